This is an optimization exercise on Yosys and OpenROAD, whose aim is small area, not a production implementation. RTL that was checked went through simulation tests only; none was proved equivalent to the original. Runs are listed by start time; runs that overlapped did not see each other's results, and the first one shown may already differ from the original design. The series may have gaps, and a smaller design here may also do less where the tests do not look. For runs 2 to 4, only the layout was checked, not whether the RTL still works. The clock port is modelled as an ideal driver; clocking choices that lean on that would not hold on a real chip.

File: run.sh
#!/bin/bash
# synth_recipe.tcl (not shown) runs the flow's synth.tcl, then flattens the netlist and writes it again
# the make line also repeats each setting of config.mk as NAME=value (left out here)
make -C /OpenROAD-flow-scripts/flow DESIGN_CONFIG=/design/flow/config.mk WORK_HOME=/design/flow/orfs CLKGATE_MAP_FILE= SYNTH_SCRIPT=/design/flow/synth_recipe.tcl finish
File: config.mk
export PLATFORM = sky130hd
export DESIGN_NAME = axi_lite_wrapper
export DESIGN_NICKNAME = axi_lite_wrapper
export VERILOG_FILES = /design/flow/design.v
export SDC_FILE = /design/flow/constraint.sdc
export NUM_CORES = 4
export LEC_CHECK = 0
export CAP_MARGIN = 20
export CORE_MARGIN = 2
export CORE_UTILIZATION = 40
export SLEW_MARGIN = 20
File: constraint.sdc
create_clock -name core_clock -period 5.0 [get_ports {m00_axi_aclk}]
set_input_delay 1.0000 -clock core_clock [delete_from_list [all_inputs] [get_ports {m00_axi_aclk}]]
set_output_delay 1.0000 -clock core_clock [all_outputs]
set_load 0.01 [all_outputs]
File: design.v
`timescale 1 ns / 1 ps
module axi_lite_wrapper_master_lite_v1_0_M00_AXI (
	input  wire          INIT_AXI_READ,
	input  wire          INIT_AXI_WRITE,
	input  wire          INIT_AXI_TXN,
	output reg           ERROR,
	output wire          TXN_DONE,
	input  wire          M_AXI_ACLK,
	input  wire          M_AXI_ARESETN,
	output wire [15 : 2] M_AXI_AWADDR,
	output reg           M_AXI_AWVALID,
	input  wire          M_AXI_AWREADY,
	output wire [31 : 0] M_AXI_WDATA,
	output reg           M_AXI_WVALID,
	input  wire          M_AXI_WREADY,
	input  wire [1 : 0]  M_AXI_BRESP,
	input  wire          M_AXI_BVALID,
	output reg           M_AXI_BREADY,
	output wire [15 : 2] M_AXI_ARADDR,
	output reg           M_AXI_ARVALID,
	input  wire          M_AXI_ARREADY,
	input  wire [1 : 0]  M_AXI_RRESP,
	input  wire          M_AXI_RVALID,
	output reg           M_AXI_RREADY
);
	reg         init_txn_ff, init_txn_ff2;
	reg         init_read_ff, init_read_ff2;
	reg         init_write_ff, init_write_ff2;
	reg  [1:0]  mst_exec_state;    
	reg         writes_done, reads_done, error_reg;
	reg  [15:2] axi_awaddr, axi_araddr;
	reg  [9:0]  write_index;
	reg  [10:0] read_index;
	wire rst   = !M_AXI_ARESETN;
	wire txn_p = init_txn_ff & !init_txn_ff2;
	wire rd_p  = init_read_ff & !init_read_ff2;
	wire wr_p  = init_write_ff & !init_write_ff2;
	wire clr   = rst | txn_p;
	wire mst_wr = !mst_exec_state[1] & mst_exec_state[0];
	wire mst_rd = mst_exec_state[1] & !mst_exec_state[0];
	wire last_w  = &write_index;
	wire w_done  = M_AXI_WVALID & M_AXI_WREADY & (M_AXI_AWREADY | !M_AXI_AWVALID);
	wire b_hs    = M_AXI_BREADY & M_AXI_BVALID;
	wire r_hs    = M_AXI_RREADY & M_AXI_RVALID;
	assign M_AXI_AWADDR = axi_awaddr;
	assign M_AXI_ARADDR = axi_araddr;
	assign M_AXI_WDATA  = {22'h2A8000, write_index};
	assign TXN_DONE     = writes_done | reads_done;
	always @(posedge M_AXI_ACLK) begin
		if (rst) begin
			init_txn_ff <= 1'b0; init_txn_ff2 <= 1'b0;
			init_read_ff <= 1'b0; init_read_ff2 <= 1'b0;
			init_write_ff <= 1'b0; init_write_ff2 <= 1'b0;
		end else begin
			init_txn_ff <= INIT_AXI_TXN; init_txn_ff2 <= init_txn_ff;
			init_read_ff <= INIT_AXI_READ; init_read_ff2 <= init_read_ff;
			init_write_ff <= INIT_AXI_WRITE; init_write_ff2 <= init_write_ff;
		end
	end
	always @(posedge M_AXI_ACLK) begin
		if (clr) begin
			M_AXI_AWVALID <= 1'b0;
			M_AXI_WVALID  <= 1'b0;
			M_AXI_BREADY  <= 1'b0;
			axi_awaddr    <= 14'd0;
			write_index   <= 10'd0;
		end else begin
			if (M_AXI_AWVALID & M_AXI_AWREADY)
				axi_awaddr <= axi_awaddr + 14'd1;
			if (w_done)
				write_index <= write_index + 10'd1;
			if (!M_AXI_WVALID) begin
				if (mst_wr) begin
					M_AXI_AWVALID <= 1'b1;
					M_AXI_WVALID  <= 1'b1;
				end else if (b_hs)
					M_AXI_BREADY <= 1'b0;
			end else if (M_AXI_AWVALID & !M_AXI_AWREADY) begin
				if (b_hs)
					M_AXI_BREADY <= 1'b0;
			end else if (M_AXI_AWVALID) begin
				M_AXI_AWVALID <= M_AXI_WREADY & !last_w;
				M_AXI_WVALID  <= !(M_AXI_WREADY & last_w);
				M_AXI_BREADY  <= M_AXI_WREADY;
			end else if (M_AXI_WREADY) begin
				M_AXI_AWVALID <= !last_w;
				M_AXI_WVALID  <= !last_w;
				M_AXI_BREADY  <= 1'b1;
			end
		end
	end
	always @(posedge M_AXI_ACLK) begin
		if (clr) begin
			M_AXI_ARVALID <= 1'b0;
			M_AXI_RREADY  <= 1'b0;
			axi_araddr    <= 14'd0;
			read_index    <= 11'd0;
		end else begin
			if (M_AXI_ARVALID) begin
				if (M_AXI_ARREADY) begin
					M_AXI_ARVALID <= 1'b0;
					M_AXI_RREADY  <= 1'b1;
					axi_araddr    <= axi_araddr + 14'd1;
				end
			end else if (M_AXI_RREADY) begin
				if (M_AXI_RVALID) begin
					M_AXI_RREADY  <= 1'b0;
					M_AXI_ARVALID <= mst_rd;
					read_index    <= mst_rd ? read_index + 11'd1 : 11'd0;
				end
			end else if (mst_rd)
				M_AXI_ARVALID <= 1'b1;
		end
	end
	always @(posedge M_AXI_ACLK) begin
		if (rst) begin
			mst_exec_state <= 2'b00;
			ERROR <= 1'b0;
		end else begin
			case (mst_exec_state)
				2'b00:
					if (wr_p) begin
						mst_exec_state <= 2'b01;
						ERROR <= 1'b0;
					end else if (rd_p) begin
						mst_exec_state <= 2'b10;
						ERROR <= 1'b0;
					end
				2'b01:
					if (writes_done) mst_exec_state <= 2'b00;
					else ERROR <= error_reg;
				2'b10:
					if (reads_done) mst_exec_state <= 2'b00;
					else ERROR <= error_reg;
				default:
					mst_exec_state <= 2'b00;
			endcase
		end
	end
	always @(posedge M_AXI_ACLK) begin
		if (clr) begin
			writes_done <= 1'b0;
			reads_done  <= 1'b0;
			error_reg   <= 1'b0;
		end else begin
			if (last_w & b_hs)
				writes_done <= 1'b1;
			if ((read_index == 11'd1023) & r_hs)
				reads_done <= 1'b1;
			if ((b_hs & M_AXI_BRESP[1]) | (r_hs & M_AXI_RRESP[1]))
				error_reg <= 1'b1;
		end
	end
endmodule
`timescale 1 ns / 1 ps
module axi_lite_wrapper (
	input  wire          m00_axi_read,
	input  wire          m00_axi_write,
	input  wire          m00_axi_init_axi_txn,
	output wire          m00_axi_error,
	output wire          m00_axi_txn_done,
	input  wire          m00_axi_aclk,
	input  wire          m00_axi_aresetn,
	output wire [15 : 2] m00_axi_awaddr,
	output wire          m00_axi_awvalid,
	input  wire          m00_axi_awready,
	output wire [31 : 0] m00_axi_wdata,
	output wire          m00_axi_wvalid,
	input  wire          m00_axi_wready,
	input  wire [1 : 0]  m00_axi_bresp,
	input  wire          m00_axi_bvalid,
	output wire          m00_axi_bready,
	output wire [15 : 2] m00_axi_araddr,
	output wire          m00_axi_arvalid,
	input  wire          m00_axi_arready,
	input  wire [31 : 0] m00_axi_rdata,
	input  wire [1 : 0]  m00_axi_rresp,
	input  wire          m00_axi_rvalid,
	output wire          m00_axi_rready
);
	axi_lite_wrapper_master_lite_v1_0_M00_AXI core (
		.INIT_AXI_READ(m00_axi_read),
		.INIT_AXI_WRITE(m00_axi_write),
		.INIT_AXI_TXN(m00_axi_init_axi_txn),
		.ERROR(m00_axi_error),
		.TXN_DONE(m00_axi_txn_done),
		.M_AXI_ACLK(m00_axi_aclk),
		.M_AXI_ARESETN(m00_axi_aresetn),
		.M_AXI_AWADDR(m00_axi_awaddr),
		.M_AXI_AWVALID(m00_axi_awvalid),
		.M_AXI_AWREADY(m00_axi_awready),
		.M_AXI_WDATA(m00_axi_wdata),
		.M_AXI_WVALID(m00_axi_wvalid),
		.M_AXI_WREADY(m00_axi_wready),
		.M_AXI_BRESP(m00_axi_bresp),
		.M_AXI_BVALID(m00_axi_bvalid),
		.M_AXI_BREADY(m00_axi_bready),
		.M_AXI_ARADDR(m00_axi_araddr),
		.M_AXI_ARVALID(m00_axi_arvalid),
		.M_AXI_ARREADY(m00_axi_arready),
		.M_AXI_RRESP(m00_axi_rresp),
		.M_AXI_RVALID(m00_axi_rvalid),
		.M_AXI_RREADY(m00_axi_rready)
	);
endmodule
==> results list, run 1 <==
* Run status: no timing/DRC/antenna violations
* Startpoint kind of the worst setup timing path: primary input
- Area of the die: 8650 sq um
* Routed wire per std cell: roughly 13 um
- H-tree depth reported by CTS: 3
- Max clock buf depth: 2
* IO Count: about 110
- CTS tree: yes
* RSZ-0062 raised after global routing: false
- In this run, post-CTS hold repair placed 0 buffers.
* Worst path arrival time: a little under 3 ns
- Upper clock frequency limit: 377 MHz
* Average size of a mapped cell: ~9 sq um
- Buf/Inv on CP: 2
- Row generation in the floorplan step produced 32 rows.
- First-pass GRT wire length: ~11000 um
* Slowest cell delay on critical path: slightly below 0.7 ns
* Clock latency reported for the late side of the worst-skew pair: around 0.34 ns
* Worst path slowest cell: sky130_fd_sc_hd__clkdlybuf4s50_1
- Using the TritonRoute via totals, the vias-per-cell ratio works out to between 5 and 6.
- Shortest period the worst path allows: 2.65 ns
- From synthesis to final layout, the design area changed by 23.8%.
- Flop and latch count out of synthesis: between 60 and 70
- Sequential cell area: approximately 1300 sq um
* Routability congestion estimate from global placement: 0.754
- Remaining max-slew budget at the tightest pin: 0.427
* Clock Root Buffer: sky130_fd_sc_hd__clkbuf_8
- Synthesized area: 3170 sq um
- At the pin with the least slew margin, the transition time is approximately 0.86 ns.
- Final Cycle Share: 0.530
- The filler cells instantiated in the layout total around 780.
- Class of the most critical hold timing path: reg -> reg
* Register-to-register path setup slack: between 3 and 4 ns
* Routed wire length: roughly 6600 um
- During placement, the flow inserted port buffers numbering between 50 and 60.
* Post-Syn Instances: roughly 360
* Proportion of synthesized chip area in sequential cells: 0.417
* Main synth FF type: sky130_fd_sc_hd__dfxtp_1
- Post CTS Setup Buffer Count: 0
- Area occupied by multi-input gates: about 1700 sq um
- The final-report hold violation count came to 0.
- The total area inside the core boundary comes to just under 8000 sq um.
* CTS sink count: 66
- Clock edge transition at the registers on the reported setup and hold paths: 0.07 ns
- DR pass1 iterations: 4
- For this run, the total global-route usage over all layers was measured as 0.160.
* Number of max-cap violations: 0
- The die is 93.0 um wide.
- Max Transition Viols Final: 0
- Kind of end point of the critical path: flip-flop
- Req. time, crit path: 5.26 ns
* Setup CP Type: in -> reg
- Final clock skew: ~0.011 ns
* Layout net count: 469
- Cell breakdown of the critical path: clkdlybuf4s50_1 -> o21ai_4 -> buf_4 -> or4_1 -> o21ai_0
- The number of antenna diodes in the final layout is 0.
- Buffers inserted during clock tree synthesis total 9.
- Grouping stages by cell kind, the critical path spends the most delay in buffers and inverters.
- For this run, the number of Yosys warnings is 1.
- Total half-perimeter wirelength after legalization and detailed placement: between 4000 and 5000 um
- Maximum number of pins on one net before global-route repair: 32
* DR iter-0 viols: between 90 and 100
- The initial utilization of the core area, before any placement, comes to 0.412.
- The detail route stage leaves a number of antenna-violating nets equal to 0.
* DRC: 0
- The floorplan step set the die height to between 90 and 100 um.
* Via count of the first global-routing pass: ~2400
- Final TNS setup: 0 ns
- Post_cts resized: 0
* Overall overflow remaining after global route: 0
- Synthesis instantiated between 50 and 60 different standard cells from the library.
* Count of endpoints failing setup in the final report: 0
* Post-synth EDFFs: 0
- Number of antenna violations at the first check in global routing: 0
- The largest registers in the layout are core.axi_araddr (14), core.axi_awaddr (14), core.read_index (11).
* Layout cells sized above 1: 0.0667
* Total number of vias: roughly 2600
- Biggest fanout along the worst timing path: 31
* Share of synthesized registers carrying an async set or reset: 0
## per-stage QoR
step | instance area, sq um | hold slack, ns | utilization | setup slack, ns | std cells
2_1_floorplan | 3240 | 0.430 | - | 3.10 | 382
4_1_cts | 3930 | 0.467 | 0.511 | 2.32 | 522
5_1_grt | 3930 | 0.503 | 0.511 | 2.19 | 522
3_5_place_dp | 3710 | 0.448 | 0.482 | 1.95 | 506
6_report | 3930 | 0.461 | 0.511 | 2.35 | 522
3_3_place_gp | 3710 | 0.437 | 0.482 | 1.97 | 506
## placed cells by master (no fill, tap or decap), drive strengths merged, types with 3 or more instances in the layout
cell / count
nor2b: 4
inv: 8
nand2b: 3
clkbuf: 11
a21oi: 22
nor2: 36
and3: 7
nand4: 14
clkdlybuf4s50: 56
xnor2: 6
nand3: 22
nor4: 3
and2: 8
a31oi: 3
o21ai: 19
dfxtp: 66
or4: 4
conb: 22
and4: 9
or3: 10
ha: 8
xor2: 20
nand2: 23
nor3: 4
o21a: 5
## synth_stat cells (2+ instances only)
| cell | number | area share |
|---|---|---|
| sky130_fd_sc_hd__a21oi_1 | 21 | 0.033 |
| sky130_fd_sc_hd__a31oi_1 | 3 | 0.0059 |
| sky130_fd_sc_hd__and2_1 | 8 | 0.016 |
| sky130_fd_sc_hd__and3_1 | 7 | 0.014 |
| sky130_fd_sc_hd__and4_1 | 7 | 0.019 |
| sky130_fd_sc_hd__buf_2 | 6 | 0.0095 |
| sky130_fd_sc_hd__buf_4 | 23 | 0.054 |
| sky130_fd_sc_hd__clkbuf_1 | 4 | 0.0047 |
| sky130_fd_sc_hd__clkbuf_8 | 2 | 0.0087 |
| sky130_fd_sc_hd__conb_1 | 2 | 0.0024 |
| sky130_fd_sc_hd__dfxtp_1 | 66 | 0.42 |
| sky130_fd_sc_hd__ha_1 | 8 | 0.032 |
| sky130_fd_sc_hd__inv_1 | 8 | 0.0095 |
| sky130_fd_sc_hd__mux2i_1 | 2 | 0.0063 |
| sky130_fd_sc_hd__nand2_1 | 22 | 0.026 |
| sky130_fd_sc_hd__nand2b_1 | 2 | 0.0039 |
| sky130_fd_sc_hd__nand3_1 | 22 | 0.035 |
| sky130_fd_sc_hd__nand4_1 | 13 | 0.026 |
| sky130_fd_sc_hd__nor2_1 | 36 | 0.043 |
| sky130_fd_sc_hd__nor2b_1 | 4 | 0.0079 |
| sky130_fd_sc_hd__nor3_1 | 3 | 0.0047 |
| sky130_fd_sc_hd__nor4_1 | 3 | 0.0059 |
| sky130_fd_sc_hd__o21a_1 | 5 | 0.012 |
| sky130_fd_sc_hd__o21ai_0 | 19 | 0.030 |
| sky130_fd_sc_hd__or3_1 | 10 | 0.020 |
| sky130_fd_sc_hd__or3b_1 | 2 | 0.0055 |
| sky130_fd_sc_hd__or4_1 | 4 | 0.0095 |
| sky130_fd_sc_hd__xnor2_1 | 6 | 0.017 |
| sky130_fd_sc_hd__xor2_1 | 20 | 0.055 |
## per-layer routing
metal  share of wire  vias to the layer above  routed length (um)  track usage
met4           0.019                        0                 122       0.0625
met3           0.046                       14                 304       0.0387
li1                -                     1341                   -            -
met1            0.47                     1204                3110        0.211
met2            0.46                       69                3030        0.252
met5               0                        -                   0            0
## path summary, 6_finish.rpt
kind | endpoint | depth (start not counted) | start
hold reg to reg | core.init_txn_ff2$_SDFF_PN0_ | 1 | core.init_txn_ff$_SDFF_PN0_
setup / recovery | core.read_index[5]$_SDFFE_PP0P_ | 5 | m00_axi_aresetn
setup reg to reg | core.read_index[10]$_SDFFE_PP0P_ | 5 | core.mst_exec_state[0]$_SDFFE_PN0P_
hold / removal | core.init_txn_ff2$_SDFF_PN0_ | 1 | core.init_txn_ff$_SDFF_PN0_
## layout make-up
type,instances,share of cell area
timing repair buffer,57,0.145
sequential,66,0.337
clock inverter,5,0.0198
multi-input combinational,273,0.423
inverter,8,0.00765
tap,102,0.0325
clock buffer,11,0.0360
## cell families after synthesis
family | synth area share
mux | 0.00987
buf+inv | 0.0869
fa+ha+maj | 0.0316
flops | 0.417
compound gates | 0.112
other cells | 0.00237
simple gates | 0.268
xor+xnor | 0.0719
Power of run 1 is not shown: the default activity estimate is doubtful for this run.
==> run 2, diff against run 1 <==
--- a/design.v
+++ b/design.v
@@ -1,4 +1,21 @@
 `timescale 1 ns / 1 ps
+module axi_lite_ripple_cnt #(parameter integer W = 14) (
+	input  wire         clk,
+	input  wire         clr,
+	input  wire         inc,
+	output reg  [W-1:0] q
+);
+	wire [W:0] t;
+	assign t[0] = inc;
+	genvar i;
+	generate
+		for (i = 0; i < W; i = i + 1) begin : bit_
+			assign t[i+1] = t[i] & q[i];
+			always @(posedge clk)
+				q[i] <= ~clr & (q[i] ^ t[i]);
+		end
+	endgenerate
+endmodule
 module axi_lite_wrapper_master_lite_v1_0_M00_AXI (
 	input  wire          INIT_AXI_READ,
 	input  wire          INIT_AXI_WRITE,
@@ -28,9 +45,7 @@
 	reg         init_write_ff, init_write_ff2;
 	reg  [1:0]  mst_exec_state;    
 	reg         writes_done, reads_done, error_reg;
-	reg  [15:2] axi_awaddr, axi_araddr;
-	reg  [9:0]  write_index;
-	reg  [10:0] read_index;
+	wire [9:0]  write_index, read_index;
 	wire rst   = !M_AXI_ARESETN;
 	wire txn_p = init_txn_ff & !init_txn_ff2;
 	wire rd_p  = init_read_ff & !init_read_ff2;
@@ -42,8 +57,14 @@
 	wire w_done  = M_AXI_WVALID & M_AXI_WREADY & (M_AXI_AWREADY | !M_AXI_AWVALID);
 	wire b_hs    = M_AXI_BREADY & M_AXI_BVALID;
 	wire r_hs    = M_AXI_RREADY & M_AXI_RVALID;
-	assign M_AXI_AWADDR = axi_awaddr;
-	assign M_AXI_ARADDR = axi_araddr;
+	axi_lite_ripple_cnt #(14) awaddr_cnt (
+		.clk(M_AXI_ACLK), .clr(clr), .inc(M_AXI_AWVALID & M_AXI_AWREADY), .q(M_AXI_AWADDR));
+	axi_lite_ripple_cnt #(14) araddr_cnt (
+		.clk(M_AXI_ACLK), .clr(clr), .inc(M_AXI_ARVALID & M_AXI_ARREADY), .q(M_AXI_ARADDR));
+	axi_lite_ripple_cnt #(10) windex_cnt (
+		.clk(M_AXI_ACLK), .clr(clr), .inc(w_done), .q(write_index));
+	axi_lite_ripple_cnt #(10) rindex_cnt (
+		.clk(M_AXI_ACLK), .clr(clr | (r_hs & !mst_rd)), .inc(r_hs), .q(read_index));
 	assign M_AXI_WDATA  = {22'h2A8000, write_index};
 	assign TXN_DONE     = writes_done | reads_done;
 	always @(posedge M_AXI_ACLK) begin
@@ -62,13 +83,7 @@
 			M_AXI_AWVALID <= 1'b0;
 			M_AXI_WVALID  <= 1'b0;
 			M_AXI_BREADY  <= 1'b0;
-			axi_awaddr    <= 14'd0;
-			write_index   <= 10'd0;
-		end else begin
-			if (M_AXI_AWVALID & M_AXI_AWREADY)
-				axi_awaddr <= axi_awaddr + 14'd1;
-			if (w_done)
-				write_index <= write_index + 10'd1;
+		end else begin
 			if (!M_AXI_WVALID) begin
 				if (mst_wr) begin
 					M_AXI_AWVALID <= 1'b1;
@@ -93,20 +108,16 @@
 		if (clr) begin
 			M_AXI_ARVALID <= 1'b0;
 			M_AXI_RREADY  <= 1'b0;
-			axi_araddr    <= 14'd0;
-			read_index    <= 11'd0;
 		end else begin
 			if (M_AXI_ARVALID) begin
 				if (M_AXI_ARREADY) begin
 					M_AXI_ARVALID <= 1'b0;
 					M_AXI_RREADY  <= 1'b1;
-					axi_araddr    <= axi_araddr + 14'd1;
 				end
 			end else if (M_AXI_RREADY) begin
 				if (M_AXI_RVALID) begin
 					M_AXI_RREADY  <= 1'b0;
 					M_AXI_ARVALID <= mst_rd;
-					read_index    <= mst_rd ? read_index + 11'd1 : 11'd0;
 				end
 			end else if (mst_rd)
 				M_AXI_ARVALID <= 1'b1;
@@ -145,7 +156,7 @@
 		end else begin
 			if (last_w & b_hs)
 				writes_done <= 1'b1;
-			if ((read_index == 11'd1023) & r_hs)
+			if ((&read_index) & r_hs)
 				reads_done <= 1'b1;
 			if ((b_hs & M_AXI_BRESP[1]) | (r_hs & M_AXI_RRESP[1]))
 				error_reg <= 1'b1;
==> flow/run.sh (new file) <==
#!/bin/bash
set -euo pipefail
bash standard.sh \
  "BUFFER_PORTS_ARGS=-buffer_cell sky130_fd_sc_hd__buf_1" \
  "CTS_ARGS=-sink_clustering_enable -repair_clock_nets -dont_use_dummy_load" \
  finish > standard.log 2>&1
==> standard.sh (new file) <==
#!/bin/bash
# synth_recipe.tcl (not shown) runs the flow's synth.tcl, then flattens the netlist and writes it again
# the make line also repeats each setting of config.mk as NAME=value (left out here)
make -C /OpenROAD-flow-scripts/flow DESIGN_CONFIG=/design/flow/config.mk WORK_HOME=/design/flow/orfs CLKGATE_MAP_FILE= SYNTH_SCRIPT=/design/flow/synth_recipe.tcl "${@:-finish}"
removed: run.sh
==> results list, run 2 <==
- Class of the most critical hold timing path: reg -> reg
* Commonest cells after routing, fill and taps aside: sky130_fd_sc_hd__dfxtp_1, sky130_fd_sc_hd__buf_1, sky130_fd_sc_hd__ha_1
- Top flop regs: core.araddr_cnt.q (14), core.awaddr_cnt.q (14)
- In this run, CTS created clock tree buffers numbering 9.
- CTS tree: yes
- Setup CP Type: in -> reg
- Final Cycle Share: 0.731
- STA classifies the critical path endpoint as a flip-flop.
- Summing over every cut layer, the via total after detailed routing is around 2000.
* Via count of the first global-routing pass: 1783
- Subtracting the final worst setup slack from the clock period gives 3.65 ns.
- Yosys printed 3 warnings.
- After synthesis, the netlist uses slightly above 40 different library cells.
- Share of synthesized registers carrying an async set or reset: 0
* Routed wire per std cell: between 10 and 15 um
- Core outline area: roughly 7100 sq um
- Startpoint kind of the worst setup timing path: primary input
- Critical path origin: m00_axi_arready
* RSZ-0062 raised after global routing: false
* IO Count: 113
- Area leader, netlist: sky130_fd_sc_hd__dfxtp_1
- CTS sink count: between 60 and 70
- Number of antenna violations at the first check in global routing: 0
- For this run, the total global-route usage over all layers was measured as 0.138.
- DR pass1 iterations: 4
* Number of buffers added on ports: 56
- Flop and latch count out of synthesis: 65
- Synthesized area: ~3000 sq um
- DR iter-0 viols: 63
* Leading cell type by number of instances after synthesis: sky130_fd_sc_hd__dfxtp_1
* Worst R2R Start: core.M_AXI_ARVALID$_SDFF_PN0_
* Routed wire length: around 5000 um
- The endpoint identified for the worst register-to-register timing path is core.araddr_cnt.q[12]$_DFF_P_.
* Count of endpoints failing setup in the final report: 0
* Initial core utilization: 0.408
- The H-tree was split into 3 levels.
- Post-synth EDFFs: 0
- Based on the critical path, the design can be clocked at up to about 270 MHz.
- Across the run, the number of max-cap violations was 0.
- Total half-perimeter wirelength after legalization and detailed placement: ~3600 um
* Number of hold-slack violations in the final timing report: 0
- Run status: no timing/DRC/antenna violations
- The cell sitting at the root of the clock tree is a sky130_fd_sc_hd__clkbuf_8.
- Average vias per placed instance: about 4.6
- For the worst setup path, the data arrival time is approximately 3.9 ns.
- Register-to-register path setup slack: around 1.8 ns
* Horiz. Die Dim: about 89 um
- Post CTS Setup Buffer Count: 0
* # rows: 31
* Req. time, crit path: 5.22 ns
* Max Transition Viols Final: 0
- Maximum number of pins on one net before global-route repair: around 50
- Most frequent cells after synthesis: sky130_fd_sc_hd__dfxtp_1, sky130_fd_sc_hd__ha_1, sky130_fd_sc_hd__and3_1
- The most critical setup path has its endpoint at core.araddr_cnt.q[12]$_DFF_P_.
- After technology mapping, the gate count stands at 270.
- Most common library cell in the layout ignoring fill and taps: sky130_fd_sc_hd__dfxtp_1
- Final clock skew: slightly below 0.02 ns
* DRC: 0
- Of the post-synthesis cell area, the dominant cell type holds 0.447.
* Clock edge transition at the registers on the reported setup and hold paths: approximately 0.05 ns
* First-pass GRT wire length: 8120 um
- Main synth FF type: sky130_fd_sc_hd__dfxtp_1
- Of the cells placed in the final design, the portion with a size suffix greater than 1 is 0.0552.
* Average size of a mapped cell: 10.8 sq um
- Ant. Diodes: 0
- Hold bufs inserted after CTS: 0
* Post_cts resized: 0
- Routability congestion estimate from global placement: approximately 0.74
- Global routing finished with a remaining overflow of 0.
- Biggest fanout along the worst timing path: 2
* Path depth of the worst reg2reg path: 15
- For this run, the register share of the synthesized area comes to 0.447.
- From synthesis to final layout, the design area changed by 11.6%.
- No sink is reached through more buffers than the 2 on the longest clock path.
* Clock latency reported for the late side of the worst-skew pair: 0.34 ns
- In the final timing run, aggregate negative setup slack is 0 ns.
* Antenna Nets Post-Route: 0
- In the final design database the tool counted approximately 420 nets.
- Area of the die: around 8000 sq um
- Die height: slightly below 90 um
- By area the synthesized netlist is led by sky130_fd_sc_hd__dfxtp_1, sky130_fd_sc_hd__ha_1, sky130_fd_sc_hd__and3_1.
[run 2: layout make-up]
type,instances,area (sq um)
Sequential cell,65,1300
Multi-Input combinational cell,188,1450
Tap cell,99,124
Inverter,6,22.5
Timing Repair Buffer,58,225
Fill cell,727,3890
Clock buffer,9,124
[run 2: worst max-delay path: stages]
cell                     delay (ns)
sky130_fd_sc_hd__buf_1         0.07
sky130_fd_sc_hd__and2_1        0.21
sky130_fd_sc_hd__ha_1          0.21
sky130_fd_sc_hd__ha_1          0.18
sky130_fd_sc_hd__ha_1          0.18
sky130_fd_sc_hd__ha_1          0.18
sky130_fd_sc_hd__ha_1          0.17
sky130_fd_sc_hd__ha_1          0.19
sky130_fd_sc_hd__ha_1          0.19
sky130_fd_sc_hd__ha_1          0.18
sky130_fd_sc_hd__ha_1          0.18
sky130_fd_sc_hd__ha_1          0.18
sky130_fd_sc_hd__ha_1          0.18
sky130_fd_sc_hd__ha_1          0.18
sky130_fd_sc_hd__ha_1          0.26
sky130_fd_sc_hd__and3_1        0.16
[run 2: kinds of logic (layout without fill, tap and decap cells)]
| logic type | count (synthesis) | count (layout) | synth area share |
|---|---|---|---|
| AOI/OAI and AO/OA | 17 | 17 | 0.0472 |
| xor gates and xnor gates | 4 | 4 | 0.0120 |
| adders and majority gates | 48 | 48 | 0.206 |
| buffers and inverters | 37 | 73 | 0.0803 |
| DFF | 65 | 65 | 0.447 |
| muxes | 2 | 2 | 0.00687 |
| other | 2 | 22 | 0.00258 |
| and+or+nand+nor | 95 | 95 | 0.198 |
[run 2: worst min-delay path by stage]
stage                                start                            to  slack, ns  depth (start not counted)
2_1_floorplan  core.init_txn_ff$_SDFF_PN0_  core.init_txn_ff2$_SDFF_PN0_       0.45                          1
3_3_place_gp       core.ERROR$_SDFFE_PN0P_       core.ERROR$_SDFFE_PN0P_       0.45                          2
3_5_place_dp       core.ERROR$_SDFFE_PN0P_       core.ERROR$_SDFFE_PN0P_       0.45                          2
4_1_cts            core.ERROR$_SDFFE_PN0P_       core.ERROR$_SDFFE_PN0P_       0.46                          2
5_1_grt            core.ERROR$_SDFFE_PN0P_       core.ERROR$_SDFFE_PN0P_       0.48                          2
6_report           core.ERROR$_SDFFE_PN0P_       core.ERROR$_SDFFE_PN0P_       0.46                          2
[run 2: through the flow]
stage	hold slack, ns	setup WS, ns	utilization	instances	instance area, sq um
floorplan	0.447	1.28	-	290	2990
global placement	0.450	1.00	0.438	416	3130
detailed placement	0.452	1.01	0.438	416	3130
CTS	0.461	1.34	0.455	425	3250
global route	0.477	1.25	0.455	425	3250
finish	0.461	1.35	0.455	425	3250
[run 2: per-layer routing]
| metal | GRT usage | share of wire |
|---|---|---|
| met4 | 0.0611 | 0.016 |
| met5 | 0 | 0 |
| met1 | 0.162 | 0.49 |
| met3 | 0.0508 | 0.051 |
| met2 | 0.224 | 0.45 |
Power of run 2 is not shown: the default activity estimate is doubtful for this run.
==> run 3, diff against run 2 <==
==> flow/run.sh (replaced) <==
#!/bin/bash
set -euo pipefail
bash standard.sh \
  "BUFFER_PORTS_ARGS=-buffer_cell sky130_fd_sc_hd__buf_1" \
  "CTS_ARGS=-repair_clock_nets -dont_use_dummy_load -buf_list {sky130_fd_sc_hd__clkbuf_16}" \
  finish > standard.log 2>&1
==> results list, run 3 <==
- For this run, design rule violations remaining after detail routing come to 0.
* Max clock buf depth: 2
* Class of the most critical hold timing path: reg -> reg
* Clock latency reported for the late side of the worst-skew pair: approximately 0.33 ns
* First-pass GRT wire length: about 8100 um
- Horiz. Die Dim: slightly below 90 um
* Area of the die: about 8000 sq um
* RSZ-0062 raised after global routing: false
- DR iter-0 viols: 51
* Shortest period the worst path allows: between 3 and 4 ns
- The largest registers in the layout are core.araddr_cnt.q (14), core.awaddr_cnt.q (14).
* Worst R2R Start: core.M_AXI_ARVALID$_SDFF_PN0_
- After synthesis, the netlist uses just over 40 different library cells.
* # rows: 31
- Startpoint kind of the worst setup timing path: primary input
* Setup CP Type: in -> reg
- Overall overflow remaining after global route: 0
- The tree is rooted in a sky130_fd_sc_hd__clkbuf_16.
* Worst path arrival time: 3.86 ns
- The run finished with no timing, DRC or antenna violations.
* Commonest cells after routing, fill and taps aside: sky130_fd_sc_hd__dfxtp_1, sky130_fd_sc_hd__buf_1, sky130_fd_sc_hd__ha_1
- In the synthesized netlist, the cells that appear most often are sky130_fd_sc_hd__dfxtp_1, sky130_fd_sc_hd__ha_1, sky130_fd_sc_hd__and3_1.
* Area leader, netlist: sky130_fd_sc_hd__dfxtp_1
* Average vias per placed instance: 4.59
- Critical path origin: m00_axi_arready
- The final number of max-transition violations came to 0.
- Post-Syn Instances: between 200 and 300
- Hold timing on the final database bottoms out at a slack of between 0.4 and 0.5 ns.
- Routed wire length: 5070 um
* Req. time, crit path: between 5 and 6 ns
- Total number of vias: around 2000
* Post-synth EDFFs: 0
- After clock tree synthesis, the clock-pin slew on the worst setup and hold paths is about 0.040 ns.
* Number of hold-slack violations in the final timing report: 0
- CTS tree: yes
- The pre-antenna-repair detailed-routing pass consisted of 4 iterations.
- Setup violations remaining at the end of the flow were counted as 0.
* Final TNS setup: 0 ns
* Upper clock frequency limit: roughly 270 MHz
- After legalization and detailed placement, the total HPWL measured between 3000 and 4000 um.
* Core outline area: 7140 sq um
- On the final layout, the worst clock skew is 0.0138 ns.
- The tool flagged a number of max-cap violations equal to 0.
* Flop and latch count out of synthesis: between 60 and 70
- Synth warnings: 3
- Hold bufs inserted after CTS: 0
* Leading cell type by number of instances after synthesis: sky130_fd_sc_hd__dfxtp_1
- The via count of the first global-routing pass was between 1500 and 2000.
* CTS sink count: 65
- Input and output buffers added on the ports amount to 56.
* IO Count: roughly 110
* Routed wire per std cell: 11.9 um
* Layout cells sized above 1: 0.0552
* Synth-to-layout area growth: 15.0%
- Beginning of the worst hold path: core.ERROR$_SDFFE_PN0P_
- Of the post-synthesis cell area, the dominant cell type holds 0.447.
* Final Cycle Share: 0.730
- Entering global routing, the biggest net connects a little over 50 pins.
* Die height: between 80 and 90 um
- Average size of a mapped cell: 10.8 sq um
- Routability congestion estimate from global placement: 0.737
* Core occupancy in the finished layout: 0.470
* Top cells by area in the synthesized netlist: sky130_fd_sc_hd__dfxtp_1, sky130_fd_sc_hd__ha_1, sky130_fd_sc_hd__and3_1
* Biggest fanout along the worst timing path: 2
- H-tree depth reported by CTS: 3
- Inserted Clock Buffers: 9
- The number of antenna violations at the first check in global routing was 0.
- Ant. Diodes: 0
* Synthesized area: between 2000 and 3000 sq um
* Main synth FF type: sky130_fd_sc_hd__dfxtp_1
- Kind of end point of the critical path: flip-flop
- Of the synthesized area, sequential elements account for 0.447.
- The detail route stage leaves a number of antenna-violating nets equal to 0.
* Gr usage total: 0.137
* Most common library cell in the layout ignoring fill and taps: sky130_fd_sc_hd__dfxtp_1
- Post CTS Setup Buffer Count: 0
* Share of synthesized registers carrying an async set or reset: 0
- Initial core utilization: 0.408
- Post_cts resized: 0
- Layout net count: between 400 and 500
==> run 3: cell counts after synthesis <==
Identical to the previous run, type by type.
==> run 3: through the flow <==
step	cell area (sq um)	cells	setup slack (ns)
floorplan	2990	290	1.28
global placement	3130	416	1.00
detailed placement	3130	416	1.01
CTS	3350	425	1.32
global route	3350	425	1.23
finish	3350	425	1.35
==> run 3: layer usage <==
layer	global-route usage	routed length (um)	vias to the layer above
li1	-	-	1008
met1	0.161	2470	879
met2	0.220	2230	55
met3	0.0591	284	8
met4	0.0570	89	0
met5	0	0	-
==> run 3: layout make-up <==
| cell class | count | area, sq um |
|---|---|---|
| Sequential cell | 65 | 1300 |
| Multi-Input combinational cell | 188 | 1450 |
| Timing Repair Buffer | 58 | 225 |
| Inverter | 6 | 22.5 |
| Tap cell | 99 | 124 |
| Clock buffer | 9 | 225 |
| Fill cell | 721 | 3780 |
==> run 3: worst paths after layout <==
kind,endpoint,slack [ns],depth (start not counted)
setup reg to reg,core.araddr_cnt.q[12]$_DFF_P_,1.77,15
hold / removal,core.ERROR$_SDFFE_PN0P_,0.46,2
hold reg to reg,core.ERROR$_SDFFE_PN0P_,0.46,2
setup / recovery,core.araddr_cnt.q[12]$_DFF_P_,1.35,16
==> run 3: logic make-up (layout without fill, tap and decap cells) <==
logic type | after synthesis | in the layout | synth area share
simple gates | 95 | 95 | 0.198
flops | 65 | 65 | 0.447
fa+ha+maj | 48 | 48 | 0.206
buf+inv | 37 | 73 | 0.0803
compound gates | 17 | 17 | 0.0472
xor+xnor | 4 | 4 | 0.0120
other cells | 2 | 22 | 0.00258
mux | 2 | 2 | 0.00687
==> run 3: worst max-delay path, cell delays in order <==
cell and delay [ns]:
sky130_fd_sc_hd__buf_1 0.07, sky130_fd_sc_hd__and2_1 0.20, sky130_fd_sc_hd__ha_1 0.20, sky130_fd_sc_hd__ha_1 0.18, sky130_fd_sc_hd__ha_1 0.18, sky130_fd_sc_hd__ha_1 0.18
sky130_fd_sc_hd__ha_1 0.17, sky130_fd_sc_hd__ha_1 0.19, sky130_fd_sc_hd__ha_1 0.19, sky130_fd_sc_hd__ha_1 0.18, sky130_fd_sc_hd__ha_1 0.18, sky130_fd_sc_hd__ha_1 0.18
sky130_fd_sc_hd__ha_1 0.18, sky130_fd_sc_hd__ha_1 0.18, sky130_fd_sc_hd__ha_1 0.26, sky130_fd_sc_hd__and3_1 0.16
Power of run 3 is not shown: the default activity estimate is doubtful for this run.
==> run 4, diff against run 3 <==
==> flow/run.sh (replaced) <==
#!/bin/bash
set -euo pipefail
bash standard.sh \
  "BUFFER_PORTS_ARGS=-buffer_cell sky130_fd_sc_hd__buf_1" \
  "CTS_ARGS=-sink_clustering_enable -sink_clustering_size 40 -sink_clustering_max_diameter 200 -repair_clock_nets -dont_use_dummy_load -buf_list {sky130_fd_sc_hd__clkbuf_4 sky130_fd_sc_hd__clkbuf_8}" \
  finish > standard.log 2>&1
==> results list, run 4 <==
* Leading cell type by number of instances after synthesis: sky130_fd_sc_hd__dfxtp_1
- Post-synth EDFFs: 0
- Number of antenna violations at the first check in global routing: 0
* RSZ-0062 raised after global routing: false
- Kind of end point of the critical path: flip-flop
* Synth warnings: 3
* Final Cycle Share: 0.731
- After synthesis, the share of flip-flops with an asynchronous set or reset is 0.
- Routed wire per std cell: about 12 um
- Of the total synthesized cell area, the portion taken by full adders, half adders and majority gates is 0.206.
- The detail route stage leaves a number of antenna-violating nets equal to 0.
* Max Transition Viols Final: 0
- The later pin in the worst-skew pair is clocked with a latency of ~0.34 ns.
- Area leader, netlist: sky130_fd_sc_hd__dfxtp_1
- Layout net count: 422
- Terminus of the critical flop-to-flop path: core.araddr_cnt.q[12]$_DFF_P_
- Clock skew on the completed layout was measured at between 0.015 and 0.02 ns.
- For this design the top-level I/O count stands at 113.
- The worst setup path is launched from a primary input.
- Final TNS setup: 0 ns
- Average vias per placed instance: ~4.6
- Compared with the post-synthesis result, the final layout area differs by 11.6%.
- The flow ran to the end and the layout has no timing, DRC or antenna violations.
- First-pass GRT wire length: 8120 um
- Worst path arrival time: between 3 and 4 ns
* Most common library cell in the layout ignoring fill and taps: sky130_fd_sc_hd__dfxtp_1
- For this block, the initial DRC count from the detailed router was 63.
* Post-Syn Instances: between 200 and 300
* Clock edge transition at the registers on the reported setup and hold paths: 0.05 ns
- Register-to-register path setup slack: around 1.8 ns
- Summed over all layers, the routed wires come to 5070 um.
- The floorplan has 31 rows.
- Main synth FF type: sky130_fd_sc_hd__dfxtp_1
* Dominant combinational cell family by area after synthesis: adder cells
- The number of hold buffers added after CTS was 0.
* Biggest fanout along the worst timing path: 2
* Post_cts resized: 0
- By area the synthesized netlist is led by sky130_fd_sc_hd__dfxtp_1, sky130_fd_sc_hd__ha_1, sky130_fd_sc_hd__and3_1.
- Multiplexer area fraction after synthesis: 0.00687
* Beginning of the worst hold path: core.ERROR$_SDFFE_PN0P_
- Of the total synthesized cell area, the portion taken by AND, OR, NAND and NOR gates is 0.198.
- Commonest cells after routing, fill and taps aside: sky130_fd_sc_hd__dfxtp_1, sky130_fd_sc_hd__buf_1, sky130_fd_sc_hd__ha_1
- Fraction of the mapped netlist area in compound gates: 0.0472
* Proportion of synthesized chip area in sequential cells: 0.447
- Total half-perimeter wirelength after legalization and detailed placement: between 3000 and 4000 um
- Synthesis inferred 65 register bits.
* Average size of a mapped cell: ~11 sq um
* Clock Root Buffer: sky130_fd_sc_hd__clkbuf_8
- The worst register-to-register path begins at core.M_AXI_ARVALID$_SDFF_PN0_.
- The tool flagged a number of max-cap violations equal to 0.
- Of the post-synthesis cell area, the dominant cell type holds 0.447.
* Total number of vias: around 2000
- Initial core utilization: 0.408
- The final-report hold violation count is 0.
- Counting cells, the worst reg-to-reg path comes to 15.
- CTS sink count: 65
* Most frequent cells after synthesis: sky130_fd_sc_hd__dfxtp_1, sky130_fd_sc_hd__ha_1, sky130_fd_sc_hd__and3_1
* Horiz. Die Dim: about 89 um
- TritonCTS created 9 clock buffers.
* DR pass1 iterations: 4
- Routability congestion estimate from global placement: 0.737
* Post CTS Setup Buffer Count: 0
- Upper clock frequency limit: around 270 MHz
- Overall overflow remaining after global route: 0
* Core outline area: roughly 7100 sq um
- Count of endpoints failing setup in the final report: 0
* Area share of xor/xnor cells in the synthesized design: 0.0120
* Number of unique standard cell types used by synthesis: a little over 40
* Max clock buf depth: 2
- Across every metal layer, demand over resource in global routing totals 0.138.
- Class of the most critical hold timing path: reg -> reg
- Via count of the first global-routing pass: approximately 1800
* Layout cells sized above 1: 0.0552
- In this run the cell area of the synthesized design comes to about 3000 sq um.
* Hold Path Stages: 2
- The path with the worst hold slack has its endpoint at core.ERROR$_SDFFE_PN0P_.
- Number of buffers added on ports: 56
- The die is roughly 89 um tall.
* Ant. Diodes: 0
- Top flop regs: core.araddr_cnt.q (14), core.awaddr_cnt.q (14)
- DRC: 0
- Maximum number of pins on one net before global-route repair: between 50 and 60
- Setup CP Type: in -> reg
* CTS tree: yes
- The clock tree synthesis step divided the H-tree into 3 levels.
- Req. time, crit path: between 5 and 6 ns
- Area of the die: 7980 sq um
- Subtracting the final worst setup slack from the clock period gives roughly 3.7 ns.
## run 4: cell type report
class                           instances  area [sq um]
Fill cell                             727          3890
Multi-Input combinational cell        188          1450
Sequential cell                        65          1300
Timing Repair Buffer                   58           225
Clock buffer                            9           124
Tap cell                               99           124
Inverter                                6          22.5
## run 4: cell families after synthesis
family,count (synthesis)
adder cells (fa/ha/maj),48
AO/OA/AOI/OAI,17
other,2
multiplexers,2
XOR/XNOR,4
flip-flops,65
buffers and inverters,37
AND/OR/NAND/NOR,95
## run 4: per-layer routing
metal / vias to the layer above / share of wire / GRT usage
li1: 1004 / - / -
met4: 0 / 0.016 / 0.0611
met1: 885 / 0.49 / 0.162
met5: - / 0 / 0
met2: 55 / 0.45 / 0.224
met3: 7 / 0.051 / 0.0508
## run 4: worst max-delay path by stage
stage / startpoint / end / depth (start not counted)
after global placement: m00_axi_awready / core.awaddr_cnt.q[12]$_DFF_P_ / 16
after detailed placement: m00_axi_awready / core.awaddr_cnt.q[12]$_DFF_P_ / 16
after floorplan: m00_axi_arready / core.araddr_cnt.q[12]$_DFF_P_ / 15
after CTS: m00_axi_arready / core.araddr_cnt.q[12]$_DFF_P_ / 16
after global routing: m00_axi_arready / core.araddr_cnt.q[12]$_DFF_P_ / 16
final: m00_axi_arready / core.araddr_cnt.q[12]$_DFF_P_ / 16
## run 4: worst max-delay path, stage by stage
cell and delay (ns):
sky130_fd_sc_hd__buf_1 0.07, sky130_fd_sc_hd__and2_1 0.21, sky130_fd_sc_hd__ha_1 0.21, sky130_fd_sc_hd__ha_1 0.18, sky130_fd_sc_hd__ha_1 0.18, sky130_fd_sc_hd__ha_1 0.18
sky130_fd_sc_hd__ha_1 0.17, sky130_fd_sc_hd__ha_1 0.19, sky130_fd_sc_hd__ha_1 0.19, sky130_fd_sc_hd__ha_1 0.18, sky130_fd_sc_hd__ha_1 0.18, sky130_fd_sc_hd__ha_1 0.18
sky130_fd_sc_hd__ha_1 0.18, sky130_fd_sc_hd__ha_1 0.18, sky130_fd_sc_hd__ha_1 0.26, sky130_fd_sc_hd__and3_1 0.16
## run 4: stage by stage
| step | worst slack [ns] | hold WS [ns] | cell area, sq um | cells | util |
|---|---|---|---|---|---|
| finish | 1.35 | 0.461 | 3250 | 425 | 0.455 |
| global route | 1.25 | 0.477 | 3250 | 425 | 0.455 |
| CTS | 1.34 | 0.461 | 3250 | 425 | 0.455 |
| detailed placement | 1.01 | 0.452 | 3130 | 416 | 0.438 |
| global placement | 1.00 | 0.450 | 3130 | 416 | 0.438 |
| floorplan | 1.28 | 0.447 | 2990 | 290 | - |
Power of run 4 is not shown: the default activity estimate is doubtful for this run.
==> run 5, diff against run 4 <==
--- a/design.v
+++ b/design.v
@@ -3,10 +3,12 @@
 	input  wire         clk,
 	input  wire         clr,
 	input  wire         inc,
-	output reg  [W-1:0] q
+	output reg  [W-1:0] q,
+	output wire         co
 );
 	wire [W:0] t;
 	assign t[0] = inc;
+	assign co   = t[W];
 	genvar i;
 	generate
 		for (i = 0; i < W; i = i + 1) begin : bit_
@@ -43,39 +45,45 @@
 	reg         init_txn_ff, init_txn_ff2;
 	reg         init_read_ff, init_read_ff2;
 	reg         init_write_ff, init_write_ff2;
-	reg  [1:0]  mst_exec_state;    
+	reg         write_run, read_run;
 	reg         writes_done, reads_done, error_reg;
 	wire [9:0]  write_index, read_index;
+	wire        w_last_done, r_last_done;
 	wire rst   = !M_AXI_ARESETN;
 	wire txn_p = init_txn_ff & !init_txn_ff2;
 	wire rd_p  = init_read_ff & !init_read_ff2;
 	wire wr_p  = init_write_ff & !init_write_ff2;
 	wire clr   = rst | txn_p;
-	wire mst_wr = !mst_exec_state[1] & mst_exec_state[0];
-	wire mst_rd = mst_exec_state[1] & !mst_exec_state[0];
-	wire last_w  = &write_index;
+	wire idle  = !write_run & !read_run;
 	wire w_done  = M_AXI_WVALID & M_AXI_WREADY & (M_AXI_AWREADY | !M_AXI_AWVALID);
 	wire b_hs    = M_AXI_BREADY & M_AXI_BVALID;
 	wire r_hs    = M_AXI_RREADY & M_AXI_RVALID;
 	axi_lite_ripple_cnt #(14) awaddr_cnt (
-		.clk(M_AXI_ACLK), .clr(clr), .inc(M_AXI_AWVALID & M_AXI_AWREADY), .q(M_AXI_AWADDR));
+		.clk(M_AXI_ACLK), .clr(clr), .inc(M_AXI_AWVALID & M_AXI_AWREADY),
+		.q(M_AXI_AWADDR), .co());
 	axi_lite_ripple_cnt #(14) araddr_cnt (
-		.clk(M_AXI_ACLK), .clr(clr), .inc(M_AXI_ARVALID & M_AXI_ARREADY), .q(M_AXI_ARADDR));
+		.clk(M_AXI_ACLK), .clr(clr), .inc(M_AXI_ARVALID & M_AXI_ARREADY),
+		.q(M_AXI_ARADDR), .co());
 	axi_lite_ripple_cnt #(10) windex_cnt (
-		.clk(M_AXI_ACLK), .clr(clr), .inc(w_done), .q(write_index));
+		.clk(M_AXI_ACLK), .clr(clr), .inc(w_done),
+		.q(write_index), .co(w_last_done));
 	axi_lite_ripple_cnt #(10) rindex_cnt (
-		.clk(M_AXI_ACLK), .clr(clr | (r_hs & !mst_rd)), .inc(r_hs), .q(read_index));
+		.clk(M_AXI_ACLK), .clr(clr | (r_hs & !read_run)), .inc(r_hs),
+		.q(read_index), .co(r_last_done));
 	assign M_AXI_WDATA  = {22'h2A8000, write_index};
 	assign TXN_DONE     = writes_done | reads_done;
 	always @(posedge M_AXI_ACLK) begin
+		init_txn_ff2   <= init_txn_ff;
+		init_read_ff2  <= init_read_ff;
+		init_write_ff2 <= init_write_ff;
 		if (rst) begin
-			init_txn_ff <= 1'b0; init_txn_ff2 <= 1'b0;
-			init_read_ff <= 1'b0; init_read_ff2 <= 1'b0;
-			init_write_ff <= 1'b0; init_write_ff2 <= 1'b0;
-		end else begin
-			init_txn_ff <= INIT_AXI_TXN; init_txn_ff2 <= init_txn_ff;
-			init_read_ff <= INIT_AXI_READ; init_read_ff2 <= init_read_ff;
-			init_write_ff <= INIT_AXI_WRITE; init_write_ff2 <= init_write_ff;
+			init_txn_ff   <= 1'b0;
+			init_read_ff  <= 1'b0;
+			init_write_ff <= 1'b0;
+		end else begin
+			init_txn_ff   <= INIT_AXI_TXN;
+			init_read_ff  <= INIT_AXI_READ;
+			init_write_ff <= INIT_AXI_WRITE;
 		end
 	end
 	always @(posedge M_AXI_ACLK) begin
@@ -83,69 +91,53 @@
 			M_AXI_AWVALID <= 1'b0;
 			M_AXI_WVALID  <= 1'b0;
 			M_AXI_BREADY  <= 1'b0;
-		end else begin
-			if (!M_AXI_WVALID) begin
-				if (mst_wr) begin
-					M_AXI_AWVALID <= 1'b1;
-					M_AXI_WVALID  <= 1'b1;
-				end else if (b_hs)
-					M_AXI_BREADY <= 1'b0;
-			end else if (M_AXI_AWVALID & !M_AXI_AWREADY) begin
-				if (b_hs)
-					M_AXI_BREADY <= 1'b0;
-			end else if (M_AXI_AWVALID) begin
-				M_AXI_AWVALID <= M_AXI_WREADY & !last_w;
-				M_AXI_WVALID  <= !(M_AXI_WREADY & last_w);
-				M_AXI_BREADY  <= M_AXI_WREADY;
-			end else if (M_AXI_WREADY) begin
-				M_AXI_AWVALID <= !last_w;
-				M_AXI_WVALID  <= !last_w;
-				M_AXI_BREADY  <= 1'b1;
-			end
+		end else if (!M_AXI_WVALID) begin
+			if (write_run) begin
+				M_AXI_AWVALID <= 1'b1;
+				M_AXI_WVALID  <= 1'b1;
+			end else if (b_hs)
+				M_AXI_BREADY <= 1'b0;
+		end else if (M_AXI_AWVALID & !M_AXI_AWREADY) begin
+			if (b_hs)
+				M_AXI_BREADY <= 1'b0;
+		end else begin
+			M_AXI_AWVALID <= w_done & !w_last_done;
+			M_AXI_WVALID  <= !w_last_done;
+			M_AXI_BREADY  <= M_AXI_WREADY | (M_AXI_BREADY & !M_AXI_AWVALID);
 		end
 	end
 	always @(posedge M_AXI_ACLK) begin
 		if (clr) begin
 			M_AXI_ARVALID <= 1'b0;
 			M_AXI_RREADY  <= 1'b0;
-		end else begin
-			if (M_AXI_ARVALID) begin
-				if (M_AXI_ARREADY) begin
-					M_AXI_ARVALID <= 1'b0;
-					M_AXI_RREADY  <= 1'b1;
-				end
-			end else if (M_AXI_RREADY) begin
-				if (M_AXI_RVALID) begin
-					M_AXI_RREADY  <= 1'b0;
-					M_AXI_ARVALID <= mst_rd;
-				end
-			end else if (mst_rd)
-				M_AXI_ARVALID <= 1'b1;
-		end
+		end else if (M_AXI_ARVALID) begin
+			if (M_AXI_ARREADY) begin
+				M_AXI_ARVALID <= 1'b0;
+				M_AXI_RREADY  <= 1'b1;
+			end
+		end else if (M_AXI_RREADY) begin
+			if (M_AXI_RVALID) begin
+				M_AXI_RREADY  <= 1'b0;
+				M_AXI_ARVALID <= read_run;
+			end
+		end else if (read_run)
+			M_AXI_ARVALID <= 1'b1;
 	end
 	always @(posedge M_AXI_ACLK) begin
 		if (rst) begin
-			mst_exec_state <= 2'b00;
-			ERROR <= 1'b0;
-		end else begin
-			case (mst_exec_state)
-				2'b00:
-					if (wr_p) begin
-						mst_exec_state <= 2'b01;
-						ERROR <= 1'b0;
-					end else if (rd_p) begin
-						mst_exec_state <= 2'b10;
-						ERROR <= 1'b0;
-					end
-				2'b01:
-					if (writes_done) mst_exec_state <= 2'b00;
-					else ERROR <= error_reg;
-				2'b10:
-					if (reads_done) mst_exec_state <= 2'b00;
-					else ERROR <= error_reg;
-				default:
-					mst_exec_state <= 2'b00;
-			endcase
+			write_run <= 1'b0;
+			read_run  <= 1'b0;
+			ERROR     <= 1'b0;
+		end else if (idle) begin
+			write_run <= wr_p;
+			read_run  <= !wr_p & rd_p;
+			if (wr_p | rd_p)
+				ERROR <= 1'b0;
+		end else begin
+			write_run <= write_run & !writes_done;
+			read_run  <= read_run & !reads_done;
+			if ((write_run & !writes_done) | (read_run & !reads_done))
+				ERROR <= error_reg;
 		end
 	end
 	always @(posedge M_AXI_ACLK) begin
@@ -154,9 +146,9 @@
 			reads_done  <= 1'b0;
 			error_reg   <= 1'b0;
 		end else begin
-			if (last_w & b_hs)
+			if ((&write_index) & b_hs)
 				writes_done <= 1'b1;
-			if ((&read_index) & r_hs)
+			if (r_last_done)
 				reads_done <= 1'b1;
 			if ((b_hs & M_AXI_BRESP[1]) | (r_hs & M_AXI_RRESP[1]))
 				error_reg <= 1'b1;
==> flow/run.sh (replaced) <==
#!/bin/bash
set -euo pipefail
bash standard.sh \
  "BUFFER_PORTS_ARGS=-buffer_cell sky130_fd_sc_hd__buf_1" \
  "CTS_ARGS=-sink_clustering_enable -repair_clock_nets -dont_use_dummy_load -buf_list sky130_fd_sc_hd__clkbuf_4 -root_buf sky130_fd_sc_hd__clkbuf_4" \
  finish > standard.log 2>&1
--- a/config.mk
+++ b/config.mk
@@ -7,5 +7,5 @@
 export LEC_CHECK = 0
 export CAP_MARGIN = 20
 export CORE_MARGIN = 2
-export CORE_UTILIZATION = 40
+export CORE_UTILIZATION = 85
 export SLEW_MARGIN = 20
==> results list, run 5 <==
- Portion of synthesized cell area occupied by the leading cell type: 0.474
- After synthesis the cells add up to 2750 sq um.
* Top cells by area in the synthesized netlist: sky130_fd_sc_hd__dfxtp_1, sky130_fd_sc_hd__ha_1, sky130_fd_sc_hd__and2_1
- From left edge to right edge, the die measures roughly 60 um.
* Most frequent cells after synthesis: sky130_fd_sc_hd__dfxtp_1, sky130_fd_sc_hd__and2_1, sky130_fd_sc_hd__ha_1
* Post-synth EDFFs: 0
- Area leader, netlist: sky130_fd_sc_hd__dfxtp_1
- Initial core utilization: 0.900
* Post-Syn Instances: roughly 240
* Tool error message: [ERROR GPL-0301] Utilization 100.525 % exceeds 100%.
* Leading cell type by number of instances after synthesis: sky130_fd_sc_hd__dfxtp_1
- For this run, the leading register cell type out of synthesis is sky130_fd_sc_hd__dfxtp_1.
- After synthesis, the mean cell area works out to between 10 and 15 sq um.
- Counting flops with an async set or reset pin after synthesis yields a share of 0.
* Number of unique standard cell types used by synthesis: 33
- The run stopped with a tool error.
* # rows: 20
- Flop and latch count out of synthesis: 65
* Stage at which the flow ended: global placement without I/O (3_1_place_gp_skip_io)
- In this run the vertical extent of the chip is 60.9 um.
- Synth warnings: 3
- Of the synthesized area, sequential elements account for 0.474.
==> run 5: logic make-up after synthesis <==
family                   after synthesis  synth area share
other                                  2           0.00273
AND/OR/NAND/NOR                       81             0.178
AO/OA/AOI/OAI                         17            0.0478
flip-flops                            65             0.474
XOR/XNOR                               2           0.00638
adder cells (fa/ha/maj)               46             0.209
buffers and inverters                 30            0.0783
multiplexers                           1           0.00364
==> run 6, diff against run 5 <==
--- a/config.mk
+++ b/config.mk
@@ -7,5 +7,5 @@
 export LEC_CHECK = 0
 export CAP_MARGIN = 20
 export CORE_MARGIN = 2
-export CORE_UTILIZATION = 85
+export CORE_UTILIZATION = 70
 export SLEW_MARGIN = 20
==> results list, run 6 <==
- Top flop regs: core.araddr_cnt.q (14), core.awaddr_cnt.q (14)
- Startpoint kind of the worst setup timing path: primary input
- Shortest period the worst path allows: 3.58 ns
- In this run the worst path has a maximum fanout of 4.
- After clock tree synthesis, the flow added hold-fix buffers numbering 0.
- The share of synthesized area in the top cell type comes to 0.474.
- The die is 66.7 um wide.
* Average size of a mapped cell: approximately 11 sq um
- DRC: 0
* Average vias per placed instance: about 4.9
- On the final layout, the worst clock skew is just under 0.02 ns.
- The tightest min-delay check is of the reg -> reg type.
- From synthesis to final layout, the design area changed by 7.92%.
- In the global route stage, overall resource usage came out at 0.212.
- Along the worst hold path, the cell count comes to 0.
* Number of hold-slack violations in the final timing report: 0
- The first global-routing pass estimated approximately 6800 um of wire.
- In this run, synthesis produced a sequential element count of between 60 and 70.
- Post-synth EDFFs: 0
* DR iter-0 viols: between 60 and 70
- Row generation in the floorplan step produced 22 rows.
- Data on the critical path is required at its endpoint by around 5.4 ns.
- Area of the die: 4440 sq um
- Routability congestion estimate from global placement: between 0.7 and 0.8
- Commonest cells after routing, fill and taps aside: sky130_fd_sc_hd__dfxtp_1, sky130_fd_sc_hd__buf_1, sky130_fd_sc_hd__and2_1
* Upper clock frequency limit: ~280 MHz
- Synthesized area: ~2700 sq um
* Ant. Diodes: 0
* Share of synthesized registers carrying an async set or reset: 0
- Antenna Nets Post-Route: 0
- Dividing the final minimum period by the clock period gives 0.715.
- The number of setup buffers added after CTS is 0.
* Synth warnings: 3
- Layout cells sized above 1: 0.0462
* Count of endpoints failing setup in the final report: 0
* RSZ-0062 raised after global routing: false
* Overall overflow remaining after global route: 0
- For hold timing, the worst endpoint is core.init_read_ff2$_DFF_P_.
- Setup CP Type: in -> reg
- Input and output buffers added on the ports amount to 56.
- Main synth FF type: sky130_fd_sc_hd__dfxtp_1
* Top cells by area in the synthesized netlist: sky130_fd_sc_hd__dfxtp_1, sky130_fd_sc_hd__ha_1, sky130_fd_sc_hd__and2_1
- Die height: about 67 um
* CTS sink count: 65
- CTS tree: yes
* Via count of the first global-routing pass: 1569
- The HPWL after detailed placement is around 3200 um.
- The run finished with no timing, DRC or antenna violations.
- The H-tree was split into 3 levels.
* Maximum number of pins on one net before global-route repair: 39
- The biggest area contributor in the post-synthesis netlist is sky130_fd_sc_hd__dfxtp_1.
* Number of unique standard cell types used by synthesis: 33
- Clock latency reported for the late side of the worst-skew pair: ~0.39 ns
* Path depth of the worst reg2reg path: 16
* Most frequent cells after synthesis: sky130_fd_sc_hd__dfxtp_1, sky130_fd_sc_hd__and2_1, sky130_fd_sc_hd__ha_1
* Core outline area: ~3700 sq um
* Transition time of the tightest slew-check pin: between 0.6 and 0.7 ns
- After clock tree synthesis, the clock-pin slew on the worst setup and hold paths is about 0.1 ns.
- Layout net count: between 300 and 400
* Total number of vias: between 1500 and 2000
- Terminus of the critical flop-to-flop path: core.araddr_cnt.q[13]$_DFF_P_
* Inserted Clock Buffers: 9
* Number of antenna violations at the first check in global routing: 0
* Most common library cell in the layout ignoring fill and taps: sky130_fd_sc_hd__dfxtp_1
- Number of max-cap violations: 0
- No sink is reached through more buffers than the 2 on the longest clock path.
* Max Transition Viols Final: 0
* Kind of end point of the critical path: flip-flop
- IO Count: between 100 and 150
- Register-to-register path setup slack: approximately 1.8 ns
- Clock Root Buffer: sky130_fd_sc_hd__clkbuf_4
- For the worst setup path, the data arrival time is between 3 and 4 ns.
* Post_cts resized: 0
* Post-Syn Instances: approximately 240
- Summed over all layers, the routed wires come to ~4200 um.
* Leading cell type by number of instances after synthesis: sky130_fd_sc_hd__dfxtp_1
* Routed wire per std cell: about 12 um
* Worst R2R Start: core.M_AXI_ARVALID$_SDFF_PN0_
- Proportion of synthesized chip area in sequential cells: 0.474
- Remaining max-slew budget at the tightest pin: 0.582
- DR pass1 iterations: 4
- Final TNS setup: 0 ns
- The initial utilization of the core area, before any placement, comes to 0.739.
- Beginning of the worst hold path: core.init_read_ff$_SDFF_PN0_
-- run 6: cell counts after synthesis --
Identical to the previous run, type by type.
-- run 6: worst max-delay path, cell delays in order --
cell and delay (ns):
sky130_fd_sc_hd__buf_1 0.11, sky130_fd_sc_hd__nand2b_1 0.16, sky130_fd_sc_hd__and3_1 0.20, sky130_fd_sc_hd__ha_1 0.19, sky130_fd_sc_hd__ha_1 0.19, sky130_fd_sc_hd__ha_1 0.18
sky130_fd_sc_hd__ha_1 0.19, sky130_fd_sc_hd__ha_1 0.18, sky130_fd_sc_hd__ha_1 0.18, sky130_fd_sc_hd__ha_1 0.18, sky130_fd_sc_hd__ha_1 0.18, sky130_fd_sc_hd__ha_1 0.18
sky130_fd_sc_hd__ha_1 0.19, sky130_fd_sc_hd__nand2b_1 0.16, sky130_fd_sc_hd__a311oi_1 0.29, sky130_fd_sc_hd__o21a_1 0.16
-- run 6: cell type report --
cell class | count | area (sq um)
fillers | 274 | 751
clock buffers | 9 | 67.6
well taps | 48 | 60.1
inverters | 4 | 15.0
multi-input cells | 169 | 1310
repair buffers | 56 | 210
flip-flops and latches | 65 | 1300
-- run 6: cells by family after synthesis --
kind of cell | after synthesis | synth area share
AO/OA/AOI/OAI | 17 | 0.0478
XOR/XNOR | 2 | 0.00638
adder cells (fa/ha/maj) | 46 | 0.209
buffers and inverters | 30 | 0.0783
flip-flops | 65 | 0.474
multiplexers | 1 | 0.00364
other | 2 | 0.00273
AND/OR/NAND/NOR | 81 | 0.178
-- run 6: how the worst max path moves through the flow --
stage,from,endpoint,cells after the start
2_1_floorplan,m00_axi_arready,core.araddr_cnt.q[12]$_DFF_P_,15
3_3_place_gp,m00_axi_awready,core.awaddr_cnt.q[12]$_DFF_P_,16
3_5_place_dp,m00_axi_arready,core.araddr_cnt.q[13]$_DFF_P_,17
4_1_cts,m00_axi_arready,core.araddr_cnt.q[13]$_DFF_P_,17
5_1_grt,m00_axi_awready,core.M_AXI_AWVALID$_SDFFE_PN0P_,16
6_report,m00_axi_awready,core.M_AXI_AWVALID$_SDFFE_PN0P_,16
-- run 6: metal layers --
layer | part of all wire | vias up | wire (um) | global-route usage
met3 | 0.068 | 8 | 286 | 0.0693
li1 | - | 892 | - | -
met5 | 0 | - | 0 | 0
met4 | 0.020 | 0 | 84 | 0.115
met1 | 0.46 | 772 | 1960 | 0.248
met2 | 0.45 | 60 | 1910 | 0.344
-- run 6: metrics by stage --
step           worst slack (ns)  utilization  area (sq um)  instances  hold WS, ns
2_1_floorplan              1.31            -          2820        264        0.323
3_3_place_gp               1.05        0.778          2890        342        0.330
3_5_place_dp               1.01        0.778          2890        342        0.336
4_1_cts                    1.41        0.797          2960        351        0.355
5_1_grt                    1.26        0.798          2970        351        0.362
6_report                   1.42        0.798          2970        351        0.353
Power of run 6 is not shown: the default activity estimate is doubtful for this run.
==> run 7, diff against run 6 <==
--- a/design.v
+++ b/design.v
@@ -3,12 +3,10 @@
 	input  wire         clk,
 	input  wire         clr,
 	input  wire         inc,
-	output reg  [W-1:0] q,
-	output wire         co
+	output reg  [W-1:0] q
 );
 	wire [W:0] t;
 	assign t[0] = inc;
-	assign co   = t[W];
 	genvar i;
 	generate
 		for (i = 0; i < W; i = i + 1) begin : bit_
@@ -47,8 +45,7 @@
 	reg         init_write_ff, init_write_ff2;
 	reg         write_run, read_run;
 	reg         writes_done, reads_done, error_reg;
-	wire [9:0]  write_index, read_index;
-	wire        w_last_done, r_last_done;
+	wire [9:0]  write_index;
 	wire rst   = !M_AXI_ARESETN;
 	wire txn_p = init_txn_ff & !init_txn_ff2;
 	wire rd_p  = init_read_ff & !init_read_ff2;
@@ -58,20 +55,16 @@
 	wire w_done  = M_AXI_WVALID & M_AXI_WREADY & (M_AXI_AWREADY | !M_AXI_AWVALID);
 	wire b_hs    = M_AXI_BREADY & M_AXI_BVALID;
 	wire r_hs    = M_AXI_RREADY & M_AXI_RVALID;
+	wire w_last  = &write_index;
 	axi_lite_ripple_cnt #(14) awaddr_cnt (
 		.clk(M_AXI_ACLK), .clr(clr), .inc(M_AXI_AWVALID & M_AXI_AWREADY),
-		.q(M_AXI_AWADDR), .co());
+		.q(M_AXI_AWADDR));
 	axi_lite_ripple_cnt #(14) araddr_cnt (
 		.clk(M_AXI_ACLK), .clr(clr), .inc(M_AXI_ARVALID & M_AXI_ARREADY),
-		.q(M_AXI_ARADDR), .co());
-	axi_lite_ripple_cnt #(10) windex_cnt (
-		.clk(M_AXI_ACLK), .clr(clr), .inc(w_done),
-		.q(write_index), .co(w_last_done));
-	axi_lite_ripple_cnt #(10) rindex_cnt (
-		.clk(M_AXI_ACLK), .clr(clr | (r_hs & !read_run)), .inc(r_hs),
-		.q(read_index), .co(r_last_done));
-	assign M_AXI_WDATA  = {22'h2A8000, write_index};
-	assign TXN_DONE     = writes_done | reads_done;
+		.q(M_AXI_ARADDR));
+	assign write_index = M_AXI_AWADDR[11:2] - {9'd0, M_AXI_WVALID & !M_AXI_AWVALID};
+	assign M_AXI_WDATA = {22'h2A8000, write_index};
+	assign TXN_DONE    = writes_done | reads_done;
 	always @(posedge M_AXI_ACLK) begin
 		init_txn_ff2   <= init_txn_ff;
 		init_read_ff2  <= init_read_ff;
@@ -101,8 +94,8 @@
 			if (b_hs)
 				M_AXI_BREADY <= 1'b0;
 		end else begin
-			M_AXI_AWVALID <= w_done & !w_last_done;
-			M_AXI_WVALID  <= !w_last_done;
+			M_AXI_AWVALID <= M_AXI_WREADY & !w_last;
+			M_AXI_WVALID  <= !(M_AXI_WREADY & w_last);
 			M_AXI_BREADY  <= M_AXI_WREADY | (M_AXI_BREADY & !M_AXI_AWVALID);
 		end
 	end
@@ -146,9 +139,9 @@
 			reads_done  <= 1'b0;
 			error_reg   <= 1'b0;
 		end else begin
-			if ((&write_index) & b_hs)
+			if (w_last & b_hs)
 				writes_done <= 1'b1;
-			if (r_last_done)
+			if (M_AXI_ARADDR[12] & r_hs)
 				reads_done <= 1'b1;
 			if ((b_hs & M_AXI_BRESP[1]) | (r_hs & M_AXI_RRESP[1]))
 				error_reg <= 1'b1;
==> results list, run 7 <==
* Final clock skew: about 0.0092 ns
- Core outline area: roughly 3000 sq um
- In this run the worst path has a maximum fanout of 4.
- Placed insts: ~300
- After synthesis, the netlist uses 42 different library cells.
- DR pass1 iterations: 4
- Fillers: 238
- STA classifies the critical path endpoint as a flip-flop.
* Max clock buf depth: 2
* First-pass GRT wire length: approximately 5100 um
- Most common library cell in the layout ignoring fill and taps: sky130_fd_sc_hd__buf_1
* Ant. Diodes: 0
- Average vias per placed instance: between 5 and 6
- Number of max-cap violations: 0
- Cell area reported after detailed placement: 2310 sq um
- Gr usage total: 0.191
- Total half-perimeter wirelength after legalization and detailed placement: about 2500 um
* RSZ-0062 raised after global routing: false
- Upper clock frequency limit: ~280 MHz
* Share of synthesized registers carrying an async set or reset: 0
- Of the post-synthesis cell area, the dominant cell type holds 0.416.
- Worst path most repeated cell: sky130_fd_sc_hd__ha_1
* Via count of the first global-routing pass: roughly 1200
* Most frequent cells after synthesis: sky130_fd_sc_hd__dfxtp_1, sky130_fd_sc_hd__and2_1, sky130_fd_sc_hd__ha_1
* Synth-to-layout area growth: 8.67%
- Leading cell type by number of instances after synthesis: sky130_fd_sc_hd__dfxtp_1
- Proportion of synthesized chip area in sequential cells: 0.416
- At the later pin of the worst-skew pair, clock insertion delay measures roughly 0.34 ns.
- Flop and latch count out of synthesis: 45
- STA puts the critical path data required time at ~5.2 ns.
* Run status: no timing/DRC/antenna violations
- Clock Root Buffer: sky130_fd_sc_hd__clkbuf_4
- Measured against its own limit, the worst slew margin works out to 0.490.
- Routed wire per std cell: 10.5 um
* Main synth FF type: sky130_fd_sc_hd__dfxtp_1
- Number of buffers added on ports: 56
* Inserted Clock Buffers: 5
- Count of endpoints failing setup in the final report: 0
- Commonest cells after routing, fill and taps aside: sky130_fd_sc_hd__buf_1, sky130_fd_sc_hd__dfxtp_1, sky130_fd_sc_hd__and2_1
- Area occupied by multi-input gates: 1140 sq um
- Shortest period the worst path allows: between 3 and 4 ns
- CTS tree: yes
- The floorplan has 20 rows.
* Number of hold-slack violations in the final timing report: 0
- CTS sink count: 45
- Routability-driven placement finished with a final weighted congestion of approximately 0.84.
* Hold bufs inserted after CTS: 0
* Clock edge transition at the registers on the reported setup and hold paths: 0.11 ns
- The largest individual stage delay along the critical path comes from the cell sky130_fd_sc_hd__ha_1.
- For the pin with the worst max-slew slack, the measured transition is between 0.7 and 0.8 ns.
- Routed wire length: around 3200 um
- The path class of the tightest hold or removal check is reg -> reg.
- Total number of vias: roughly 1500
* Initial core utilization: 0.721
- Cell area after layout: ~2400 sq um
- IO Count: roughly 110
- Final TNS setup: 0 ns
* Synth warnings: 2
- Area leader, netlist: sky130_fd_sc_hd__dfxtp_1
- A synthesized cell averages just over 10 sq um.
* Antenna Nets Post-Route: 0
* Slowest cell delay on critical path: between 0.15 and 0.2 ns
- The number of antenna violations at the first check in global routing was 0.
- The final number of max-transition violations is 0.
- Gates resized during post-CTS repair numbered 0.
- Post-Syn Instances: roughly 210
* Worst path arrival time: ~3.8 ns
- By area the synthesized netlist is led by sky130_fd_sc_hd__dfxtp_1, sky130_fd_sc_hd__ha_1, sky130_fd_sc_hd__and2_1.
- The largest registers in the layout are core.araddr_cnt.q (14), core.awaddr_cnt.q (14).
* Post-synth EDFFs: 0
* Horiz. Die Dim: ~60 um
- The H-tree was split into 2 levels.
- Layout net count: about 350
- DRC: 0
- Entering global routing, the biggest net connects 30 pins.
- DR iter-0 viols: 32
* Die height: roughly 60 um
* Overall overflow remaining after global route: 0
* Final Cycle Share: 0.726
- The worst setup path is of the in -> reg kind.
* Post CTS Setup Buffer Count: 0
- Filler-free cell count of the finished design: slightly above 300
- Cell breakdown of the critical path: buf_1 -> and2_1 -> ha_1 -> ha_1 -> ha_1 -> ha_1 -> ha_1 -> ha_1 -> ha_1 -> ha_1 -> ha_1 -> ha_1 -> ha_1 -> ha_1 -> ha_1 -> xnor2_1 -> nor2_1
- The cell area that synthesis handed to floorplanning was between 2000 and 2500 sq um.
* Layout cells sized above 1: 0.0556
- STA classifies the critical path startpoint as a primary input.
* Area of the die: 3550 sq um
- Sequential cell area: roughly 900 sq um
[run 7: cell types whose count changed after synthesis, sizes merged, moves of 4 or more]
cell | before | now
and2 | 52 | 32
dfxtp | 65 | 45
ha | 46 | 28
nand2 | 1 | 8
buf | 26 | 22
nor2 | 9 | 13
o21ai | 1 | 5
xor2 | 0 | 4
[run 7: kinds of logic after synthesis]
group / after synthesis / share of synthesized area
simple gates: 74 / 0.206
flops: 45 / 0.416
buf+inv: 32 / 0.0936
fa+ha+maj: 28 / 0.162
compound gates: 23 / 0.0734
xor+xnor: 9 / 0.0399
other cells: 2 / 0.00347
mux: 1 / 0.00520
[run 7: final cells by class]
cell class / count / area share
repair buffers: 56 / 0.0894
flip-flops and latches: 45 / 0.383
multi-input cells: 157 / 0.483
well taps: 33 / 0.0176
inverters: 7 / 0.0112
clock buffers: 5 / 0.0160
[run 7: worst paths after layout]
path | end | depth (start not counted) | slack (ns) | from
max | core.awaddr_cnt.q[13]$_DFF_P_ | 17 | 1.37 | m00_axi_awready
min | core.init_read_ff2$_DFF_P_ | 0 | 0.36 | core.init_read_ff$_SDFF_PN0_
max reg2reg | core.awaddr_cnt.q[13]$_DFF_P_ | 16 | 1.76 | core.M_AXI_AWVALID$_SDFFE_PN0P_
min reg2reg | core.init_read_ff2$_DFF_P_ | 0 | 0.36 | core.init_read_ff$_SDFF_PN0_
[run 7: per-layer routing]
layer  track usage  up-vias  share of wire
met5             0        -              0
met4        0.0857        0          0.018
met3        0.0524        7          0.074
met2         0.300       71           0.46
met1         0.246      671           0.45
li1              -      784              -
[run 7: critical path, delay by kind of cell]
family / cells / cell delay [ns]
xor+xnor: 1 / 0.15
fa+ha+maj: 13 / 2.36
buf+inv: 1 / 0.10
simple gates: 2 / 0.21
[run 7: stage by stage]
stage | hold slack (ns) | util | setup WS [ns]
finish | 0.361 | 0.783 | 1.37
CTS | 0.364 | 0.783 | 1.37
global route | 0.369 | 0.783 | 1.21
detailed placement | 0.342 | 0.771 | 1.01
global placement | 0.334 | 0.771 | 1.02
floorplan | 0.323 | - | 1.31
Power of run 7 is not shown: the default activity estimate is doubtful for this run.
==> run 8, diff against run 7 <==
--- a/design.v
+++ b/design.v
@@ -15,6 +15,18 @@
 				q[i] <= ~clr & (q[i] ^ t[i]);
 		end
 	endgenerate
+endmodule
+module axi_lite_xor2 (input wire a, input wire b, output wire y);
+	assign y = a ^ b;
+endmodule
+module axi_lite_xnor2 (input wire a, input wire b, output wire y);
+	assign y = ~(a ^ b);
+endmodule
+module axi_lite_nor2 (input wire a, input wire b, output wire y);
+	assign y = ~(a | b);
+endmodule
+module axi_lite_nand2b (input wire a_n, input wire b, output wire y);
+	assign y = ~(~a_n & b);
 endmodule
 module axi_lite_wrapper_master_lite_v1_0_M00_AXI (
 	input  wire          INIT_AXI_READ,
@@ -62,7 +74,17 @@
 	axi_lite_ripple_cnt #(14) araddr_cnt (
 		.clk(M_AXI_ACLK), .clr(clr), .inc(M_AXI_ARVALID & M_AXI_ARREADY),
 		.q(M_AXI_ARADDR));
-	assign write_index = M_AXI_AWADDR[11:2] - {9'd0, M_AXI_WVALID & !M_AXI_AWVALID};
+	wire [10:0] w_bc;
+	assign w_bc[0] = M_AXI_WVALID & !M_AXI_AWVALID;
+	genvar gi;
+	generate
+		for (gi = 0; gi < 10; gi = gi + 2) begin : wdec
+			axi_lite_xor2   dx (.a(M_AXI_AWADDR[gi+2]), .b(w_bc[gi]),   .y(write_index[gi]));
+			axi_lite_nand2b db (.a_n(M_AXI_AWADDR[gi+2]), .b(w_bc[gi]), .y(w_bc[gi+1]));
+			axi_lite_xnor2  ox (.a(M_AXI_AWADDR[gi+3]), .b(w_bc[gi+1]), .y(write_index[gi+1]));
+			axi_lite_nor2   ob (.a(M_AXI_AWADDR[gi+3]), .b(w_bc[gi+1]), .y(w_bc[gi+2]));
+		end
+	endgenerate
 	assign M_AXI_WDATA = {22'h2A8000, write_index};
 	assign TXN_DONE    = writes_done | reads_done;
 	always @(posedge M_AXI_ACLK) begin
==> flow/run.sh (replaced) <==
#!/bin/bash
set -euo pipefail
F=$PWD/flow
bash standard.sh \
  "SYNTH_SCRIPT=$F/synth.tcl" \
  "SYNTH_KEEP_MODULES=axi_lite_xor2 axi_lite_xnor2 axi_lite_nor2 axi_lite_nand2b" \
  "SKIP_REPAIR_TIE_FANOUT=1" \
  "POST_FLOORPLAN_TCL=$F/merge_ties.tcl" \
  "POST_CTS_TCL=$F/fix_clock_slew.tcl" \
  "BUFFER_PORTS_ARGS=-buffer_cell sky130_fd_sc_hd__buf_1" \
  "CTS_ARGS=-sink_clustering_enable -repair_clock_nets -dont_use_dummy_load -buf_list sky130_fd_sc_hd__clkbuf_4 -root_buf sky130_fd_sc_hd__clkbuf_4" \
  finish > standard.log 2>&1
==> flow/abc_area.script (new file) <==
&get -n
&st
&dch -f
&nf -a -p
&put
==> flow/fix_clock_slew.tcl (new file) <==
set_propagated_clock [all_clocks]
estimate_parasitics -placement
set limit 0.11
set bigger_buf {
  sky130_fd_sc_hd__clkbuf_2 sky130_fd_sc_hd__clkbuf_4
  sky130_fd_sc_hd__clkbuf_4 sky130_fd_sc_hd__clkbuf_8
  sky130_fd_sc_hd__clkbuf_8 sky130_fd_sc_hd__clkbuf_16
}
set changed 0
foreach inst [get_cells *] {
  set m [get_property $inst ref_name]
  if {![dict exists $bigger_buf $m]} { continue }
  set out [get_pins -of_objects $inst -filter "direction==output"]
  set worst 0
  foreach p [get_pins -of_objects [get_nets -of_objects $out] -filter "direction==input"] {
    if {[get_property $p lib_pin_name] ne "CLK"} { continue }
    foreach pr {slew_max_rise slew_max_fall} {
      set s [get_property $p $pr]
      if {$s > $worst} { set worst $s }
    }
  }
  if {$worst > $limit} {
    set b [dict get $bigger_buf $m]
    puts "fix_clock_slew: [get_full_name $inst] $m -> $b (worst clock pin slew $worst ns)"
    replace_cell $inst $b
    incr changed
  }
}
if {$changed > 0} {
  detailed_placement
  check_placement -verbose
  estimate_parasitics -placement
}
==> flow/merge_ties.tcl (new file) <==
# After floorplan: drive every constant from one tie cell (conb_1 has both a
# HI and a LO output) instead of one tie cell per constant.
set block [ord::get_db_block]
set keep ""
foreach inst [$block getInsts] {
  if {[[$inst getMaster] getName] ne "sky130_fd_sc_hd__conb_1"} { continue }
  if {$keep eq ""} { set keep $inst; continue }
  foreach pin {HI LO} {
    set it [$inst findITerm $pin]
    set net [$it getNet]
    if {$net eq "NULL"} { continue }
    set kit [$keep findITerm $pin]
    set knet [$kit getNet]
    $it disconnect
    if {$knet eq "NULL"} {
      $kit connect $net
    } else {
      foreach i2 [$net getITerms] { $i2 disconnect; $i2 connect $knet }
      foreach b [$net getBTerms] { $b connect $knet }
      odb::dbNet_destroy $net
    }
  }
  puts "merge_ties: removed [$inst getName]"
  odb::dbInst_destroy $inst
}
==> flow/synth.tcl (new file) <==
# The standard synthesis (synth_recipe.tcl), except that ABC maps the
# logic with an area-oriented script (abc_area.script beside this file).
# The flip-flops are mapped before ABC runs, so the registers, their names and
# their cells are the standard synthesis's.
set ::my_abc_script [file join [file dirname [file normalize [info script]]] abc_area.script]
proc synth {args} { yosys synth -nofsm -noshare {*}$args }
proc abc {args} {
  set i [lsearch -exact $args -script]
  if {$i >= 0} { lset args [expr {$i + 1}] $::my_abc_script }
  puts "abc with the area script: $args"
  yosys abc {*}$args
}
source $::env(SCRIPTS_DIR)/synth.tcl
# left out here: clear keep_hierarchy, flatten, clean up, hide names made inside functions, write 1_2_yosys.v
--- a/config.mk
+++ b/config.mk
@@ -6,6 +6,6 @@
 export NUM_CORES = 4
 export LEC_CHECK = 0
 export CAP_MARGIN = 20
-export CORE_MARGIN = 2
-export CORE_UTILIZATION = 70
+export CORE_AREA = 2 2 59 59
+export DIE_AREA = 0 0 61 61
 export SLEW_MARGIN = 20
==> results list, run 8 <==
- Overall overflow remaining after global route: 0
- In this run the worst hold path is classified as reg -> reg.
- The final-report hold violation count came to 0.
* Maximum number of pins on one net before global-route repair: 37
- After detailed routing, the number of remaining DRC violations is 0.
- After floorplanning, the core was sized to cover slightly above 3000 sq um.
* Sequential cell area: 901 sq um
* Endpoint of the worst hold path: core.init_read_ff2$_DFF_P_
* RSZ-0062 raised after global routing: false
- Post-Syn Instances: 200
- Dividing the synthesized area by the synthesized cell count gives 10.1 sq um.
* Portion of synthesized cell area occupied by the leading cell type: 0.444
- For the worst setup path, the data required time is between 5 and 6 ns.
- STA classifies the critical path endpoint as a flip-flop.
- Layout net count: around 310
* Ant. Diodes: 0
- Worst R2R Start: core.M_AXI_AWVALID$_SDFFE_PN0P_
- From bottom edge to top edge, the die measures 61 um.
- CTS sink count: 45
- Upper clock frequency limit: around 280 MHz
- For the worst-skew pair, the clock arrives at the later sink with an insertion delay of 0.33 ns.
- Most common library cell in the layout ignoring fill and taps: sky130_fd_sc_hd__buf_1
- Number of antenna violations at the first check in global routing: 0
* # rows: 20
- From synthesis to final layout, the design area changed by 8.08%.
* Path depth of the worst reg2reg path: 15
- After layout, the worst setup slack is 1.37 ns.
- Synth warnings: 2
- Layout cells sized above 1: 0.0293
- Area leader, netlist: sky130_fd_sc_hd__dfxtp_1
* Top cells by area in the synthesized netlist: sky130_fd_sc_hd__dfxtp_1, sky130_fd_sc_hd__ha_1, sky130_fd_sc_hd__nor2b_1
* Cell breakdown of the critical path: buf_1 -> and2_0 -> ha_1 -> ha_1 -> ha_1 -> ha_1 -> ha_1 -> ha_1 -> ha_1 -> ha_1 -> ha_1 -> ha_1 -> ha_1 -> ha_1 -> ha_1 -> xnor2_1 -> nor2_1
- In this run the tool buffered the top-level ports with 56 buffer cells.
* Final Cycle Share: 0.726
* Share of synthesized registers carrying an async set or reset: 0
- Number of max-cap violations: 0
- Main synth FF type: sky130_fd_sc_hd__dfxtp_1
- Cell family with the largest share of critical-path delay: adder cells
* First-pass GRT wire length: 5160 um
- Beginning of the worst hold path: core.init_read_ff$_SDFF_PN0_
- The share of the Yosys chip area taken by registers is 0.444.
* Startpoint kind of the worst setup timing path: primary input
- Ranked by instance count, the synthesized netlist is headed by sky130_fd_sc_hd__dfxtp_1, sky130_fd_sc_hd__nor2b_1, sky130_fd_sc_hd__ha_1.
- TritonCTS built the clock tree.
- By instance count, the leading cell after synthesis is sky130_fd_sc_hd__dfxtp_1.
- Final TNS setup: 0 ns
- Top flop regs: core.araddr_cnt.q (14), core.awaddr_cnt.q (14)
- Biggest fanout along the worst timing path: 2
- Terminus of the critical flop-to-flop path: core.awaddr_cnt.q[12]$_DFF_P_
- Counting instances, the worst hold path has a depth of 0.
- Including well taps, the total number of placed cells is 278.
* Clock edge transition at the registers on the reported setup and hold paths: about 0.080 ns
* Antenna Nets Post-Route: 0
- In the final layout, the multi-input gates occupy 945 sq um.
- DR pass1 iterations: 4
* Worst path most repeated cell: sky130_fd_sc_hd__ha_1
- The final number of max-transition violations is 0.
* Gr usage total: 0.190
* Flop and latch count out of synthesis: between 40 and 50
- Routability-driven placement finished with a final weighted congestion of approximately 0.70.
- Synthesized area: between 2000 and 2500 sq um
* Horiz. Die Dim: 61 um
- The die covers ~3700 sq um.
- Number of unique standard cell types used by synthesis: 25
- IO Count: between 100 and 150
- After the first detailed-routing iteration, the DRC count stood at 45.
* Total half-perimeter wirelength after legalization and detailed placement: around 2600 um
- Register-to-register path setup slack: between 1.5 and 2 ns
- For this configuration, the core starts out at a cell density of 0.659.
* Commonest cells after routing, fill and taps aside: sky130_fd_sc_hd__buf_1, sky130_fd_sc_hd__dfxtp_1, sky130_fd_sc_hd__nor2b_1
- For the worst setup path, the data arrival time is 3.83 ns.
* Core occupancy in the finished layout: 0.713
- Counting flops with a built-in enable in the synthesized netlist gives 0.
- Setup violations remaining at the end of the flow were counted as 0.
- Filler-free cell count of the finished design: 283
- The final route contains 1423 vias.
* Setup CP Type: in -> reg
- After detailed routing, the average wire length per cell comes to approximately 12 um.
- In this design, the stage delay of the slowest critical-path cell is between 0.15 and 0.2 ns.
* Via count of the first global-routing pass: around 1300
- Routed wire length: between 3000 and 4000 um
* Fillers: between 200 and 300
- The flow ran to the end and the layout has no timing, DRC or antenna violations.
* Average vias per placed instance: around 5.0
* Buf/Inv on CP: 1
- For the finished layout, the period the worst path requires is approximately 3.6 ns.
- Final clock skew: roughly 0.016 ns
- Worst path slowest cell: sky130_fd_sc_hd__ha_1
* Worst slack at placement: just over 1 ns
run 8: cell count changes after synthesis, moves of 4 or more:
cell	change
sky130_fd_sc_hd__and2_1	-32
sky130_fd_sc_hd__nand2b_1	+6
sky130_fd_sc_hd__and2_0	+6
sky130_fd_sc_hd__nor2_1	-4
sky130_fd_sc_hd__clkinv_1	+5
sky130_fd_sc_hd__nor2b_1	+27
sky130_fd_sc_hd__inv_1	-7
run 8: cell type report:
cell class | instances | share of cell area
inverters | 5 | 0.00856
repair buffers | 57 | 0.0993
well taps | 44 | 0.0251
flip-flops and latches | 45 | 0.411
multi-input cells | 127 | 0.431
clock buffers | 5 | 0.0257
run 8: worst reg2reg max path, cell delays in order, from the launching register on:
cell and delay (ns):
sky130_fd_sc_hd__dfxtp_1 0.37, sky130_fd_sc_hd__and2_0 0.16, sky130_fd_sc_hd__ha_1 0.18, sky130_fd_sc_hd__ha_1 0.18, sky130_fd_sc_hd__ha_1 0.18, sky130_fd_sc_hd__ha_1 0.18
sky130_fd_sc_hd__ha_1 0.18, sky130_fd_sc_hd__ha_1 0.18, sky130_fd_sc_hd__ha_1 0.19, sky130_fd_sc_hd__ha_1 0.18, sky130_fd_sc_hd__ha_1 0.18, sky130_fd_sc_hd__ha_1 0.19
sky130_fd_sc_hd__ha_1 0.19, sky130_fd_sc_hd__ha_1 0.19, sky130_fd_sc_hd__ha_1 0.26, sky130_fd_sc_hd__nor2b_1 0.12
run 8: kinds of logic (layout without fill, tap and decap cells):
kind of cell / Yosys count / in the layout / share of synthesized area
AND/OR/NAND/NOR: 71 / 71 / 0.199
flip-flops: 45 / 45 / 0.444
buffers and inverters: 27 / 67 / 0.0906
adder cells (fa/ha/maj): 26 / 26 / 0.160
AO/OA/AOI/OAI: 17 / 17 / 0.0512
XOR/XNOR: 12 / 12 / 0.0518
other: 2 / 1 / 0.00370
run 8: how the worst max path moves through the flow:
stage | from | slack, ns | depth (start not counted) | end
floorplan | m00_axi_arready | 1.23 | 15 | core.araddr_cnt.q[12]$_DFF_P_
global placement | m00_axi_awready | 1.10 | 17 | core.awaddr_cnt.q[13]$_DFF_P_
detailed placement | m00_axi_awready | 1.03 | 17 | core.awaddr_cnt.q[13]$_DFF_P_
global route | core.M_AXI_WVALID$_SDFF_PN0_ | 1.11 | 12 | m00_axi_wdata[9]
finish | m00_axi_arready | 1.37 | 17 | core.araddr_cnt.q[13]$_DFF_P_
run 8: per-layer routing:
metal | part of all wire | global-route usage
met5 | 0 | 0
met1 | 0.42 | 0.206
met3 | 0.057 | 0.0490
met4 | 0.010 | 0.0745
met2 | 0.51 | 0.352
run 8: Yosys stat by module (local to each module, per instance):
module	flip-flops and latches	cell area [sq um]
axi_lite_wrapper	45	1900
axi_lite_nor2	0	3.75
axi_lite_xor2	0	8.76
axi_lite_nand2b	0	6.26
axi_lite_xnor2	0	8.76
run 8: through the flow:
step           instance area [sq um]  hold WS [ns]
2_1_floorplan                   2030         0.324
3_3_place_gp                    2140         0.330
3_5_place_dp                    2140         0.339
5_1_grt                         2190         0.368
6_report                        2190         0.353
Power of run 8 is not shown: the default activity estimate is doubtful for this run.
==> run 9, diff against run 8 <==
--- a/design.v
+++ b/design.v
@@ -5,14 +5,27 @@
 	input  wire         inc,
 	output reg  [W-1:0] q
 );
-	wire [W:0] t;
-	assign t[0] = inc;
+	wire [W-1:0] c;    
+	wire [W-1:0] x;    
+	wire [W-1:0] d;
+	assign c[0] = inc;
 	genvar i;
 	generate
 		for (i = 0; i < W; i = i + 1) begin : bit_
-			assign t[i+1] = t[i] & q[i];
+			if (i % 2 == 0) begin : ev
+				axi_lite_xnor2 gx (.a(q[i]), .b(c[i]), .y(x[i]));
+				if (i < W - 1) begin : cy
+					axi_lite_nand2 gc (.a(q[i]), .b(c[i]), .y(c[i+1]));
+				end
+			end else begin : od
+				axi_lite_xor2  gx (.a(q[i]), .b(c[i]), .y(x[i]));
+				if (i < W - 1) begin : cy
+					axi_lite_nor2b gc (.a(c[i]), .b_n(q[i]), .y(c[i+1]));
+				end
+			end
+			axi_lite_nor2 gd (.a(clr), .b(x[i]), .y(d[i]));
 			always @(posedge clk)
-				q[i] <= ~clr & (q[i] ^ t[i]);
+				q[i] <= d[i];
 		end
 	endgenerate
 endmodule
@@ -24,6 +37,12 @@
 endmodule
 module axi_lite_nor2 (input wire a, input wire b, output wire y);
 	assign y = ~(a | b);
+endmodule
+module axi_lite_nand2 (input wire a, input wire b, output wire y);
+	assign y = ~(a & b);
+endmodule
+module axi_lite_nor2b (input wire a, input wire b_n, output wire y);
+	assign y = ~(a | ~b_n);
 endmodule
 module axi_lite_nand2b (input wire a_n, input wire b, output wire y);
 	assign y = ~(~a_n & b);
@@ -74,7 +93,7 @@
 	axi_lite_ripple_cnt #(14) araddr_cnt (
 		.clk(M_AXI_ACLK), .clr(clr), .inc(M_AXI_ARVALID & M_AXI_ARREADY),
 		.q(M_AXI_ARADDR));
-	wire [10:0] w_bc;
+	wire [9:0]  w_bc;
 	assign w_bc[0] = M_AXI_WVALID & !M_AXI_AWVALID;
 	genvar gi;
 	generate
@@ -82,7 +101,9 @@
 			axi_lite_xor2   dx (.a(M_AXI_AWADDR[gi+2]), .b(w_bc[gi]),   .y(write_index[gi]));
 			axi_lite_nand2b db (.a_n(M_AXI_AWADDR[gi+2]), .b(w_bc[gi]), .y(w_bc[gi+1]));
 			axi_lite_xnor2  ox (.a(M_AXI_AWADDR[gi+3]), .b(w_bc[gi+1]), .y(write_index[gi+1]));
-			axi_lite_nor2   ob (.a(M_AXI_AWADDR[gi+3]), .b(w_bc[gi+1]), .y(w_bc[gi+2]));
+			if (gi < 8) begin : bo
+				axi_lite_nor2 ob (.a(M_AXI_AWADDR[gi+3]), .b(w_bc[gi+1]), .y(w_bc[gi+2]));
+			end
 		end
 	endgenerate
 	assign M_AXI_WDATA = {22'h2A8000, write_index};
--- a/flow/run.sh
+++ b/flow/run.sh
@@ -3,7 +3,7 @@
 F=$PWD/flow
 bash standard.sh \
   "SYNTH_SCRIPT=$F/synth.tcl" \
-  "SYNTH_KEEP_MODULES=axi_lite_xor2 axi_lite_xnor2 axi_lite_nor2 axi_lite_nand2b" \
+  "SYNTH_KEEP_MODULES=axi_lite_xor2 axi_lite_xnor2 axi_lite_nor2 axi_lite_nand2 axi_lite_nor2b axi_lite_nand2b" \
   "SKIP_REPAIR_TIE_FANOUT=1" \
   "POST_FLOORPLAN_TCL=$F/merge_ties.tcl" \
   "POST_CTS_TCL=$F/fix_clock_slew.tcl" \
==> results list, run 9 <==
* Run status: no timing/DRC/antenna violations
- Portion of synthesized cell area occupied by the leading cell type: 0.456
- Cell family with the largest share of critical-path delay: simple AND/OR/NAND/NOR gates
- Using the TritonRoute via totals, the vias-per-cell ratio works out to about 4.8.
- For this design, the slowest cell found on the critical path is sky130_fd_sc_hd__dfxtp_1.
* Die height: around 61 um
* Synth warnings: 2
- CTS tree: yes
- Worst path arrival time: around 2.8 ns
- The initial utilization of the core area, before any placement, comes to 0.642.
* Top flop regs: core.araddr_cnt.q (14), core.awaddr_cnt.q (14)
- The library cell used most frequently in the layout, excluding fill and tap cells, is sky130_fd_sc_hd__buf_1.
- In this run, the number of DRC markers left after iteration 0 of detailed routing was 36.
* CTS sink count: 45
- Detailed routing inserted a total of around 1500 vias.
- Startpoint kind of the worst setup timing path: flip-flop
* Hold Path Stages: 0
* Share of synthesized registers carrying an async set or reset: 0
- Upper clock frequency limit: 266 MHz
* Routed wire per std cell: just over 10 um
- Register-to-register path setup slack: around 1.9 ns
- For this run, the total global-route usage over all layers was measured as 0.187.
* Synthesized area: roughly 2000 sq um
- Biggest fanout along the worst timing path: 6
- Sequential cell area: 901 sq um
* Number of hold-slack violations in the final timing report: 0
* Layout net count: between 300 and 400
- The total overflow left after global routing is 0.
* Critical path origin: core.M_AXI_WVALID$_SDFF_PP0_
- Of the cells placed in the final design, the portion with a size suffix greater than 1 is 0.0265.
* Area occupied by multi-input gates: just under 900 sq um
- Worst R2R Start: core.M_AXI_WVALID$_SDFF_PP0_
- Synth-to-layout area growth: 7.66%
- Maximum number of pins on one net before global-route repair: 23
- # rows: 20
- Number of buffers added on ports: 56
* Req. time, crit path: roughly 4.0 ns
- Pin placement for this block handled between 100 and 150 I/O pins.
* RSZ-0062 raised after global routing: false
- Clock latency reported for the late side of the worst-skew pair: around 0.33 ns
- Horiz. Die Dim: just over 60 um
* Kind of end point of the critical path: output pin
* Area of the die: 3720 sq um
- The synthesized design spends more area on one cell type than any other, namely sky130_fd_sc_hd__dfxtp_1.
- Via count of the first global-routing pass: 1278
- Transition time of the tightest slew-check pin: roughly 0.63 ns
* Setup CP Type: reg -> out
- Buf/Inv on CP: 2
- Path depth of the worst reg2reg path: 16
- Max-cap violations in this run came to 0.
- After synthesis, the mean cell area works out to a little under 9 sq um.
* Flop and latch count out of synthesis: 45
- Number of antenna violations at the first check in global routing: 0
* Max Transition Viols Final: 0
- Cell breakdown of the critical path: clkinv_1 -> nor2_1 -> nand2b_1 -> nor2_1 -> nand2b_1 -> nor2_1 -> nand2b_1 -> nor2_1 -> nand2b_1 -> nor2_1 -> nand2b_1 -> xnor2_1 -> buf_1
* Final Cycle Share: 0.752
* Top cells by area in the synthesized netlist: sky130_fd_sc_hd__dfxtp_1, sky130_fd_sc_hd__xnor2_1, sky130_fd_sc_hd__xor2_1
* Endpoint of the worst hold path: core.init_read_ff2$_DFF_P_
- Number of unique standard cell types used by synthesis: 22
- Terminus of the critical flop-to-flop path: core.M_AXI_WVALID$_SDFF_PP0_
* Routed wire length: around 3200 um
- Clock skew on the completed layout was measured at roughly 0.019 ns.
- Count of endpoints failing setup in the final report: 0
* Leading cell type by number of instances after synthesis: sky130_fd_sc_hd__dfxtp_1
- The wire-length estimate of the detail-placed layout is ~2400 um.
- Ant. Diodes: 0
* Routability congestion estimate from global placement: between 0.7 and 0.8
* Beginning of the worst hold path: core.init_read_ff$_SDFF_PN0_
* Commonest cells after routing, fill and taps aside: sky130_fd_sc_hd__buf_1, sky130_fd_sc_hd__dfxtp_1, sky130_fd_sc_hd__nor2_1
* Slowest cell delay on critical path: around 0.44 ns
* Antenna Nets Post-Route: 0
- Remaining max-slew budget at the tightest pin: 0.582
- Shortest period the worst path allows: between 3 and 4 ns
- Synthesis handed over a netlist of 225 instances.
* Clock edge transition at the registers on the reported setup and hold paths: 0.10 ns
* Main synth FF type: sky130_fd_sc_hd__dfxtp_1
- In the final timing run, aggregate negative setup slack is 0 ns.
- DR pass1 iterations: 4
- First-pass GRT wire length: approximately 5100 um
- Class of the most critical hold timing path: reg -> reg
- The core region is between 3000 and 4000 sq um.
- By count the netlist is led by sky130_fd_sc_hd__dfxtp_1, sky130_fd_sc_hd__nor2_1, sky130_fd_sc_hd__buf_4.
* Post-synth EDFFs: 0
* DRC: 0
* Fillers: approximately 280
- Of the synthesized area, sequential elements account for 0.456.
run 9: how the worst max path moves through the flow:
stage,endpoint,cells after the start
floorplan,core.awaddr_cnt.q[13]$_DFF_P_,16
detailed placement,core.araddr_cnt.q[13]$_DFF_P_,17
finish,m00_axi_wdata[9],13
global placement,core.awaddr_cnt.q[13]$_DFF_P_,17
global route,m00_axi_wdata[9],13
run 9: cell families (layout without fill, tap and decap cells):
group,count (synthesis),after routing,synth area share
AOI/OAI and AO/OA,18,18,0.0551
xor gates and xnor gates,38,38,0.168
buffers and inverters,28,68,0.0949
and+or+nand+nor,94,94,0.222
other,2,1,0.00380
DFF,45,45,0.456
run 9: layout make-up:
class,count,area share
timing repair buffer,57,0.102
clock buffer,5,0.0206
sequential,45,0.423
tap,44,0.0259
multi-input combinational,151,0.417
inverter,6,0.0106
run 9: per-layer routing:
metal / global-route usage / wire length, um / up-vias
met5: 0 / 0 / -
met4: 0.0870 / 44 / 0
met3: 0.0512 / 217 / 5
met2: 0.306 / 1480 / 44
met1: 0.228 / 1440 / 649
li1: - / - / 768
run 9: per-module statistics from Yosys (local to each module, per instance):
module	flip-flops and latches	cells	copies in the design
axi_lite_nand2	0	1	14
axi_lite_nand2b	0	1	5
axi_lite_nor2	0	1	32
axi_lite_nor2b	0	1	12
axi_lite_wrapper	45	124	1
axi_lite_xnor2	0	1	19
axi_lite_xor2	0	1	19
run 9: worst reg2reg max path, delay by kind of cell (launching register included):
kind / cells / cell delay, ns
and+or+nand+nor: 12 / 2.00
DFF: 1 / 0.44
AOI/OAI and AO/OA: 2 / 0.27
xor gates and xnor gates: 1 / 0.21
buffers and inverters: 1 / 0.11
run 9: metrics by stage:
stage               setup slack [ns]  hold WS, ns  area, sq um  std cells  utilization
detailed placement              1.53        0.340         2080        303        0.677
global placement                1.57        0.341         2080        303        0.677
global route                   0.896        0.365         2130        308        0.691
finish                          1.24        0.357         2130        308        0.691
floorplan                       1.78        0.332         1980        225            -
Power of run 9 is not shown: the default activity estimate is doubtful for this run.
==> run 10, diff against run 9 <==
==> flow/abc_area.script (replaced) <==
&get -n
&st
&syn2
&dch -f
&nf -a -R 1000
&put
--- a/config.mk
+++ b/config.mk
@@ -8,4 +8,5 @@
 export CAP_MARGIN = 20
 export CORE_AREA = 2 2 59 59
 export DIE_AREA = 0 0 61 61
+export PLACE_DENSITY = 0.85
 export SLEW_MARGIN = 20
==> results list, run 10 <==
- For this block, the routed nets add up to roughly 3200 um of wire.
- By count the netlist is led by sky130_fd_sc_hd__dfxtp_1, sky130_fd_sc_hd__nor2_1, sky130_fd_sc_hd__buf_4.
- In the routed layout, each cell is associated on average with a via count of 4.72.
- Portion of synthesized cell area occupied by the leading cell type: 0.457
- Final TNS setup: 0 ns
- For this run, design rule violations remaining after detail routing come to 0.
- CTS sink count: 45
* Layout net count: just over 300
- Commonest cells after routing, fill and taps aside: sky130_fd_sc_hd__buf_1, sky130_fd_sc_hd__dfxtp_1, sky130_fd_sc_hd__nor2_1
- Cell breakdown of the critical path: nor2b_1 -> nand2b_1 -> nor2_1 -> nand2b_1 -> nor2_1 -> nand2b_1 -> nor2_1 -> nand2b_1 -> nor2_1 -> nand2b_1 -> xnor2_1 -> buf_1
- Min setup slack post-route: between 1 and 1.5 ns
* Cell area reported after detailed placement: about 2100 sq um
- Clock-pin slew was measured on the worst setup and hold paths at ~0.10 ns.
- Area of the die: 3720 sq um
- Leading cell type by number of instances after synthesis: sky130_fd_sc_hd__dfxtp_1
- Relative to the synthesized area, the layout overhead comes to 7.69%.
* Share of synthesized registers carrying an async set or reset: 0
- TritonCTS built the clock tree.
- Clock latency reported for the late side of the worst-skew pair: 0.33 ns
- Max-cap violations in this run came to 0.
* Final Cycle Share: 0.753
- Worst R2R Start: core.M_AXI_WVALID$_SDFF_PP0_
- In the synthesized netlist the dominant register cell turns out to be sky130_fd_sc_hd__dfxtp_1.
* Number of buffers added on ports: 56
* Synth warnings: 2
- Counting stages on the worst path, the most repeated cell is sky130_fd_sc_hd__nand2b_1.
* Path depth of the worst reg2reg path: 16
- Synthesized area: 1970 sq um
- Derived from the worst setup path, the maximum achievable clock frequency is roughly 270 MHz.
- OpenSTA, run right after detailed placement, puts the worst setup slack at 1.47 ns.
- On the worst path, the slowest cell contributes a delay of between 0.4 and 0.5 ns.
* Maximum number of pins on one net before global-route repair: 28
- Cell area after layout: between 2000 and 2500 sq um
- Max Transition Viols Final: 0
- In the global route stage, overall resource usage came out at 0.181.
* Core outline area: 3080 sq um
- The worst register-to-register path ends at core.M_AXI_AWVALID$_SDFFE_PP0P_.
- In this design, the largest share of critical-path delay is due to simple AND/OR/NAND/NOR gates.
* Final clock skew: 0.0212 ns
* Routed wire per std cell: slightly above 10 um
- The floorplan step set the die width to 61 um.
- At the worst endpoint, the arrival time is between 2 and 3 ns.
- Most common library cell in the layout ignoring fill and taps: sky130_fd_sc_hd__buf_1
- Routability-driven placement finished with a final weighted congestion of around 0.70.
- Initial core utilization: 0.640
- For this design the top-level I/O count stands at 113.
- Via count of the first global-routing pass: roughly 1200
* Buf/Inv on CP: 1
- STA classifies the critical path startpoint as a flip-flop.
- Count of endpoints failing setup in the final report: 0
- First-pass GRT wire length: ~5000 um
- Once layout is complete, the utilization of the core stands at 0.689.
- Flop and latch count out of synthesis: 45
- Total half-perimeter wirelength after legalization and detailed placement: ~2400 um
- DR pass1 iterations: 4
- Biggest fanout along the worst timing path: 7
- Layout cells sized above 1: 0.0268
- The most critical setup path has its startpoint at core.M_AXI_WVALID$_SDFF_PP0_.
- The critical path runs through a total of 12 cells.
- Kind of end point of the critical path: output pin
* Class of the most critical hold timing path: reg -> reg
- The routed layout has 1440 vias.
* Overall overflow remaining after global route: 0
- RSZ-0062 raised after global routing: false
* Worst path slowest cell: sky130_fd_sc_hd__dfxtp_1
* Antenna Nets Post-Route: 0
- DR iter-0 viols: 33
* Die height: 61 um
- sky130_fd_sc_hd__dfxtp_1 takes more of the synthesized area than any other cell.
- Req. time, crit path: approximately 4 ns
* Average size of a mapped cell: ~8.9 sq um
* Crit path to: m00_axi_wdata[9]
* Number of antenna violations at the first check in global routing: 0
- The worst path needs around 3.8 ns of the cycle, external delays included.
- Setup CP Type: reg -> out
- Across all register-to-register paths, the minimum setup slack is 1.77 ns.
* Top flop regs: core.araddr_cnt.q (14), core.awaddr_cnt.q (14)
* Post-synth EDFFs: 0
- After technology mapping, the gate count stands at between 200 and 250.
* Number of hold-slack violations in the final timing report: 0
- Ant. Diodes: 0
- In this run the core area contains 20 standard-cell rows.
- Top cells by area in the synthesized netlist: sky130_fd_sc_hd__dfxtp_1, sky130_fd_sc_hd__xnor2_1, sky130_fd_sc_hd__xor2_1
- After synthesis, the netlist uses 22 different library cells.
* Proportion of synthesized chip area in sequential cells: 0.457
* Run status: no timing/DRC/antenna violations
[run 10: changes by cell type in the layout (fill, tap and decap cells not counted), sizes merged, moves of 2 or more]
| cell | delta |
|---|---|
| clkinv | -4 |
| a31oi | -3 |
| nand2 | -3 |
| nand2b | +3 |
| a21oi | +2 |
| nand3 | -2 |
| nor3 | +2 |
| o21ai | +2 |
[run 10: kinds of logic after synthesis]
logic type                count (synthesis)  synth area share
buffers and inverters                    24            0.0877
other                                     2           0.00381
and+or+nand+nor                          95             0.230
xor gates and xnor gates                 38             0.169
AOI/OAI and AO/OA                        18            0.0521
DFF                                      45             0.457
[run 10: final cells by class]
type	count	area, sq um
clock buffers	5	43.8
fillers	273	957
inverters	2	7.51
multi-input cells	152	896
flip-flops and latches	45	901
well taps	44	55.1
repair buffers	57	218
[run 10: modules after synthesis (local to each module, per instance)]
| module | cells inside | area (sq um) | flip-flops and latches |
|---|---|---|---|
| axi_lite_nand2 | 1 | 3.75 | 0 |
| axi_lite_nand2b | 1 | 6.26 | 0 |
| axi_lite_nor2 | 1 | 3.75 | 0 |
| axi_lite_nor2b | 1 | 6.26 | 0 |
| axi_lite_wrapper | 121 | 1360 | 45 |
| axi_lite_xnor2 | 1 | 8.76 | 0 |
| axi_lite_xor2 | 1 | 8.76 | 0 |
[run 10: through the flow]
step | hold WS (ns) | cells
floorplan | 0.323 | 222
global placement | 0.333 | 300
detailed placement | 0.335 | 300
global route | 0.369 | 305
finish | 0.355 | 305
[run 10: worst min-delay path by stage]
stage	startpoint	depth (start not counted)	end	slack [ns]
floorplan	core.init_read_ff$_SDFF_PN0_	0	core.init_read_ff2$_DFF_P_	0.32
global placement	core.init_read_ff$_SDFF_PN0_	0	core.init_read_ff2$_DFF_P_	0.33
detailed placement	core.init_read_ff$_SDFF_PN0_	0	core.init_read_ff2$_DFF_P_	0.33
global route	core.init_txn_ff$_SDFF_PN0_	0	core.init_txn_ff2$_DFF_P_	0.37
finish	core.init_read_ff$_SDFF_PN0_	0	core.init_read_ff2$_DFF_P_	0.35
[run 10: layer usage]
layer  up-vias  share of wire  global-route usage
met5         -              0                   0
met4         0          0.017              0.0839
met3         5          0.060              0.0490
met2        42           0.46               0.306
met1       630           0.46               0.215
li1        763              -                   -
Power of run 10 is not shown: the default activity estimate is doubtful for this run.
==> run 11, diff against run 10 <==
--- a/config.mk
+++ b/config.mk
@@ -6,7 +6,7 @@
 export NUM_CORES = 4
 export LEC_CHECK = 0
 export CAP_MARGIN = 20
-export CORE_AREA = 2 2 59 59
-export DIE_AREA = 0 0 61 61
-export PLACE_DENSITY = 0.85
+export CORE_AREA = 2 2 58 58
+export DIE_AREA = 0 0 60 60
+export PLACE_DENSITY = 0.95
 export SLEW_MARGIN = 20
==> results list, run 11 <==
- Hold Path Stages: 0
- The first global-routing pass estimated 5140 um of wire.
* Terminus of the critical flop-to-flop path: core.M_AXI_AWVALID$_SDFFE_PP0P_
- A synthesized cell averages 8.87 sq um.
- Counting every sink on the clock net gives 45.
* Worst path arrival time: about 2.7 ns
- The startpoint identified for the worst register-to-register timing path is core.M_AXI_WVALID$_SDFF_PP0_.
- Leading cell type by number of instances after synthesis: sky130_fd_sc_hd__dfxtp_1
- Routed wire length: about 3200 um
- Most common library cell in the layout ignoring fill and taps: sky130_fd_sc_hd__buf_1
- The number of antenna violations at the first check in global routing came to 0.
- After the first detailed-routing iteration, the DRC count stood at 41.
- Relative to the synthesized area, the layout overhead comes to 8.01%.
- Register-to-register path setup slack: approximately 1.8 ns
- Layout cells sized above 1: 0.0268
* Worst path slowest cell: sky130_fd_sc_hd__dfxtp_1
- Clock skew on the completed layout was measured at around 0.034 ns.
- Via count of the first global-routing pass: about 1300
* Final Cycle Share: 0.742
* Layout net count: a little over 300
- The repair_antennas step left the layout with diodes totalling 0.
* Share of synthesized registers carrying an async set or reset: 0
* Class of the most critical hold timing path: reg -> reg
- Main synth FF type: sky130_fd_sc_hd__dfxtp_1
- In the layout the commonest cells are sky130_fd_sc_hd__buf_1, sky130_fd_sc_hd__dfxtp_1, sky130_fd_sc_hd__nor2_1.
* Setup CP Type: reg -> out
* Proportion of synthesized chip area in sequential cells: 0.457
- Number of max-cap violations: 0
- Most frequent cells after synthesis: sky130_fd_sc_hd__dfxtp_1, sky130_fd_sc_hd__nor2_1, sky130_fd_sc_hd__buf_4
- The wire-length estimate of the detail-placed layout is around 2400 um.
* Cell breakdown of the critical path: nor2b_1 -> nand2b_1 -> nor2_1 -> nand2b_1 -> nor2_1 -> nand2b_1 -> nor2_1 -> nand2b_1 -> nor2_1 -> nand2b_1 -> xnor2_1 -> buf_1
* Final TNS setup: 0 ns
* IO Count: roughly 110
- Port buffering added 56 buffers.
- Area leader, netlist: sky130_fd_sc_hd__dfxtp_1
- DR pass1 iterations: 4
- By area the synthesized netlist is led by sky130_fd_sc_hd__dfxtp_1, sky130_fd_sc_hd__xnor2_1, sky130_fd_sc_hd__xor2_1.
* Core outline area: 3030 sq um
* Cell area reported after detailed placement: 2080 sq um
- Setup violations remaining at the end of the flow were counted as 0.
- For this run, the top clock speed supported by timing is 270 MHz.
- For this configuration, the core starts out at a cell density of 0.650.
- Die height: 60 um
* Synth warnings: 2
- Endpoint of the worst hold path: core.init_read_ff2$_DFF_P_
* Run status: no timing/DRC/antenna violations
* Area of the die: between 3000 and 4000 sq um
- The number of cells on the worst reg-to-reg path is 16.
- The floorplan step set the die width to ~60 um.
- The startpoint identified for the worst hold timing path is core.init_read_ff$_SDFF_PN0_.
* # rows: 20
- Startpoint kind of the worst setup timing path: flip-flop
* Req. time, crit path: about 4.0 ns
- Post-synth EDFFs: 0
- Top flop regs: core.araddr_cnt.q (14), core.awaddr_cnt.q (14)
- By instance count, the cell type seen most on the critical path is sky130_fd_sc_hd__nand2b_1.
- Flop and latch count out of synthesis: between 40 and 50
* Synthesized area: about 2000 sq um
- Along the worst path, the maximum fanout reaches 7.
* Average vias per placed instance: around 4.8
- Max Transition Viols Final: 0
* Shortest period the worst path allows: 3.71 ns
- RSZ-0062 raised after global routing: false
- Number of hold-slack violations in the final timing report: 0
- Routability-driven placement finished with a final weighted congestion of approximately 0.8.
- Of the post-synthesis cell area, the dominant cell type holds 0.457.
* Gr usage total: 0.194
* Slowest cell delay on critical path: between 0.4 and 0.5 ns
- After clock tree synthesis, the clock-pin slew on the worst setup and hold paths is around 0.1 ns.
- Antenna Nets Post-Route: 0
- Cell area after layout: ~2100 sq um
- Synthesis produced a netlist whose cell count is roughly 220.
- Clock latency reported for the late side of the worst-skew pair: approximately 0.35 ns
* DRC: 0
- Entering global routing, the biggest net connects 29 pins.
- Dividing the detail-routed wire length by the instance count gives about 10 um.
- Overall overflow remaining after global route: 0
- Total number of vias: 1467
- STA classifies the critical path endpoint as an output pin.
- TritonCTS built the clock tree.
* Number of unique standard cell types used by synthesis: 22
[run 11: modules after synthesis (local to each module, per instance)]
module,copies in the design,flip-flops and latches,area (sq um),cells
axi_lite_wrapper,1,45,1360,121
axi_lite_xnor2,19,0,8.76,1
axi_lite_xor2,19,0,8.76,1
axi_lite_nand2b,5,0,6.26,1
axi_lite_nor2b,12,0,6.26,1
axi_lite_nand2,14,0,3.75,1
axi_lite_nor2,32,0,3.75,1
[run 11: kinds of logic (layout without fill, tap and decap cells)]
kind of cell / after synthesis / in the layout / synth area share
AND/OR/NAND/NOR: 95 / 95 / 0.230
other: 2 / 1 / 0.00381
AO/OA/AOI/OAI: 18 / 18 / 0.0521
flip-flops: 45 / 45 / 0.457
XOR/XNOR: 38 / 38 / 0.169
buffers and inverters: 24 / 64 / 0.0877
[run 11: area by class of cell]
| cell class | instances | area (sq um) |
|---|---|---|
| repair buffers | 57 | 218 |
| inverters | 2 | 7.51 |
| fillers | 233 | 901 |
| flip-flops and latches | 45 | 901 |
| clock buffers | 5 | 50.0 |
| well taps | 44 | 55.1 |
| multi-input cells | 152 | 896 |
[run 11: metal layers]
layer / vias up / routed length (um) / track usage
met5: - / 0 / 0
met4: 0 / 64 / 0.108
met3: 7 / 191 / 0.0519
met2: 44 / 1550 / 0.331
met1: 650 / 1380 / 0.218
li1: 766 / - / -
[run 11: metrics by stage]
step	hold slack (ns)	std cells	worst slack [ns]	util
after floorplan	0.323	222	1.73	-
after global placement	0.333	300	1.54	0.686
after detailed placement	0.335	300	1.42	0.686
after global routing	0.366	305	1.02	0.702
final	0.355	305	1.29	0.702
[run 11: worst max path at each step]
| stage | start | end | depth (start not counted) | slack, ns |
|---|---|---|---|---|
| finish | core.M_AXI_WVALID$_SDFF_PP0_ | m00_axi_wdata[9] | 12 | 1.29 |
| global route | core.M_AXI_WVALID$_SDFF_PP0_ | m00_axi_wdata[9] | 12 | 1.02 |
| detailed placement | m00_axi_awready | core.awaddr_cnt.q[13]$_DFF_P_ | 17 | 1.42 |
| global placement | m00_axi_arready | core.araddr_cnt.q[13]$_DFF_P_ | 17 | 1.54 |
| floorplan | m00_axi_arready | core.araddr_cnt.q[13]$_DFF_P_ | 16 | 1.73 |
[run 11: worst max-delay path: cells and delay by family, from the launching register on]
family | cells | cell delay [ns]
flops | 1 | 0.44
simple gates | 10 | 1.59
xor+xnor | 1 | 0.20
buf+inv | 1 | 0.17
Power of run 11 is not shown: the default activity estimate is doubtful for this run.

port drivers added, routing unchanged:
In the flow no input, the clock included, has a driving cell. The finished layouts below were timed again as built, in two steps.
Step 1 assumes that a clkbuf_16 drives the clock port and a buf_2 every other input.
Step 2, shift: input delay + t, output delay - t, t = (earliest + latest rising clock arrival at the registers) / 2. This alone moves slack from input paths to output paths.
Three values: no drivers, after step 1, after step 2; two values: the first two.
run	t, ns	setup slack, ns	worst setup path at the end	clock arrival spread, ns
run 1	0.368	2.351 / 2.359 / 1.990	input to register	0.011 / 0.011
run 2	0.358	1.346 / 1.354 / 0.996	input to register	0.020 / 0.020
run 3	0.350	1.348 / 1.361 / 1.011	input to register	0.014 / 0.014
run 4	0.358	1.346 / 1.354 / 0.996	input to register	0.020 / 0.020
run 6	0.406	1.424 / 1.417 / 1.011	input to register	0.019 / 0.020
run 7	0.355	1.372 / 1.375 / 1.019	input to register	0.010 / 0.009
run 8	0.346	1.369 / 1.362 / 1.024	input to register	0.016 / 0.016
run 9	0.348	1.239 / 1.216 / 1.536	input to register	0.019 / 0.019
run 10	0.344	1.235 / 1.214 / 1.468	input to register	0.022 / 0.022
run 11	0.351	1.292 / 1.269 / 1.411	input to register	0.034 / 0.034
After both steps setup and hold are still met in every run listed. The setup slack of run 6, which loses most, moves by -0.007 ns with the drivers and by -0.413 ns with both steps.
